Background: an optimization exercise with open tools, aiming at small area. Do not read the settings as production practice. Where RTL was checked, it was by simulation tests only, not by an equivalence proof against the original. The runs stand in the order in which they began. Some may have run side by side, so a run need not build on the results above it, and the first need not be the original design. Some runs may be left out. An edit can pass the tests and still lose a function that they never use. Only the layout flow was run in runs 3, 5 and 6; the RTL was not checked for function there. In runs 4 to 11 the design's own scripts or RTL, not TritonCTS, make the clock network. No driver is modelled on the clock port, so clock power and skew are understated where the tree is cut down; a real chip needs a root buffer or a tree.

$ cat constraint.sdc
create_clock -name core_clock -period 20.0 [get_ports {clk}]
set_input_delay 4.0000 -clock core_clock [delete_from_list [all_inputs] [get_ports {clk}]]
set_output_delay 4.0000 -clock core_clock [all_outputs]
set_load 0.01 [all_outputs]
$ cat run.sh
#!/bin/bash
# synth_recipe.tcl (not shown) runs the flow's synth.tcl, then flattens the netlist and writes it again
# the make line also repeats each setting of config.mk as NAME=value (left out here)
make -C /OpenROAD-flow-scripts/flow DESIGN_CONFIG=/design/flow/config.mk WORK_HOME=/design/flow/orfs CLKGATE_MAP_FILE= SYNTH_SCRIPT=/design/flow/synth_recipe.tcl finish
$ cat config.mk
export PLATFORM = sky130hd
export DESIGN_NAME = top
export DESIGN_NICKNAME = top
export VERILOG_FILES = /design/flow/design.v
export SDC_FILE = /design/flow/constraint.sdc
export NUM_CORES = 4
export LEC_CHECK = 0
export CAP_MARGIN = 20
export CORE_MARGIN = 2
export CORE_UTILIZATION = 40
export SLEW_MARGIN = 20
$ cat design.v
`timescale 1ns / 1ps
module clock_divider #(parameter div_val = 24999)(  
input wire clk, 				 
input wire rst,				 
output reg divided_clk,		 
output wire rise			 
    );
integer counter_value;   
always@ (posedge clk)
begin
	if(rst)
		counter_value <= 0;
	else if(counter_value == div_val)
		counter_value <= 0;  
	else
		counter_value <= counter_value + 1;
end
always@ (posedge clk)
begin
	if(rst)
		divided_clk <= 1'b0;
	else if(counter_value == div_val)
		divided_clk <= ~divided_clk;	 
	else
		divided_clk <= divided_clk;	 
end
assign rise = (counter_value == div_val) && !divided_clk;
endmodule
`timescale 1ns / 1ps
module counter_14bit(
input wire clk,
input wire rst,					 
input wire counter_clk_signal,	 
input wire switch, 				 
output reg [13:0] counter 	 
    );
always@(posedge clk)
if (rst) begin
	counter <= 0;
end else if (counter_clk_signal) begin
	if (switch == 0) begin
		counter <= counter;
	end
	if (switch == 1) begin
		if (counter == 9999) begin
			counter <= 0;
		end else begin
			counter <= counter+1;
		end
	end
end
endmodule
`timescale 1ns / 1ps
module refreshcounter(
input clk,
input rst,					 
input refresh_clk,			 
output reg [1:0] refreshcounter
    );
always@ (posedge clk)
	if (rst) refreshcounter <= 0;
	else if (refresh_clk) refreshcounter <= refreshcounter+1;
endmodule
`timescale 1ns / 1ps
module bin_to_4dig_BCD(
input [13:0] bin,
output reg [15:0] bcd
    );
integer i;  
always @(bin) begin
    bcd=0;		 	
    for (i=0;i<14;i=i+1) begin					 
      if (bcd[3:0] >= 5) bcd[3:0] = bcd[3:0] + 3;		 
		if (bcd[7:4] >= 5) bcd[7:4] = bcd[7:4] + 3;
		if (bcd[11:8] >= 5) bcd[11:8] = bcd[11:8] + 3;
		if (bcd[15:12] >= 5) bcd[15:12] = bcd[15:12] + 3;
		bcd = {bcd[14:0],bin[13-i]};				 
    end
end
endmodule
`timescale 1ns / 1ps
module anode_control(
input [1:0] refreshcounter,
output reg [3:0] anode
    );
always@ (refreshcounter)
begin
	case (refreshcounter)
		2'b00:
			anode = 4'b1110;   
		2'b01:
			anode = 4'b1101;   
		2'b10:
			anode = 4'b1011;   
		2'b11:
			anode = 4'b0111;   
	endcase
end
endmodule
`timescale 1ns / 1ps
module BCD_control(
input [3:0] digit1,  
input [3:0] digit2,  
input [3:0] digit3,  
input [3:0] digit4,  
input [1:0] refreshcounter,
output reg [3:0] digit  
    );
always@ (*)  
begin
	case (refreshcounter)
		2'd0:
			digit = digit1;   
		2'd1:
			digit = digit2;   
		2'd2:
			digit = digit3;   
		2'd3:
			digit = digit4;   
	endcase
end
endmodule
`timescale 1ns / 1ps
module BCD_to_cathodes(
input [3:0] digit,
output reg [7:0] cathode
    );
always@ (digit)
begin
	case (digit)
		4'd0:
			cathode = 8'b00000011;  
		4'd1:
			cathode = 8'b10011111;  
		4'd2:
			cathode = 8'b00100101;  
		4'd3:
			cathode = 8'b00001101;  
		4'd4:
			cathode = 8'b10011001;  
		4'd5:
			cathode = 8'b01001001;  
		4'd6:
			cathode = 8'b01000001;  
		4'd7:
			cathode = 8'b00011111;  
		4'd8:
			cathode = 8'b00000001;  
		4'd9:
			cathode = 8'b00001001;  
		default:
			cathode = 8'b11111111;  
	endcase
end
endmodule
`timescale 1ns / 1ps
module top(
input wire clk,
input wire rst,		 
input switch,
output wire [3:0] anode,
output wire [7:0] cathode
    );
localparam REFRESH_DIV = 4;
localparam COUNT_DIV = 799;
wire refresh_clk_unused;
wire counter_clk_unused;
wire refresh_clk;			 
wire counter_clk_signal;
wire [1:0] refreshcounter;
wire [13:0] bin;
wire [15:0] bcd;
wire [3:0] digit;
clock_divider #(REFRESH_DIV) refreah_clk_generator(clk, rst, refresh_clk_unused, refresh_clk);  
clock_divider #(COUNT_DIV) counter_clk_generator(clk, rst, counter_clk_unused, counter_clk_signal);  
counter_14bit counter_14bit_uut (
.clk(clk),
.rst(rst),
.counter_clk_signal(counter_clk_signal),
.switch(switch),
.counter(bin)			
 );
bin_to_4dig_BCD bin_to_4dig_BCD_uut(
.bin(bin),
.bcd(bcd)
);
refreshcounter refreshcounter_uut (
.clk(clk),
.rst(rst),
.refresh_clk(refresh_clk),
.refreshcounter(refreshcounter)
);
anode_control anode_control_uut (
.refreshcounter(refreshcounter),
.anode(anode)
);
BCD_control BCD_control_uut (
.digit1(bcd[3:0]),
.digit2(bcd[7:4]),
.digit3(bcd[11:8]),
.digit4(bcd[15:12]),
.refreshcounter(refreshcounter),
.digit(digit)
);
BCD_to_cathodes BCD_to_cathode_uut (
.digit(digit),
.cathode(cathode)
);
endmodule
==> flow_summary_export.csv, run 1 <==
group,metric,value,unit
route,final_antenna_net_count,0,
final_layout,drive_gt1_share,7.81,%
place,port_buffers,13,
worst_setup_path,worstPathArrival,13660,ps
worst_setup_path,end_kind,"output pin",
floorplanning,initial_utilization,41.0,%
timing,maxSlewHeadroom,48.7,%
logic_synthesis,synth-edff-count,0,
floorplanning,core,19700,um^2
clock_tree,htree_levels,3,
final_layout,layout_commonest_cell,"nor2_1",
logic_synthesis,yosys.cell_types.count,109,
timing,slew_violations,0,
grt,antenna_found_initial,1,
logic_synthesis,ys_seq_elements,82,
grt,grt_pass1_vias,7024,
worst_setup_path,required,16000,ps
clock_tree,clk_pin_slew_worst_paths,60,ps
logic_synthesis,yosys_warnings,8,
final_layout,syn_to_final_growth,7.43,%
timing,setup_tns,0,ps
grt,grt-ovfl-total,0,
clock_tree,cts_tree,"yes",
floorplanning,rows,51,
clock_tree,post_cts_buffers,0,
route,first_pass_iters,4,
route,vias,7712,
clock_tree,numCtsBuffers,9,
clock_tree,cts.sinks,82,
logic_synthesis,async_flop_share,0,%
route,drc_errors,0,
logic_synthesis,synthCells,1084,
timing,fin_crit,17660,ps
min_path,hold_class,"flip-flop to flip-flop",
floorplanning,pin_count,15,
job,cap_violations,0,
place,place_area,8360,um^2
logic_synthesis,syn_avg_cell_area,7.44,um^2
timing,rsz0062_at_grt,"false",
final_layout,mostFrequentLayoutCells,"151 x nor2_1, 82 x dfxtp_1, 79 x nand2_1",
clock_tree,cts.repair.resized,0,
run_status,status,"timing/DRC/antenna clean",
timing,holdWs,460,ps
worst_setup_path,crit_buf_inv,8,
route,viasPerCell,5.75,
logic_synthesis,syn_area,8070,um^2
worst_setup_path,cpMaxStageDelayCell,"xnor2_1",
clock_tree,cts_buffer_depth,2,
timing,maxClockFrequency,56.6,MHz
worst_setup_path,critPathMaxFanout,11,
place,gp_routability_congestion,0.910,
clock_tree,clk_latency,340,ps
worst_setup_path,critPathMaxStageDelay,600,ps
worst_setup_path,r2r_slack,17120,ps
worst_setup_path,critPathKind,"flip-flop to output pin",
grt,grt_first_pass_wirelength,32.5,mm
timing,worstMarginPinSlew,769,ps
grt,grt_usage,17.3,%
clock_tree,ctsHoldBuffers,0,
grt,grt_max_degree,33,
place,place_hpwl,14.0,mm
logic_synthesis,yosys.area.top_type_share,20.4,%
floorplanning,die_h,146,um
final_layout,antenna_cells,0,
route,drt-initial-drc-count,450,
floorplanning,die_x,146,um
final_layout,finalNetCount,1114,
worst_setup_path,crit_top_cell,"ha_1",
worst_setup_path,crit_family,"compound AO/OA/AOI/OAI gates",
timing,finalHoldViolations,0,
clock_tree,root_buffer,"clkbuf_16",
route,routed_wl,18.6,mm
floorplanning,die_area,21300,um^2
logic_synthesis,synth_top_flop_cell,"dfxtp_1",
timing,min_period_over_period,88.3,%
final_layout,design_area,8660,um^2
logic_synthesis,synth_top_area_cell,"dfxtp_1",
worst_setup_path,cp-start-kind,"flip-flop",
timing,setup_violations,0,
route,routedWlPerCell,13.9,um
timing,skew,6.66,ps
logic_synthesis,synthesis.nets,1127,
logic_synthesis,ys_top_cells_by_area,"dfxtp_1 20%, nor2_1 7.0%, ha_1 6.2%",
logic_synthesis,seq_area_frac_synth,20.4,%
layout make-up:
type                    count  area (um^2)
clock buffers              11          243
flip-flops and latches     82         1640
repair buffers             14          138
well taps                 265          332
multi-input cells         898         6010
inverters                  66          250
fillers                  2034        11000
clock inverters             5         53.8
state kept, by name, summed over array words and instances, names as in the netlist:
name and count:
counter_clk_generator.counter_value 32, counter_14bit_uut.counter 14, counter_clk_generator.divided_clk 1, refreshcounter_uut.refreshcounter 2, refreah_clk_generator.counter_value 32, refreah_clk_generator.divided_clk 1
cells by family (layout without fill, tap and decap cells):
family / count (synthesis) / after routing / share of synthesized area (%)
AO/OA/AOI/OAI: 276 / 276 / 26.1
adder cells (fa/ha/maj): 40 / 40 / 6.21
multiplexers: 27 / 27 / 3.51
buffers and inverters: 104 / 96 / 5.23
flip-flops: 82 / 82 / 20.4
other: 1 / 1 / 0.0465
AND/OR/NAND/NOR: 471 / 471 / 29.2
XOR/XNOR: 83 / 83 / 9.39
cells in the mapped netlist, drive strengths merged, types with 5 or more instances:
| master | count |
|---|---|
| o21ai | 51 |
| or4 | 6 |
| xnor2 | 47 |
| buf | 10 |
| or3 | 20 |
| ha | 40 |
| mux2 | 7 |
| clkbuf | 28 |
| a22oi | 8 |
| and3 | 29 |
| a21oi | 49 |
| nand3 | 52 |
| nor4 | 23 |
| o31ai | 6 |
| o211ai | 13 |
| nor4b | 6 |
| and2 | 16 |
| mux2i | 20 |
| xor2 | 36 |
| nand2 | 80 |
| a211o | 7 |
| a32o | 5 |
| or2 | 6 |
| a32oi | 6 |
| a211oi | 14 |
| a31oi | 12 |
| nor2 | 152 |
| inv | 65 |
| o221ai | 8 |
| dfxtp | 82 |
| nand4 | 18 |
| nor3 | 37 |
| a221oi | 7 |
| a21o | 11 |
| a311oi | 6 |
| o21a | 10 |
| nand2b | 5 |
| o22ai | 11 |
per-layer routing:
metal | wire length (um) | global-route usage, %
met5 | 13 | 0
met4 | 261 | 4.71
met3 | 557 | 2.48
met2 | 8700 | 28.9
met1 | 9070 | 23.4
final timing paths:
path,endpoint,depth (start not counted),start
setup / recovery,cathode[6],56,counter_14bit_uut.counter[11]
hold / removal,counter_clk_generator.counter_value[0],1,counter_clk_generator.counter_value[0]
hold reg to reg,counter_clk_generator.counter_value[0],1,counter_clk_generator.counter_value[0]
setup reg to reg,counter_14bit_uut.counter[13],10,counter_clk_generator.counter_value[20]
stage by stage:
stage | worst slack [ps] | utilization (%) | instances
after floorplan | 4900 | - | 1084
after global placement | 3200 | 42.6 | 1325
after detailed placement | 2760 | 42.6 | 1325
after CTS | 2360 | 44.1 | 1341
after global routing | 975 | 44.1 | 1341
final | 2340 | 44.1 | 1341
Power of run 1 is not shown: the default activity estimate is doubtful for this run.
==> run 2: changes to the inputs <==
==> design.v (replaced) <==
module top(
input wire clk,
input wire rst,		 
input switch,
output wire [3:0] anode,
output wire [7:0] cathode
    );
reg [3:0] p;		 
reg [1:0] d;		 
reg [5:0] r;		 
reg [3:0] h, a, b, c;	 
reg cy;			 
wire pw    = p[3] & p[0];				 
wire first = r[5] & r[4];				 
wire rw    = r[5] & r[2] & r[1] & r[0];			 
wire ev    = p[2] & ~p[1] & ~p[0] & ~d[1] & ~d[0] & (r == 6'd19);	 
function [3:0] binc(input [3:0] x);
	binc = {(x[2] & x[1] & x[0]) | (x[3] & ~x[0]), x[2] ^ (x[1] & x[0]), (x[1] ^ x[0]) & ~x[3], ~x[0]};
endfunction
always @(posedge clk)
	if (rst) begin
		p <= 4'd5; d <= 2'd0; r <= 6'd63;
		h <= 4'd0;
	end else begin
		p <= pw ? 4'd0 : p + 4'd1;
		if (pw) d <= d + 2'd1;
		if (pw & d[1] & d[0]) r <= rw ? 6'd0 : r + 6'd1;
		if (pw) h <= first ? 4'd0 : cy ? binc(a) : a;
		else if (ev & switch) h <= binc(h);
	end
always @(posedge clk) begin
	if (pw) begin
		a <= b; b <= c; c <= h;
	end
	if (pw) cy <= cy & a[3] & a[0] & ~d[1];
	else if (ev) cy <= switch & h[3] & h[0];
end
assign anode = ~(4'b0001 << d);
wire w = h[3], x = h[2], y = h[1], z = h[0];
assign cathode[7] = (~w & ~x & ~y & z) | (x & ~y & ~z);		 
assign cathode[6] = x & (y ^ z);				 
assign cathode[5] = ~x & y & ~z;				 
assign cathode[4] = (~w & ~x & ~y & z) | (x & ~y & ~z) | (x & y & z);	 
assign cathode[3] = z | (x & ~y);				 
assign cathode[2] = (~x & y) | (y & z) | (~w & ~x & z);		 
assign cathode[1] = (~w & ~x & ~y) | (x & y & z);		 
assign cathode[0] = 1'b1;					 
endmodule
--- a/config.mk
+++ b/config.mk
@@ -7,2 +7,3 @@
 export LEC_CHECK = 0
+export ABC_AREA = 1
 export CAP_MARGIN = 20
==> run 2 against run 1 <==
  * Still clean
  * Global-route usage down 2.7 points
  * Area after synthesis down 82%
  * Clock skew is 2.5 ps higher
  * Design area fell by 81%
  * Cell count shrank 83%
  * Count of clock-buffer cells in the layout down 6
  * Register-to-register slack better by 1300 ps
  * First-iteration DRC count decreased by 92%
  * Sequential cell count is 53 lower
  * Utilization up 4.5 points
==> flow_summary_export.csv, run 2 <==
group,metric,value,unit
final_layout,fin_util,48.5,%
final_layout,drive_gt1_share,8.43,%
place,gp_routability_congestion,0.880,
timing,fin_crit,5800,ps
logic_synthesis,synth_mux_area_share,0,%
clock_tree,cts.sinks,29,
floorplanning,initial_utilization,42.0,%
worst_setup_path,cp-start-kind,"flip-flop",
timing,setup_tns,0,ps
clock_tree,cts_buffer_depth,2,
worst_setup_path,critPathMaxStageDelay,600,ps
grt,antenna_found_initial,0,
floorplanning,die_x,63.4,um
clock_tree,clk_latency,320,ps
timing,skew,9.20,ps
route,routed_wl,2.58,mm
logic_synthesis,ys_top_cells_by_area,"edfxtp_1 28%, dfxtp_1 23%, nand2_1 8.0%",
grt,use_met2,21.7,%
logic_synthesis,yosys.area.top_type_share,27.6,%
grt,busiest_layer,"met2",
timing,slew_violations,0,
worst_setup_path,crit_buf_inv,2,
worst_setup_path,worst_r2r_startpoint,"p[0]",
min_path,hold_start,"c[0]",
worst_setup_path,cpMaxStageDelayCell,"clkdlybuf4s50_1",
worst_setup_path,r2r_slack,18420,ps
place,port_buffers,13,
grt,grt_pass1_vias,996,
logic_synthesis,synth_top_flop_cell,"dfxtp_1",
logic_synthesis,synth_compound_area_share,8.59,%
logic_synthesis,ys_seq_elements,29,
timing,worst_slack,14200,ps
worst_setup_path,crit_path_cell_trace,"inv_1, o311ai_0, clkdlybuf4s50_1",
final_layout,syn_to_final_growth,15.6,%
min_path,hold_class,"flip-flop to flip-flop",
grt,grt_first_pass_wirelength,4.58,mm
route,viasPerCell,4.84,
floorplanning,core,3360,um^2
worst_setup_path,worstPathArrival,1800,ps
logic_synthesis,synth-simple-area-share,23.5,%
logic_synthesis,synthAdderAreaFrac,7.09,%
logic_synthesis,yosysMostFrequentCell,"nand2_1",
worst_setup_path,critPathMaxFanout,6,
floorplanning,die_area,4020,um^2
place,place_area,1580,um^2
logic_synthesis,syn_area,1410,um^2
worst_setup_path,crit_family,"buffers and inverters",
final_layout,mostFrequentLayoutCells,"30 x nand2_1, 20 x inv_1, 19 x nand3_1",
floorplanning,rows,21,
logic_synthesis,yosys.cell_types.count,26,
clock_tree,numCtsBuffers,5,
logic_synthesis,synth-edff-count,13,
final_layout,antenna_cells,0,
worst_setup_path,critPathKind,"flip-flop to output pin",
logic_synthesis,yosys_warnings,1,
floorplanning,die_h,63.4,um
grt,met3_usage,3.75,%
timing,setup_violations,0,
grt,grt_max_degree,20,
route,routedWlPerCell,11.5,um
grt,grt-ovfl-total,0,
logic_synthesis,synth_top_area_cell,"edfxtp_1",
worst_setup_path,end_kind,"output pin",
worst_setup_path,required,16000,ps
route,vias,1084,
route,drt-initial-drc-count,38,
route,final_antenna_net_count,0,
run_status,status,"timing/DRC/antenna clean",
final_layout,layout_commonest_cell,"nand2_1",
timing,finalHoldViolations,0,
clock_tree,ctsHoldBuffers,0,
job,cap_violations,0,
logic_synthesis,async_flop_share,0,%
grt,grt_use_met1,20.2,%
logic_synthesis,netlist_top_cells_count,"30 x nand2_1, 20 x inv_1, 19 x nand3_1, 16 x dfxtp_1, 14 x nor2_1",
clock_tree,root_buffer,"clkbuf_4",
timing,maxClockFrequency,172,MHz
grt,grt_usage,14.7,%
logic_synthesis,synthCells,160,
clock_tree,cts.repair.resized,0,
timing,rsz0062_at_grt,"false",
floorplanning,pin_count,15,
route,drc_errors,0,
timing,min_period_over_period,29.0,%
clock_tree,cts_tree,"yes",
final_layout,largest_register_ffs,6,
place,place_hpwl,1.86,mm
clock_tree,post_cts_buffers,0,
logic_synthesis,synth_top_family_by_area,"simple AND/OR/NAND/NOR gates",
final_layout,max_flop_register,"r",
final_layout,finalNetCount,188,
logic_synthesis,seq_area_frac_synth,50.3,%
place,dp_slack,14520,ps
clock_tree,htree_levels,2,
worst_setup_path,startpoint,"h[0]",
logic_synthesis,syn_avg_cell_area,8.83,um^2
route,first_pass_iters,4,
logic_synthesis,synthesis.nets,171,
logic_synthesis,synth_xor_area_share,3.10,%
clock_tree,clk_pin_slew_worst_paths,100,ps
final_layout,design_area,1630,um^2
run 2: changes by cell type in the layout (fill, tap and decap cells not counted), sizes merged, moves of 32 or more:
cell,delta
nor2,-136
a21oi,-43
xor2,-32
inv,-44
ha,-32
nand3,-33
xnor2,-46
nand2,-47
nor3,-35
o21ai,-44
dfxtp,-66
run 2: area by class of cell:
cell class / count / area, um^2
fill: 358 / 1730
sequential: 29 / 711
multi-input combinational: 106 / 601
timing repair buffer: 13 / 130
inverter: 22 / 83.8
tap: 46 / 57.6
clock buffer: 5 / 37.5
clock inverter: 3 / 12.5
run 2: cells by family after synthesis:
| family | after synthesis |
|---|---|
| flops | 29 |
| simple gates | 73 |
| buf+inv | 25 |
| fa+ha+maj | 8 |
| compound gates | 19 |
| other cells | 1 |
| xor+xnor | 5 |
run 2: metal layers:
metal	up-vias	part of all wire, %
met3	5	3.5
met1	488	52
met5	-	0
met2	22	43
li1	569	-
met4	0	1.7
run 2: path summary, 6_finish.rpt:
| kind | to | depth (start not counted) |
|---|---|---|
| worst max register to register | flip-flop | 8 |
| worst min-delay path | b[0] | 0 |
| worst max-delay path | cathode[2] | 3 |
| worst min register to register | b[0] | 0 |
run 2: through the flow:
stage / hold slack, ps / instances
after floorplan: 400 / 160
after global placement: 402 / 216
after detailed placement: 405 / 216
after CTS: 423 / 224
after global routing: 429 / 224
final: 415 / 224
run 2: worst reg2reg max path: stages, from the launching register on:
cell and delay [ps]:
dfxtp_1 360, nand2_2 270, clkinv_2 340, nand2_2 170
nor2_1 60, nand2_1 60, o21ai_0 70, nor2_1 100
nor2_1 50
Power of run 2 is not shown: the default activity estimate is doubtful for this run.
==> run 3: changes to the inputs <==
==> design.v (replaced) <==
module top(
input wire clk,
input wire rst,		 
input switch,
output wire [3:0] anode,
output wire [7:0] cathode
    );
reg [3:0] p;		 
reg [1:0] d;		 
reg [5:0] r;		 
reg [3:0] h, a, b, c;	 
wire pw    = p[3] & p[0];				 
wire rs    = p[2] & ~p[1] & ~p[0] & ~d[1] & ~d[0];	 
wire first = ~r[5] & ~r[3];				 
wire ev    = rs & (r == 6'd42);				 
wire d3    = d[1] & ~d[0];
wire cin   = pw ? (h[3] & h[1] & ~d3) : (ev & switch);
wire [3:0] x = pw ? a : h;
wire [3:0] xi = x + {3'd0, cin};
always @(posedge clk)
	if (rst) begin
		p <= 4'd5; d <= 2'd0; r <= 6'd23;
		h <= 4'd0;
	end else begin
		p <= pw ? 4'd0 : p + 4'd1;
		if (pw) d <= {d[0], ~d[1]};
		if (rs) r <= (&r) ? 6'd24 : r + 6'd1;
		h <= (pw & first) ? 4'd0 : xi;
	end
always @(posedge clk)
	if (pw) begin
		a <= b; b <= c; c <= {h[3] & ~h[1], h[2], h[1] & ~h[3], h[0]};
	end
assign anode = {~(d[1] & ~d[0]), ~(d[1] & d[0]), ~(~d[1] & d[0]), ~(~d[1] & ~d[0])};
wire w = h[3], xx = h[2], y = h[1], z = h[0];
assign cathode[7] = (~w & ~xx & ~y & z) | (xx & ~y & ~z);		 
assign cathode[6] = xx & (y ^ z);					 
assign cathode[5] = ~w & ~xx & y & ~z;					 
assign cathode[4] = (~w & ~xx & ~y & z) | (xx & ~y & ~z) | (xx & y & z);	 
assign cathode[3] = z | (xx & ~y);					 
assign cathode[2] = (~w & ~xx & (y | z)) | (y & z);			 
assign cathode[1] = (~w & ~xx & ~y) | (xx & y & z) | (w & y);		 
assign cathode[0] = 1'b1;						 
endmodule
==> flow/run.sh (new file) <==
#!/bin/bash
# Standard layout, with small port buffers and a clock tree of one cluster without dummy loads.
export BUFFER_PORTS_ARGS="-buffer_cell sky130_fd_sc_hd__buf_1"
export CTS_ARGS="-sink_clustering_enable -repair_clock_nets -dont_use_dummy_load -buf_list sky130_fd_sc_hd__clkbuf_8 -root_buf sky130_fd_sc_hd__clkbuf_8 -sink_clustering_size 40 -sink_clustering_max_diameter 200"
bash standard.sh > standard.log 2>&1
==> standard.sh (new file) <==
#!/bin/bash
# synth_recipe.tcl (not shown) runs the flow's synth.tcl, then flattens the netlist and writes it again
# the make line also repeats each setting of config.mk as NAME=value (left out here)
make -C /OpenROAD-flow-scripts/flow DESIGN_CONFIG=/design/flow/config.mk WORK_HOME=/design/flow/orfs CLKGATE_MAP_FILE= SYNTH_SCRIPT=/design/flow/synth_recipe.tcl "${@:-finish}"
removed: run.sh
==> run 3 against run 2 <==
  * Via count down 6.5%
  * Sequential share of layout area up 1.9 points
  * Maximum frequency up 5.5%
  * Die area down 2.3%
  * Count of clock-buffer cells in the layout down 2
  * Clock skew down 0.51 ps
  * Synthesized cell count down 5.6%
  * Utilization down 3.3 points
  * Sequential cell count down 1
  * Setup slack better by 300 ps
  * Critical path depth up 2
  * Still clean
  * Largest cell class unchanged
==> flow_summary_export.csv, run 3 <==
group,metric,value,unit
run_status,status,"timing/DRC/antenna clean",
grt,met3_usage,2.16,%
grt,grt_use_met1,17.1,%
final_layout,fillers,350,
final_layout,drive_gt1_share,13.4,%
logic_synthesis,synth-edff-count,12,
clock_tree,cts_tree,"yes",
worst_setup_path,end_kind,"output pin",
clock_tree,clk_pin_slew_worst_paths,90,ps
final_layout,largest_register_ffs,6,
worst_setup_path,worst_r2r_startpoint,"p[0]",
grt,antenna_found_initial,0,
place,place_hpwl,1.80,mm
clock_tree,cts_buffer_depth,2,
route,drc_errors,0,
worst_setup_path,critPathMaxFanout,7,
worst_setup_path,critPathKind,"flip-flop to output pin",
floorplanning,initial_utilization,41.6,%
logic_synthesis,synth_top_area_cell,"edfxtp_1",
logic_synthesis,syn_avg_cell_area,9.12,um^2
route,routed_wl,2.48,mm
logic_synthesis,syn_area,1380,um^2
timing,fin_crit,5500,ps
timing,maxClockFrequency,182,MHz
grt,use_met2,23.3,%
clock_tree,cts.repair.resized,0,
floorplanning,rows,21,
timing,slew_violations,0,
logic_synthesis,synthCells,151,
route,drt-initial-drc-count,32,
route,first_pass_iters,4,
timing,skew,8.69,ps
timing,min_period_over_period,27.5,%
final_layout,mostFrequentLayoutCells,"29 x nand2_1, 19 x inv_1, 16 x dfxtp_1",
min_path,min_to,"b[2]",
floorplanning,die_x,62.7,um
final_layout,layout_commonest_cell,"nand2_1",
worst_setup_path,required,16000,ps
min_path,whs_path_depth,0,
worst_setup_path,r2r_slack,17990,ps
worst_setup_path,r2r_cells,9,
route,final_antenna_net_count,0,
clock_tree,numCtsBuffers,3,
worst_setup_path,worstPathArrival,1500,ps
final_layout,finalNetCount,176,
grt,grt_usage,13.6,%
logic_synthesis,synthesis.nets,161,
timing,rsz0062_at_grt,"false",
clock_tree,root_buffer,"clkbuf_8",
route,vias,1014,
grt,grt_pass1_vias,994,
clock_tree,post_cts_buffers,0,
logic_synthesis,synth_top_flop_cell,"dfxtp_1",
logic_synthesis,yosysMostFrequentCell,"nand2_1",
route,routedWlPerCell,11.8,um
logic_synthesis,seq_area_frac_synth,49.4,%
clock_tree,cts.sinks,28,
floorplanning,die_h,62.7,um
logic_synthesis,ys_seq_elements,28,
grt,grt-ovfl-total,0,
clock_tree,ctsHoldBuffers,0,
min_path,hold_start,"c[2]",
clock_tree,clk_latency,270,ps
logic_synthesis,yosys.area.top_type_share,26.2,%
timing,setup_tns,0,ps
grt,busiest_layer,"met2",
route,viasPerCell,4.83,
worst_setup_path,rr_endpoint,"h[1]",
min_path,hold_class,"flip-flop to flip-flop",
logic_synthesis,yosys_warnings,1,
place,port_buffers,13,
floorplanning,die_area,3930,um^2
clock_tree,htree_levels,1,
final_layout,antenna_cells,0,
grt,grt_first_pass_wirelength,4.24,mm
grt,grt_max_degree,19,
timing,setup_violations,0,
place,gp_routability_congestion,0.846,
logic_synthesis,ys_top_cells_by_area,"edfxtp_1 26%, dfxtp_1 23%, nand2_1 7.9%",
timing,finalHoldViolations,0,
job,cap_violations,0,
floorplanning,core,3310,um^2
logic_synthesis,async_flop_share,0,%
floorplanning,pin_count,15,
worst_setup_path,cp-start-kind,"flip-flop",
final_layout,max_flop_register,"r",
final_layout,syn_to_final_growth,8.81,%
logic_synthesis,netlist_top_cells_count,"29 x nand2_1, 19 x inv_1, 16 x dfxtp_1, 12 x edfxtp_1, 11 x nor2_1",
logic_synthesis,yosys.cell_types.count,30,
run 3: worst max-delay path by stage:
stage	slack, ps	startpoint	end
2_1_floorplan	15020	switch	h[1]
3_3_place_gp	14840	h[1]	cathode[6]
3_5_place_dp	14790	h[1]	cathode[6]
4_1_cts	14490	h[1]	cathode[6]
5_1_grt	14380	h[1]	cathode[6]
6_report	14500	h[1]	cathode[6]
run 3: critical path: stages (launching register included):
cell	delay [ps]
dfxtp_1	490
inv_1	180
ha_1	320
nand2_1	50
inv_1	60
buf_1	140
run 3: layout make-up:
| type | count | area [um^2] | area share, % |
|---|---|---|---|
| tap | 46 | 57.6 | 3.84 |
| multi-input combinational | 98 | 586 | 39.1 |
| clock buffer | 3 | 41.3 | 2.75 |
| sequential | 28 | 681 | 45.4 |
| inverter | 22 | 85.1 | 5.68 |
| timing repair buffer | 13 | 48.8 | 3.26 |
run 3: routing by layer:
layer / vias to the layer above / wire length, um
met4: 0 / 33
met2: 14 / 1230
li1: 522 / -
met1: 474 / 1160
met3: 4 / 53
met5: - / 0
run 3: cells by family (layout without fill, tap and decap cells):
| logic type | Yosys count | count (layout) | synth area share (%) |
|---|---|---|---|
| AND/OR/NAND/NOR | 66 | 66 | 24.0 |
| flip-flops | 28 | 28 | 49.4 |
| buffers and inverters | 25 | 38 | 8.08 |
| AO/OA/AOI/OAI | 23 | 23 | 11.3 |
| adder cells (fa/ha/maj) | 7 | 7 | 6.36 |
| other | 1 | 1 | 0.272 |
| XOR/XNOR | 1 | 1 | 0.636 |
run 3: through the flow:
step	cell area, um^2	hold slack, ps	utilization [%]	setup WS, ps	cells
floorplan	1380	400	-	15020	151
global placement	1460	402	44.0	14840	207
detailed placement	1460	405	44.0	14790	207
CTS	1500	429	45.3	14490	210
global route	1500	436	45.3	14380	210
finish	1500	426	45.3	14500	210
Power of run 3 is not shown: the default activity estimate is doubtful for this run.
==> run 4: changes to the inputs <==
--- a/design.v
+++ b/design.v
@@ -9,8 +9,9 @@
 reg [1:0] d;		 
-reg [5:0] r;		 
+reg [2:0] q;		 
+reg [2:0] e;		 
 reg [3:0] h, a, b, c;	 
-wire pw    = p[3] & p[0];				 
-wire rs    = p[2] & ~p[1] & ~p[0] & ~d[1] & ~d[0];	 
-wire first = ~r[5] & ~r[3];				 
-wire ev    = rs & (r == 6'd42);				 
+wire pw    = ~p[0] & p[1] & p[2];			 
+wire rs    = ~p[0] & ~p[1] & ~p[2] & ~d[1] & ~d[0];	 
+wire first = q[2] & q[0];				 
+wire ev    = rs & ~q[1] & q[0] & (&e);		 
 wire d3    = d[1] & ~d[0];
@@ -21,8 +22,11 @@
 	if (rst) begin
-		p <= 4'd5; d <= 2'd0; r <= 6'd23;
+		p <= 4'b0001; d <= 2'd0; q <= 3'b111; e <= 3'b100;
 		h <= 4'd0;
 	end else begin
-		p <= pw ? 4'd0 : p + 4'd1;
+		p <= {p[2:0], (~p[3] & p[0]) | (p[3] & ~p[1] & ~p[0])};
 		if (pw) d <= {d[0], ~d[1]};
-		if (rs) r <= (&r) ? 6'd24 : r + 6'd1;
+		if (rs) begin
+			q <= {q[1:0], ~q[2] & ~q[1]};
+			e <= e + 3'd1;
+		end
 		h <= (pw & first) ? 4'd0 : xi;
==> flow/run.sh (replaced) <==
#!/bin/bash
# The standard layout (standard.sh), changed in four ways to save area:
#  - synthesis maps the logic with an area-oriented ABC script (flow/abc_amap.script);
#    everything else in synth_recipe.tcl is unchanged, so the registers are the same;
#  - the port buffers are buf_1;
#  - the clock tree is one clock buffer driving every flip-flop (flow/cts_one_buffer.tcl);
#  - repair_timing recovers power (downsizes cells) where there is slack.
set -euo pipefail
here=$(pwd)
{
  head -n 1 synth_recipe.tcl
  cat <<'TCL'
proc abc {args} {
  set i [lsearch -exact $args -script]
  if { $i >= 0 } {
    set args [lreplace $args [expr {$i + 1}] [expr {$i + 1}] $::env(FLOW_ABC_SCRIPT)]
  }
  yosys abc {*}$args
}
TCL
  tail -n +2 synth_recipe.tcl
} > flow_synth.tcl
sed "s|SYNTH_SCRIPT=[^ ]*|SYNTH_SCRIPT=$here/flow_synth.tcl|" standard.sh > flow_standard.sh
export FLOW_ABC_SCRIPT=$here/flow/abc_amap.script
export BUFFER_PORTS_ARGS="-buffer_cell sky130_fd_sc_hd__buf_1"
export PRE_CTS_TCL=$here/flow/cts_one_buffer.tcl
export FLOW_CLOCK_BUFFER=sky130_fd_sc_hd__clkbuf_16
export RECOVER_POWER=100
bash flow_standard.sh > flow_standard.log 2>&1
==> flow/abc_amap.script (new file) <==
strash
dch
amap
==> flow/cts_one_buffer.tcl (new file) <==
# Sourced by ORFS's cts.tcl before its clock_tree_synthesis call (PRE_CTS_TCL).
# The design has a few dozen flip-flops close together, so the clock tree is a
# single buffer: clk -> FLOW_CLOCK_BUFFER -> every clock sink. This replaces
# clock_tree_synthesis; the rest of cts.tcl (legalization, timing repair) runs as usual.
rename clock_tree_synthesis orfs_clock_tree_synthesis
proc clock_tree_synthesis { args } {
  set db [ord::get_db]
  set block [ord::get_db_block]
  set master [$db findMaster $::env(FLOW_CLOCK_BUFFER)]
  set clknet [$block findNet clk]
  set sinks {}
  set sx 0
  set sy 0
  foreach it [$clknet getITerms] {
    set inst [$it getInst]
    set loc [$inst getLocation]
    set sx [expr { $sx + [lindex $loc 0] }]
    set sy [expr { $sy + [lindex $loc 1] }]
    lappend sinks $it
  }
  set n [llength $sinks]
  puts "one-buffer clock tree: $n sinks"
  set buf [odb::dbInst_create $block $master clkbuf_0_clk]
  set net [odb::dbNet_create $block clknet_0_clk]
  foreach it $sinks {
    $it disconnect
    $it connect $net
  }
  [$buf findITerm A] connect $clknet
  [$buf findITerm X] connect $net
  $clknet setSigType CLOCK
  $net setSigType CLOCK
  $buf setLocation [expr { $sx / $n }] [expr { $sy / $n }]
  $buf setPlacementStatus PLACED
  global_connect
  set_propagated_clock [all_clocks]
}
--- a/config.mk
+++ b/config.mk
@@ -7,6 +7,5 @@
 export LEC_CHECK = 0
-export ABC_AREA = 1
 export CAP_MARGIN = 20
 export CORE_MARGIN = 2
-export CORE_UTILIZATION = 40
+export CORE_UTILIZATION = 25
 export SLEW_MARGIN = 20
==> run 4 against run 3 <==
  * Wire length down 18%
  * Register-to-register slack worse by 940 ps
  * Setup slack better by 76 ps
  * Die area up 28%
  * Utilization down 16 points
  * Sequential cell count unchanged
  * Critical path depth unchanged
  * Synthesized cell count down 29%
  * Cell count down 18%
==> flow_summary_export.csv, run 4 <==
group,metric,value,unit
route,final_antenna_net_count,0,
worst_setup_path,worstPathArrival,1420,ps
worst_setup_path,critPathMaxFanout,4,
route,first_pass_iters,4,
floorplanning,die_area,5030,um^2
timing,maxClockFrequency,184,MHz
logic_synthesis,synthCells,107,
route,drc_errors,0,
timing,rsz0062_at_grt,"false",
timing,worstMarginPinSlew,920,ps
logic_synthesis,syn_area,1120,um^2
floorplanning,rows,24,
final_layout,design_area,1250,um^2
route,drt-initial-drc-count,50,
floorplanning,die_x,70.9,um
final_layout,finalNetCount,132,
clock_tree,ctsHoldBuffers,0,
clock_tree,post_cts_buffers,0,
logic_synthesis,yosys.area.top_type_share,32.2,%
timing,slew_violations,0,
route,viasPerCell,4.72,
grt,grt_pass1_vias,778,
logic_synthesis,yosys.cell_types.count,24,
worst_setup_path,cpMaxStageDelayCell,"dfxtp_1",
timing,holdWs,430,ps
logic_synthesis,synth-edff-count,12,
timing,maxSlewHeadroom,38.7,%
place,gp_routability_congestion,0.863,
logic_synthesis,synth_top_flop_cell,"dfxtp_1",
route,vias,816,
floorplanning,initial_utilization,25.9,%
timing,setup_violations,0,
floorplanning,pin_count,15,
place,port_buffers,13,
grt,grt_max_degree,29,
logic_synthesis,ys_top_cells_by_area,"edfxtp_1 32%, dfxtp_1 29%, ha_1 6.7%",
logic_synthesis,syn_avg_cell_area,10.5,um^2
logic_synthesis,synthesis.nets,116,
logic_synthesis,seq_area_frac_synth,60.8,%
floorplanning,die_h,70.9,um
job,cap_violations,0,
place,place_area,1240,um^2
run_status,status,"timing/DRC/antenna clean",
worst_setup_path,required,16000,ps
worst_setup_path,critPathKind,"flip-flop to output pin",
route,routed_wl,2.04,mm
logic_synthesis,async_flop_share,0,%
grt,antenna_found_initial,0,
timing,finalHoldViolations,0,
worst_setup_path,end_kind,"output pin",
worst_setup_path,critPathMaxStageDelay,370,ps
clock_tree,clk_latency,160,ps
worst_setup_path,crit_path_cell_trace,"clkinv_1, o21ai_0, o21a_1, or2_0, buf_1",
place,place_hpwl,1.51,mm
logic_synthesis,synth_top_area_cell,"edfxtp_1",
route,routedWlPerCell,11.8,um
grt,grt_first_pass_wirelength,3.55,mm
worst_setup_path,cp-start-kind,"flip-flop",
clock_tree,clk_pin_slew_worst_paths,100,ps
timing,fin_crit,5420,ps
min_path,hold_class,"flip-flop to flip-flop",
logic_synthesis,netlist_top_cells_count,"16 x clkinv_1, 16 x dfxtp_1, 14 x nor2_1, 12 x edfxtp_1, 10 x nand2_1",
floorplanning,core,4320,um^2
timing,setup_tns,0,ps
final_layout,syn_to_final_growth,12.1,%
logic_synthesis,ys_seq_elements,28,
grt,grt-ovfl-total,0,
grt,grt_usage,8.30,%
timing,min_period_over_period,27.1,%
final_layout,antenna_cells,0,
logic_synthesis,yosys_warnings,1,
final_layout,drive_gt1_share,0.826,%
timing,skew,2.24,ps
final_layout,mostFrequentLayoutCells,"16 x clkinv_1, 16 x dfxtp_1, 14 x nor2_1",
clock_tree,cts.repair.resized,0,
run 4: cell count changes in the layout (fill, tap and decap cells not counted), moves of 4 or more:
| cell | before | now |
|---|---|---|
| clkinv_1 | 1 | 16 |
| o21ai_0 | 7 | 3 |
| nand2_1 | 29 | 10 |
| nand2_2 | 8 | 0 |
| inv_1 | 19 | 0 |
| o211ai_1 | 4 | 0 |
| nand3_1 | 7 | 0 |
| a21oi_1 | 7 | 3 |
| o22ai_1 | 0 | 4 |
run 4: cell families (layout without fill, tap and decap cells):
group           Yosys count  in the layout  share of synthesized area, %
compound gates           21             21                          13.0
fa+ha+maj                 6              6                          6.70
buf+inv                  17             31                          6.03
flops                    28             28                          60.8
other cells               1              1                         0.335
simple gates             34             34                          13.2
run 4: metal layers:
| layer | share of wire [%] | up-vias | global-route usage [%] |
|---|---|---|---|
| met5 | 0 | - | 0 |
| met4 | 0 | 0 | 0.210 |
| met3 | 2.9 | 0 | 0.570 |
| met2 | 52 | 12 | 16.4 |
| met1 | 45 | 403 | 10.4 |
| li1 | - | 401 | - |
run 4: stage by stage:
stage	std cells	utilization (%)	worst slack, ps
5_1_grt	173	29.0	14460
4_1_cts	173	29.2	14590
3_5_place_dp	172	28.6	14800
2_1_floorplan	107	-	14800
3_3_place_gp	172	28.6	14890
6_report	173	29.0	14580
run 4: layout make-up:
type                       instances  area (um^2)
inverter                          16         60.1
sequential                        28          681
multi-input combinational         62          372
buffer                             1         25.0
fill                             464         3070
timing repair buffer              14         52.6
tap                               52         65.1
run 4: path summary, 6_finish.rpt:
kind,from,endpoint,slack (ps),depth (start not counted)
setup / recovery,h[2],cathode[4],14580,5
hold / removal,c[3],b[3],430,0
setup reg to reg,p[1],h[1],17050,9
hold reg to reg,c[3],b[3],430,0
run 4: worst max-delay path, delay by kind of cell, from the launching register on:
kind,cells,cell delay [ps]
buffers and inverters,2,310
and+or+nand+nor,1,130
DFF,1,370
AOI/OAI and AO/OA,2,460
Power of run 4 is not shown: the default activity estimate is doubtful for this run.
==> run 5: changes to the inputs <==
==> design.v (replaced) <==
module top(
input wire clk,
input wire rst,		 
input switch,
output wire [3:0] anode,
output wire [7:0] cathode
    );
localparam [3:0] PM = 4'd1;
localparam [1:0] DM = 2'd0;
localparam [2:0] QM = 3'd2;
localparam [2:0] EM = 3'd0;
localparam [3:0] HM = 4'd5;
reg [3:0] ps;		 
reg [1:0] ds;		 
reg [2:0] qs;		 
reg [2:0] es;		 
reg [3:0] hs, as, bs, cs;	 
wire [3:0] p = ps ^ PM;
wire [1:0] d = ds ^ DM;
wire [2:0] q = qs ^ QM;
wire [2:0] e = es ^ EM;
wire [3:0] h = hs ^ HM;		 
wire [3:0] a = as ^ HM;
wire pw    = ~p[0] & p[1] & p[2];			 
wire rs    = ~p[0] & ~p[1] & ~p[2] & ~d[1] & ~d[0];	 
wire first = q[2] & q[0];				 
wire ev    = rs & ~q[1] & q[0] & (&e);		 
wire d3    = d[1] & ~d[0];
wire cin   = pw ? (h[3] & h[1] & ~d3) : (ev & switch);	 
wire [3:0] x = pw ? a : h;
wire [3:0] xi = x + {3'd0, cin};
always @(posedge clk)
	if (rst) begin
		ps <= 4'b0001 ^ PM; ds <= 2'd0 ^ DM; qs <= 3'b111 ^ QM; es <= 3'b100 ^ EM;
		hs <= 4'd0 ^ HM;
	end else begin
		ps <= {p[2:0], (~p[3] & p[0]) | (p[3] & ~p[1] & ~p[0])} ^ PM;
		if (pw) ds <= {d[0], ~d[1]} ^ DM;
		if (rs) begin
			qs <= {q[1:0], ~q[2] & ~q[1]} ^ QM;
			es <= (e + 3'd1) ^ EM;
		end
		hs <= ((pw & first) ? 4'd0 : xi) ^ HM;
	end
always @(posedge clk)
	if (pw) begin
		as <= bs; bs <= cs; cs <= {h[3] & ~h[1], h[2], h[1] & ~h[3], h[0]} ^ HM;
	end
assign anode = {~(d[1] & ~d[0]), ~(d[1] & d[0]), ~(~d[1] & d[0]), ~(~d[1] & ~d[0])};
wire w = h[3], xx = h[2], y = h[1], z = h[0];
assign cathode[7] = (~w & ~xx & ~y & z) | (xx & ~y & ~z);
assign cathode[6] = xx & (y ^ z);
assign cathode[5] = ~w & ~xx & y & ~z;
assign cathode[4] = (~w & ~xx & ~y & z) | (xx & ~y & ~z) | (xx & y & z);
assign cathode[3] = z | (xx & ~y);
assign cathode[2] = (~w & ~xx & (y | z)) | (y & z);
assign cathode[1] = (~w & ~xx & ~y) | (xx & y & z) | (w & y);
assign cathode[0] = 1'b1;
endmodule
==> run 5 against run 4 <==
  * Still clean on timing, DRC and antenna
  * Register-to-register slack improved by 540 ps
  * Clock skew decreased by 0.68 ps
  * Synthesized cell count decreased by 7.5%
  * Wire length decreased by 3.8%
  * Area after synthesis decreased by 1.7%
  * Sequential cell count unchanged
  * First-iteration DRC count decreased by 22%
  * Die area decreased by 1.6%
  * Largest cell class unchanged
==> flow_summary_export.csv, run 5 <==
group,metric,value,unit
timing,finalHoldViolations,0,
logic_synthesis,syn_area,1100,um^2
logic_synthesis,yosys.cell_types.count,28,
floorplanning,die_x,70.4,um
place,gp_routability_congestion,0.732,
logic_synthesis,synthCells,99,
logic_synthesis,yosys.area.top_type_share,32.7,%
worst_setup_path,critPathMaxFanout,6,
worst_setup_path,worst_r2r_startpoint,"ps[0]",
timing,rsz0062_at_grt,"false",
timing,worstMarginPinSlew,624,ps
timing,setup_violations,0,
run_status,status,"timing/DRC/antenna clean",
clock_tree,clk_latency,160,ps
worst_setup_path,critPathCapture,"cathode[6]",
timing,maxClockFrequency,185,MHz
timing,fin_crit,5390,ps
timing,setup_tns,0,ps
floorplanning,pin_count,15,
worst_setup_path,crit_path_cell_trace,"clkinv_1, ha_1, nor2b_1, buf_1",
final_layout,antenna_cells,0,
logic_synthesis,synth_top_flop_cell,"dfxtp_1",
logic_synthesis,yosysMostFrequentCell,"dfxtp_1",
floorplanning,core,4290,um^2
worst_setup_path,worstPathArrival,1390,ps
floorplanning,die_area,4950,um^2
grt,grt_usage,7.92,%
final_layout,drive_gt1_share,0.893,%
place,place_hpwl,1.50,mm
clock_tree,clk_pin_slew_worst_paths,100,ps
logic_synthesis,synth_top_area_cell,"edfxtp_1",
worst_setup_path,rr_endpoint,"hs[2]",
final_layout,mostFrequentLayoutCells,"16 x dfxtp_1, 13 x nor2_1, 12 x edfxtp_1, 12 x buf_1, 8 x clkinv_1",
worst_setup_path,cpMaxStageDelayCell,"dfxtp_1",
grt,grt_pass1_vias,716,
grt,grt-ovfl-total,0,
worst_setup_path,end_kind,"output pin",
logic_synthesis,syn_avg_cell_area,11.1,um^2
route,vias,760,
worst_setup_path,critPathMaxStageDelay,420,ps
logic_synthesis,netlist_top_cells_count,"16 x dfxtp_1, 13 x nor2_1, 12 x edfxtp_1, 8 x clkinv_1, 7 x nand2_1",
logic_synthesis,seq_area_frac_synth,61.8,%
grt,grt_first_pass_wirelength,3.37,mm
logic_synthesis,synthesis.nets,108,
clock_tree,post_cts_buffers,0,
floorplanning,die_h,70.4,um
clock_tree,ctsHoldBuffers,0,
logic_synthesis,yosys_warnings,1,
place,port_buffers,13,
timing,min_period_over_period,27.0,%
timing,skew,1.56,ps
route,drc_errors,0,
min_path,hold_class,"flip-flop to flip-flop",
route,drt-initial-drc-count,39,
route,first_pass_iters,4,
floorplanning,rows,24,
grt,grt_max_degree,29,
final_layout,finalNetCount,123,
worst_setup_path,r2r_cells,7,
clock_tree,cts.repair.resized,0,
worst_setup_path,cp-start-kind,"flip-flop",
logic_synthesis,ys_top_cells_by_area,"edfxtp_1 33%, dfxtp_1 29%, ha_1 6.8%",
job,cap_violations,0,
route,routedWlPerCell,11.9,um
route,routed_wl,1.96,mm
logic_synthesis,synth-edff-count,12,
logic_synthesis,async_flop_share,0,%
route,viasPerCell,4.63,
final_layout,layout_commonest_cell,"dfxtp_1",
timing,slew_violations,0,
worst_setup_path,required,16000,ps
grt,antenna_found_initial,0,
worst_setup_path,r2r_slack,17590,ps
route,final_antenna_net_count,0,
worst_setup_path,critPathKind,"flip-flop to output pin",
logic_synthesis,ys_seq_elements,28,
timing,maxSlewHeadroom,58.2,%
floorplanning,initial_utilization,25.6,%
worst_setup_path,startpoint,"hs[1]",
final_layout,syn_to_final_growth,11.9,%
==> run 5: cell count changes after synthesis, moves of 2 or more <==
cell | previous run | this run
clkinv_1 | 16 | 8
o221ai_1 | 3 | 0
nor3_1 | 4 | 2
nand3_1 | 0 | 4
o21ai_0 | 3 | 5
a21oi_1 | 3 | 1
nand2b_1 | 0 | 2
nand2_1 | 10 | 7
==> run 5: worst min-delay path by stage <==
stage,to,from,slack [ps],depth (start not counted)
2_1_floorplan,as[0],bs[0],400,0
3_3_place_gp,as[3],bs[3],410,0
3_5_place_dp,as[2],bs[2],410,0
4_1_cts,as[2],bs[2],430,0
5_1_grt,bs[1],cs[1],440,0
6_report,bs[1],cs[1],430,0
==> run 5: stage by stage <==
step           area [um^2]  setup WS [ps]  cells  util [%]  hold WS [ps]
2_1_floorplan         1100          14890     99         -           400
3_3_place_gp          1210          14820    163      28.1           406
3_5_place_dp          1210          14790    163      28.1           405
4_1_cts               1230          14610    164      28.7           430
5_1_grt               1230          14520    164      28.7           438
6_report              1230          14610    164      28.7           429
==> run 5: cell families (layout without fill, tap and decap cells) <==
logic type | Yosys count | in the layout | synth area share, %
buf+inv | 9 | 22 | 3.41
other cells | 1 | 1 | 0.341
flops | 28 | 28 | 61.8
fa+ha+maj | 6 | 6 | 6.82
simple gates | 34 | 34 | 14.1
compound gates | 20 | 20 | 12.7
xor+xnor | 1 | 1 | 0.796
==> run 5: final cells by class <==
class	count	area (um^2)
multi-input cells	62	383
repair buffers	13	48.8
fillers	450	3060
flip-flops and latches	28	681
well taps	52	65.1
inverters	8	30.0
plain buffers	1	25.0
==> run 5: layer usage <==
layer	up-vias	GRT usage [%]	share of wire (%)
li1	381	-	-
met1	367	11.5	49
met2	12	13.5	46
met3	0	0.722	4.6
met4	0	0.214	0
met5	-	0	0
==> run 5: critical path, delay by kind of cell (launching register included) <==
family	cells	cell delay, ps
buffers and inverters	2	360
adders and majority gates	1	320
DFF	1	420
and+or+nand+nor	1	120
Power of run 5 is not shown: the default activity estimate is doubtful for this run.
==> run 6: changes to the inputs <==
--- a/design.v
+++ b/design.v
@@ -11,3 +11,3 @@
 localparam [2:0] EM = 3'd0;
-localparam [3:0] HM = 4'd5;
+localparam [3:0] HM = 4'd15;
 reg [3:0] ps;		 
@@ -28,5 +28,8 @@
 wire d3    = d[1] & ~d[0];
-wire cin   = pw ? (h[3] & h[1] & ~d3) : (ev & switch);	 
+wire hz    = (~h[0] & h[2] & ~h[3]);	 
+wire cin   = pw ? (hz & ~d3) : (ev & switch);	 
 wire [3:0] x = pw ? a : h;
-wire [3:0] xi = x + {3'd0, cin};
+wire [3:0] xt = {	 
+	1'b1, (x[1]), (~x[1] & ~x[2]) | (~x[3]), (x[1]) | (x[0] & ~x[3])};
+wire [3:0] xi = x ^ ({4{cin}} & xt);
 always @(posedge clk)
@@ -46,13 +49,12 @@
 	if (pw) begin
-		as <= bs; bs <= cs; cs <= {h[3] & ~h[1], h[2], h[1] & ~h[3], h[0]} ^ HM;
+		as <= bs; bs <= cs; cs <= {h[3], h[2] & ~hz, h[1], h[0]} ^ HM;
 	end
 assign anode = {~(d[1] & ~d[0]), ~(d[1] & d[0]), ~(~d[1] & d[0]), ~(~d[1] & ~d[0])};
-wire w = h[3], xx = h[2], y = h[1], z = h[0];
-assign cathode[7] = (~w & ~xx & ~y & z) | (xx & ~y & ~z);
-assign cathode[6] = xx & (y ^ z);
-assign cathode[5] = ~w & ~xx & y & ~z;
-assign cathode[4] = (~w & ~xx & ~y & z) | (xx & ~y & ~z) | (xx & y & z);
-assign cathode[3] = z | (xx & ~y);
-assign cathode[2] = (~w & ~xx & (y | z)) | (y & z);
-assign cathode[1] = (~w & ~xx & ~y) | (xx & y & z) | (w & y);
+assign cathode[7] = (~h[0] & h[1] & ~h[2]);	 
+assign cathode[6] = (h[0] & ~h[1]);	 
+assign cathode[5] = (h[0] & h[1] & h[2]);	 
+assign cathode[4] = (~h[0] & h[1]);	 
+assign cathode[3] = (~h[0] & h[1]) | (h[3]);	 
+assign cathode[2] = (h[1] & h[2]) | (~h[2] & h[3]);	 
+assign cathode[1] = (h[1] & h[3]) | (~h[0] & ~h[1] & ~h[3]);	 
 assign cathode[0] = 1'b1;
==> run 6 against run 5 <==
  * Still clean
  * Via count is 2.1% lower
  * Sequential share of layout area grew 2.6 points
  * Synthesized cell count down 3.0%
  * Worst hold slack gained 1.2 ps
  * Die area fell by 4.6%
  * Critical path depth is 1 lower
  * Utilization up 0.49 points
  * Register-to-register slack gained 130 ps
  * Global-route usage fell by 0.36 points
  * Area after synthesis shrank 4.9%
  * Wire length shrank 7.0%
  * Critical path type unchanged
  * Highest routed layer is now met4
==> flow_summary_export.csv, run 6 <==
group,metric,value,unit
final_layout,design_area,1180,um^2
route,final_antenna_net_count,0,
route,first_pass_iters,4,
timing,setup_tns,0,ps
timing,maxClockFrequency,192,MHz
clock_tree,cts.repair.resized,0,
route,drc_errors,0,
timing,rsz0062_at_grt,"false",
final_layout,layout_commonest_cell,"dfxtp_1",
final_layout,antenna_cells,0,
final_layout,finalNetCount,116,
job,cap_violations,0,
logic_synthesis,yosys.area.top_type_share,34.4,%
worst_setup_path,cp-start-kind,"flip-flop",
logic_synthesis,synth-edff-count,12,
grt,grt-ovfl-total,0,
worst_setup_path,critPathMaxFanout,9,
floorplanning,rows,23,
final_layout,syn_to_final_growth,12.3,%
route,vias,744,
timing,slew_violations,0,
route,routed_wl,1.82,mm
logic_synthesis,ys_seq_elements,28,
timing,maxSlewHeadroom,60.5,%
logic_synthesis,syn_area,1050,um^2
timing,finalHoldViolations,0,
final_layout,drive_gt1_share,0.917,%
logic_synthesis,ys_top_cells_by_area,"edfxtp_1 34%, dfxtp_1 31%, clkinv_1 5.4%",
floorplanning,pin_count,15,
logic_synthesis,synth_top_flop_cell,"dfxtp_1",
final_layout,instances_no_fill,159,
logic_synthesis,synthesis.nets,101,
grt,grt_usage,7.57,%
floorplanning,initial_utilization,26.0,%
clock_tree,ctsHoldBuffers,0,
place,port_buffers,13,
logic_synthesis,netlist_top_cells_count,"16 x dfxtp_1, 15 x clkinv_1, 12 x edfxtp_1, 9 x nor2_1, 8 x nand2_1",
grt,grt_pass1_vias,649,
worst_setup_path,critPathKind,"flip-flop to output pin",
grt,grt_first_pass_wirelength,2.82,mm
worst_setup_path,required,16000,ps
logic_synthesis,yosys_warnings,1,
logic_synthesis,syn_avg_cell_area,10.9,um^2
timing,min_period_over_period,26.0,%
floorplanning,die_area,4720,um^2
logic_synthesis,async_flop_share,0,%
floorplanning,die_x,68.7,um
worst_setup_path,end_kind,"output pin",
timing,fin_crit,5210,ps
final_layout,mostFrequentLayoutCells,"16 x dfxtp_1, 15 x clkinv_1, 12 x edfxtp_1, 12 x buf_1, 9 x nor2_1",
route,routedWlPerCell,11.5,um
logic_synthesis,synth_top_area_cell,"edfxtp_1",
place,gp_routability_congestion,0.755,
floorplanning,die_h,68.7,um
route,drt-initial-drc-count,17,
timing,worstMarginPinSlew,588,ps
place,dpl.cell_count,158,
logic_synthesis,synthCells,96,
timing,skew,5.48,ps
grt,grt_max_degree,29,
run_status,status,"timing/DRC/antenna clean",
clock_tree,clk_latency,160,ps
floorplanning,core,4030,um^2
logic_synthesis,seq_area_frac_synth,65.0,%
logic_synthesis,yosys.cell_types.count,21,
timing,setup_violations,0,
route,viasPerCell,4.68,
clock_tree,clk_pin_slew_worst_paths,100,ps
place,place_hpwl,1.41,mm
worst_setup_path,worstPathArrival,1210,ps
min_path,hold_class,"flip-flop to flip-flop",
final_layout,fillers,426,
grt,antenna_found_initial,0,
place,place_area,1150,um^2
logic_synthesis,yosysMostFrequentCell,"dfxtp_1",
clock_tree,post_cts_buffers,0,
==> run 6: cell types whose count changed after synthesis, moves of 2 or more <==
cell | before | now
nor2b_1 | 3 | 1
o221ai_1 | 0 | 5
nand2b_1 | 2 | 0
o22ai_1 | 3 | 6
nand3_1 | 4 | 2
nor2_1 | 13 | 9
ha_1 | 6 | 2
a31oi_1 | 0 | 3
clkinv_1 | 8 | 15
==> run 6: worst max-delay path: stages, from the launching register on <==
cell,delay [ps]
dfxtp_1,510
clkinv_1,160
o22ai_1,200
buf_1,180
==> run 6: stage by stage <==
stage / utilization (%) / hold slack [ps] / setup slack, ps
after floorplan: - / 400 / 15190
after global placement: 28.6 / 405 / 15050
after detailed placement: 28.6 / 408 / 14970
after CTS: 29.2 / 434 / 14810
after global routing: 29.2 / 447 / 14740
final: 29.2 / 430 / 14790
==> run 6: layout make-up <==
type                       instances  area, um^2  share of cell area (%)
buffer                             1        25.0                    2.13
inverter                          15        56.3                    4.79
multi-input combinational         52         303                    25.7
sequential                        28         681                    57.9
tap                               50        62.6                    5.32
timing repair buffer              13        48.8                    4.15
==> run 6: cells by family (layout without fill, tap and decap cells) <==
group | Yosys count | after routing | share of synthesized area, %
flops | 28 | 28 | 65.0
compound gates | 26 | 26 | 17.0
simple gates | 23 | 23 | 9.20
buf+inv | 16 | 29 | 6.09
fa+ha+maj | 2 | 2 | 2.39
other cells | 1 | 1 | 0.358
==> run 6: routing by layer <==
| layer | vias to the layer above | routed length, um | track usage (%) |
|---|---|---|---|
| li1 | 376 | - | - |
| met1 | 349 | 795 | 10.3 |
| met2 | 15 | 934 | 13.5 |
| met3 | 4 | 61 | 0.325 |
| met4 | 0 | 29 | 1.47 |
| met5 | - | 0 | 0 |
==> run 6: path summary, 6_finish.rpt <==
check	from	endpoint	slack (ps)	cells after the start
worst max-delay path	hs[1]	cathode[1]	14790	3
worst min-delay path	bs[1]	as[1]	430	0
worst max register to register	ps[0]	hs[0]	17720	6
worst min register to register	bs[1]	as[1]	430	0
Power of run 6 is not shown: the default activity estimate is doubtful for this run.
==> run 7: changes to the inputs <==
--- a/design.v
+++ b/design.v
@@ -8,3 +8,3 @@
 localparam [3:0] PM = 4'd1;
-localparam [1:0] DM = 2'd0;
+localparam [1:0] DM = 2'd2;
 localparam [2:0] QM = 3'd2;
==> run 7 against run 6 <==
  * Still clean on timing, DRC and antenna
  * Utilization is the same
  * Register-to-register slack lost 20 ps
  * Cell count is the same
  * Die area is the same
  * Global-route usage grew 0.68 points
  * Critical path depth is the same
  * Wire length grew 3.1%
  * Setup slack gained 30 ps
  * Via count shrank 1.2%
  * Maximum frequency grew 0.59%
  * Synthesized cell count is the same
  * Largest cell class unchanged
==> flow_summary_export.csv, run 7 <==
group,metric,value,unit
run_status,status,"timing/DRC/antenna clean",
logic_synthesis,seq_area_frac_synth,65.0,%
logic_synthesis,yosys.area.top_type_share,34.4,%
final_layout,syn_to_final_growth,12.3,%
clock_tree,post_cts_buffers,0,
floorplanning,die_x,68.7,um
grt,grt_pass1_vias,702,
worst_setup_path,worst_r2r_startpoint,"ps[0]",
place,port_buffers,13,
grt,grt_max_degree,29,
route,drt-initial-drc-count,33,
worst_setup_path,critPathKind,"flip-flop to output pin",
floorplanning,initial_utilization,26.0,%
clock_tree,clk_latency,160,ps
final_layout,finalNetCount,116,
timing,maxClockFrequency,193,MHz
final_layout,mostFrequentLayoutCells,"16 x dfxtp_1, 15 x clkinv_1, 12 x edfxtp_1, 12 x buf_1, 9 x nor2_1",
logic_synthesis,ys_seq_elements,28,
logic_synthesis,yosysMostFrequentCell,"dfxtp_1",
route,routed_wl,1.88,mm
route,routedWlPerCell,11.8,um
timing,fin_crit,5180,ps
floorplanning,rows,23,
worst_setup_path,required,16000,ps
logic_synthesis,syn_area,1050,um^2
route,drc_errors,0,
route,first_pass_iters,4,
logic_synthesis,ys_top_cells_by_area,"edfxtp_1 34%, dfxtp_1 31%, clkinv_1 5.4%",
floorplanning,die_area,4720,um^2
worst_setup_path,rr_endpoint,"hs[0]",
worst_setup_path,critPathMaxFanout,9,
logic_synthesis,yosys.cell_types.count,21,
logic_synthesis,synth_top_flop_cell,"dfxtp_1",
worst_setup_path,r2r_slack,17700,ps
worst_setup_path,critPathCapture,"cathode[1]",
clock_tree,clk_pin_slew_worst_paths,100,ps
grt,grt-ovfl-total,0,
timing,slew_violations,0,
logic_synthesis,yosys_warnings,1,
final_layout,design_area,1180,um^2
job,cap_violations,0,
logic_synthesis,synth-edff-count,12,
min_path,hold_class,"flip-flop to flip-flop",
timing,setup_tns,0,ps
worst_setup_path,worstPathArrival,1180,ps
logic_synthesis,syn_avg_cell_area,10.9,um^2
min_path,hold_start,"bs[0]",
worst_setup_path,startpoint,"hs[1]",
timing,worstMarginPinSlew,612,ps
timing,setup_violations,0,
place,gp_routability_congestion,0.736,
floorplanning,pin_count,15,
place,dp_slack,14940,ps
logic_synthesis,synthesis.nets,101,
grt,grt_first_pass_wirelength,3.09,mm
min_path,whs_path_depth,0,
grt,grt_usage,8.25,%
logic_synthesis,synth_top_area_cell,"edfxtp_1",
worst_setup_path,r2r_cells,6,
final_layout,drive_gt1_share,0.917,%
timing,skew,5.02,ps
worst_setup_path,end_kind,"output pin",
worst_setup_path,cp-start-kind,"flip-flop",
logic_synthesis,async_flop_share,0,%
logic_synthesis,synthCells,96,
grt,antenna_found_initial,0,
final_layout,layout_commonest_cell,"dfxtp_1",
timing,worst_slack,14820,ps
place,place_area,1150,um^2
route,vias,735,
timing,min_period_over_period,25.9,%
logic_synthesis,netlist_top_cells_count,"16 x dfxtp_1, 15 x clkinv_1, 12 x edfxtp_1, 9 x nor2_1, 8 x nand2_1",
timing,finalHoldViolations,0,
timing,maxSlewHeadroom,59.0,%
route,viasPerCell,4.62,
clock_tree,ctsHoldBuffers,0,
floorplanning,die_h,68.7,um
floorplanning,core,4030,um^2
clock_tree,cts.repair.resized,0,
place,place_hpwl,1.47,mm
route,final_antenna_net_count,0,
timing,rsz0062_at_grt,"false",
final_layout,antenna_cells,0,
==> run 7: final cells by class <==
type                    count  area, um^2
repair buffers             13        48.8
plain buffers               1        25.0
fillers                   420        2850
flip-flops and latches     28         681
well taps                  50        62.6
multi-input cells          52         303
inverters                  15        56.3
==> run 7: worst max-delay path, stage by stage, from the launching register on <==
cell and delay, ps:
dfxtp_1 510, clkinv_1 150, o22ai_1 180, buf_1 190
==> run 7: cell families after synthesis <==
kind of cell	after synthesis	synth area share, %
fa+ha+maj	2	2.39
buf+inv	16	6.09
compound gates	26	17.0
other cells	1	0.358
simple gates	23	9.20
flops	28	65.0
==> run 7: how the worst min path moves through the flow <==
stage / end
after detailed placement: bs[2]
final: as[0]
after floorplan: as[0]
after global routing: bs[2]
after global placement: bs[2]
after CTS: as[0]
==> run 7: stage by stage <==
step	hold WS (ps)	instances	util (%)
3_5_place_dp	410	158	28.6
6_report	430	159	29.2
2_1_floorplan	400	96	-
5_1_grt	446	159	29.2
4_1_cts	432	159	29.2
3_3_place_gp	405	158	28.6
==> run 7: per-layer routing <==
layer	wire [um]	up-vias	global-route usage [%]
met3	31	0	0.487
met4	0	0	0.245
met1	788	354	10.5
met2	1060	6	16.1
li1	-	375	-
met5	0	-	0
Power of run 7 is not shown: the default activity estimate is doubtful for this run.
==> run 8: changes to the inputs <==
--- a/flow/run.sh
+++ b/flow/run.sh
@@ -26,3 +26,3 @@
 export PRE_CTS_TCL=$here/flow/cts_one_buffer.tcl
-export FLOW_CLOCK_BUFFER=sky130_fd_sc_hd__clkbuf_16
+export FLOW_CLOCK_BUFFER=sky130_fd_sc_hd__buf_12
 export RECOVER_POWER=100
==> run 8 against run 7 <==
  * Design area shrank 0.43%
  * Largest cell class unchanged
  * Sequential share of layout area grew 0.25 points
  * Via count grew 0.27%
  * Still clean on timing, DRC and antenna
  * Critical path type unchanged
  * Cell count is the same
  * Setup slack gained 20 ps
==> flow_summary_export.csv, run 8 <==
group,metric,value,unit
run_status,status,"timing/DRC/antenna clean",
floorplanning,rows,23,
worst_setup_path,critPathMaxFanout,9,
route,vias,737,
place,place_hpwl,1.47,mm
floorplanning,initial_utilization,26.0,%
timing,slew_violations,0,
clock_tree,cts.repair.resized,0,
floorplanning,die_x,68.7,um
final_layout,layout_commonest_cell,"dfxtp_1",
route,routedWlPerCell,11.8,um
final_layout,finalNetCount,116,
place,dp_slack,14940,ps
min_path,hold_start,"bs[0]",
floorplanning,core,4030,um^2
route,final_antenna_net_count,0,
place,gp_routability_congestion,0.736,
place,port_buffers,13,
timing,setup_violations,0,
floorplanning,die_h,68.7,um
timing,worst_slack,14840,ps
worst_setup_path,r2r_cells,6,
worst_setup_path,cpMaxStageDelayCell,"dfxtp_1",
final_layout,antenna_cells,0,
clock_tree,ctsHoldBuffers,0,
worst_setup_path,cp-start-kind,"flip-flop",
logic_synthesis,synth_top_flop_cell,"dfxtp_1",
worst_setup_path,worstPathArrival,1160,ps
timing,skew,1.46,ps
worst_setup_path,critPathMaxStageDelay,510,ps
logic_synthesis,synthCells,96,
final_layout,syn_to_final_growth,11.8,%
worst_setup_path,rr_endpoint,"hs[0]",
logic_synthesis,synth_top_area_cell,"edfxtp_1",
timing,rsz0062_at_grt,"false",
final_layout,fillers,420,
worst_setup_path,required,16000,ps
timing,fin_crit,5160,ps
floorplanning,die_area,4720,um^2
grt,grt-ovfl-total,0,
logic_synthesis,synth-edff-count,12,
grt,grt_max_degree,29,
min_path,whs_path_depth,0,
logic_synthesis,ys_top_cells_by_area,"edfxtp_1 34%, dfxtp_1 31%, clkinv_1 5.4%",
timing,maxClockFrequency,194,MHz
worst_setup_path,worst_r2r_startpoint,"ps[0]",
logic_synthesis,yosys.area.top_type_share,34.4,%
job,cap_violations,0,
logic_synthesis,yosys.cell_types.count,21,
timing,finalHoldViolations,0,
worst_setup_path,end_kind,"output pin",
grt,grt_pass1_vias,697,
grt,grt_first_pass_wirelength,3.10,mm
route,drt-initial-drc-count,31,
timing,setup_tns,0,ps
worst_setup_path,r2r_slack,17690,ps
min_path,hold_class,"flip-flop to flip-flop",
logic_synthesis,syn_area,1050,um^2
grt,grt_usage,8.22,%
min_path,min_to,"as[0]",
logic_synthesis,yosys_warnings,1,
grt,antenna_found_initial,0,
floorplanning,pin_count,15,
timing,min_period_over_period,25.8,%
final_layout,instances_no_fill,159,
route,viasPerCell,4.64,
worst_setup_path,critPathKind,"flip-flop to output pin",
timing,worstMarginPinSlew,617,ps
place,dpl.cell_count,158,
clock_tree,clk_latency,130,ps
worst_setup_path,crit_path_cell_trace,"clkinv_1, o22ai_1, buf_1",
timing,maxSlewHeadroom,58.6,%
logic_synthesis,seq_area_frac_synth,65.0,%
final_layout,mostFrequentLayoutCells,"16 x dfxtp_1, 15 x clkinv_1, 12 x edfxtp_1, 12 x buf_1, 9 x nor2_1",
route,first_pass_iters,4,
final_layout,drive_gt1_share,0.917,%
logic_synthesis,async_flop_share,0,%
route,drc_errors,0,
final_layout,seqCellArea,681,um^2
logic_synthesis,netlist_top_cells_count,"16 x dfxtp_1, 15 x clkinv_1, 12 x edfxtp_1, 9 x nor2_1, 8 x nand2_1",
final_layout,multi_input_area,303,um^2
logic_synthesis,synthesis.nets,101,
clock_tree,post_cts_buffers,0,
logic_synthesis,ys_seq_elements,28,
route,routed_wl,1.88,mm
logic_synthesis,syn_avg_cell_area,10.9,um^2
clock_tree,clk_pin_slew_worst_paths,100,ps
logic_synthesis,yosysMostFrequentCell,"dfxtp_1",
## run 8: final cells by class
type	count	area share, %
flip-flops and latches	28	58.1
multi-input cells	52	25.9
repair buffers	13	4.17
well taps	50	5.34
plain buffers	1	1.71
inverters	15	4.81
## run 8: logic make-up after synthesis
kind of cell | Yosys count | synth area share, %
AO/OA/AOI/OAI | 26 | 17.0
adder cells (fa/ha/maj) | 2 | 2.39
AND/OR/NAND/NOR | 23 | 9.20
flip-flops | 28 | 65.0
other | 1 | 0.358
buffers and inverters | 16 | 6.09
## run 8: how the worst max path moves through the flow
stage                            end  startpoint  slack (ps)
after floorplan                hs[0]      switch       15190
after global placement         hs[2]      switch       15050
after detailed placement       hs[2]      switch       14940
after CTS                 cathode[1]       hs[1]       14840
after global routing      cathode[1]       hs[1]       14720
final                     cathode[1]       hs[1]       14840
## run 8: critical path, delay by kind of cell (launching register included)
kind	cells	cell delay (ps)
compound gates	1	180
buf+inv	2	340
flops	1	510
## run 8: metal layers
metal / vias up / routed length (um) / track usage (%)
met5: - / 0 / 0
met4: 0 / 0 / 0.245
met3: 0 / 34 / 0.487
met2: 6 / 1050 / 16.2
met1: 357 / 797 / 10.3
li1: 374 / - / -
## run 8: stage by stage
| step | utilization (%) | area (um^2) | hold slack, ps |
|---|---|---|---|
| 2_1_floorplan | - | 1050 | 400 |
| 3_3_place_gp | 28.6 | 1150 | 405 |
| 3_5_place_dp | 28.6 | 1150 | 410 |
| 4_1_cts | 29.1 | 1170 | 433 |
| 5_1_grt | 29.1 | 1170 | 445 |
| 6_report | 29.1 | 1170 | 431 |
Power of run 8 is not shown: the default activity estimate is doubtful for this run.
==> run 9: changes to the inputs <==
--- a/design.v
+++ b/design.v
@@ -16,3 +16,4 @@
 reg [2:0] es;		 
-reg [3:0] hs, as, bs, cs;	 
+reg [3:0] hs;		 
+reg [3:0] r0s, r1s, r2s;	 
 wire [3:0] p = ps ^ PM;
@@ -22,3 +23,3 @@
 wire [3:0] h = hs ^ HM;		 
-wire [3:0] a = as ^ HM;
+wire [3:0] r2 = r2s ^ HM;	 
 wire pw    = ~p[0] & p[1] & p[2];			 
@@ -30,3 +31,3 @@
 wire cin   = pw ? (hz & ~d3) : (ev & switch);	 
-wire [3:0] x = pw ? a : h;
+wire [3:0] x = pw ? r2 : h;
 wire [3:0] xt = {	 
@@ -47,6 +48,7 @@
 	end
-always @(posedge clk)
-	if (pw) begin
-		as <= bs; bs <= cs; cs <= {h[3], h[2] & ~hz, h[1], h[0]} ^ HM;
-	end
+always @(posedge clk) begin
+	r1s <= r0s;
+	r2s <= r1s;
+	r0s <= pw ? {h[3], h[2] & ~hz, h[1], h[0]} ^ HM : r2s;
+end
 assign anode = {~(d[1] & ~d[0]), ~(d[1] & d[0]), ~(~d[1] & d[0]), ~(~d[1] & ~d[0])};
==> run 9 against run 8 <==
  * Critical path depth increased by 2
  * Via count increased by 3.4%
  * Worst hold slack got worse by 94 ps
  * Critical path type unchanged
  * Largest cell class unchanged
  * Still clean
==> flow_summary_export.csv, run 9 <==
group,metric,value,unit
run_status,status,"timing/DRC/antenna clean",
floorplanning,die_h,66.4,um
grt,grt_max_degree,29,
logic_synthesis,syn_area,973,um^2
route,drc_errors,0,
timing,skew,5.35,ps
timing,worstMarginPinSlew,556,ps
logic_synthesis,synth-edff-count,0,
place,port_buffers,13,
worst_setup_path,crit_path_cell_trace,"clkinv_1, nor2_1, nand2_1, o21ai_0, buf_1",
final_layout,seqCellArea,561,um^2
logic_synthesis,syn_avg_cell_area,9.10,um^2
floorplanning,pin_count,15,
min_path,min_to,"r2s[2]",
worst_setup_path,r2r_slack,17760,ps
worst_setup_path,crit_buf_inv,2,
logic_synthesis,synth_top_area_cell,"dfxtp_1",
timing,min_period_over_period,26.4,%
timing,fin_crit,5270,ps
clock_tree,clk_latency,140,ps
floorplanning,die_x,66.4,um
worst_setup_path,rr_endpoint,"hs[2]",
route,first_pass_iters,4,
clock_tree,cts.repair.resized,0,
worst_setup_path,worst_r2r_startpoint,"ps[2]",
worst_setup_path,crit_family,"flip-flops",
worst_setup_path,required,16000,ps
logic_synthesis,ys_top_cells_by_area,"dfxtp_1 58%, o21ai_0 6.2%, clkinv_1 5.4%",
worst_setup_path,critPathKind,"flip-flop to output pin",
clock_tree,ctsHoldBuffers,0,
grt,grt-ovfl-total,0,
place,place_hpwl,1.33,mm
timing,setup_violations,0,
final_layout,layout_commonest_cell,"dfxtp_1",
clock_tree,clk_pin_slew_worst_paths,110,ps
route,viasPerCell,4.54,
logic_synthesis,ys_seq_elements,28,
logic_synthesis,synth_top_flop_cell,"dfxtp_1",
timing,rsz0062_at_grt,"false",
worst_setup_path,cpMaxStageDelayCell,"dfxtp_1",
route,final_antenna_net_count,0,
timing,slew_violations,0,
logic_synthesis,netlist_top_cells_count,"28 x dfxtp_1, 14 x clkinv_1, 13 x nor2_1, 12 x o21ai_0, 10 x nand2_1",
final_layout,mostFrequentLayoutCells,"28 x dfxtp_1, 14 x clkinv_1, 13 x nor2_1",
worst_setup_path,critPathMaxStageDelay,400,ps
floorplanning,die_area,4410,um^2
floorplanning,rows,22,
grt,grt_first_pass_wirelength,3.17,mm
timing,finalHoldViolations,0,
grt,antenna_found_initial,0,
final_layout,antenna_cells,0,
worst_setup_path,critPathMaxFanout,5,
final_layout,finalNetCount,127,
min_path,hold_start,"r1s[2]",
timing,holdWs,337,ps
job,cap_violations,0,
worst_setup_path,cp-start-kind,"flip-flop",
final_layout,multi_input_area,353,um^2
place,gp_routability_congestion,0.666,
timing,maxSlewHeadroom,62.8,%
route,routedWlPerCell,10.5,um
logic_synthesis,yosys_warnings,1,
grt,grt_usage,8.52,%
floorplanning,core,3720,um^2
route,vias,762,
logic_synthesis,synthCells,107,
worst_setup_path,r2r_cells,7,
final_layout,syn_to_final_growth,12.5,%
worst_setup_path,end_kind,"output pin",
final_layout,fillers,419,
clock_tree,post_cts_buffers,0,
floorplanning,initial_utilization,26.2,%
logic_synthesis,seq_area_frac_synth,57.6,%
final_layout,drive_gt1_share,0.833,%
route,routed_wl,1.76,mm
route,drt-initial-drc-count,19,
logic_synthesis,yosys.area.top_type_share,57.6,%
logic_synthesis,yosysMostFrequentCell,"dfxtp_1",
worst_setup_path,worstPathArrival,1270,ps
min_path,hold_class,"flip-flop to flip-flop",
timing,maxClockFrequency,190,MHz
min_path,whs_path_depth,0,
timing,setup_tns,0,ps
logic_synthesis,async_flop_share,0,%
logic_synthesis,yosys.cell_types.count,22,
grt,grt_pass1_vias,723,
logic_synthesis,synthesis.nets,112,
-- run 9: changes by cell type after synthesis, moves of 2 or more --
| cell | delta |
|---|---|
| dfxtp_1 | +12 |
| edfxtp_1 | -12 |
| o21ai_0 | +7 |
| o221ai_1 | -5 |
| nor2_1 | +4 |
| a211o_1 | +2 |
| a31oi_1 | -2 |
| nand2_1 | +2 |
-- run 9: final cells by class --
cell class	count	area share [%]
Buffer	1	1.83
Inverter	14	4.80
Multi-Input combinational cell	64	32.2
Sequential cell	28	51.2
Tap cell	48	5.49
Timing Repair Buffer	13	4.46
-- run 9: kinds of logic after synthesis --
logic type      synth area share [%]
compound gates                  20.6
simple gates                    12.7
flops                           57.6
buf+inv                         6.17
fa+ha+maj                       2.57
other cells                    0.385
-- run 9: how the worst max path moves through the flow --
stage                start         end  slack (ps)  depth (start not counted)
floorplan           switch       hs[2]       14990                          6
global route         hs[0]  cathode[1]       14600                          5
CTS                  hs[0]  cathode[1]       14720                          5
finish               hs[0]  cathode[1]       14730                          5
global placement    switch       hs[2]       14820                          7
detailed placement  switch       hs[2]       14720                          7
-- run 9: through the flow --
stage,std cells,util (%),cell area [um^2],worst slack (ps)
after floorplan,107,-,973,14990
after global placement,167,28.9,1070,14820
after detailed placement,167,28.9,1070,14720
after CTS,168,29.5,1090,14720
after global routing,168,29.5,1090,14600
final,168,29.5,1090,14730
-- run 9: routing by layer --
| metal | vias to the layer above | global-route usage (%) | routed length [um] |
|---|---|---|---|
| li1 | 399 | - | - |
| met1 | 348 | 12.7 | 922 |
| met2 | 15 | 14.0 | 748 |
| met3 | 0 | 0.681 | 86 |
| met4 | 0 | 0.255 | 0 |
| met5 | - | 0 | 0 |
Power of run 9 is not shown: the default activity estimate is doubtful for this run.
==> run 10: changes to the inputs <==
--- a/design.v
+++ b/design.v
@@ -26,3 +26,3 @@
 wire rs    = ~p[0] & ~p[1] & ~p[2] & ~d[1] & ~d[0];	 
-wire first = q[2] & q[0];				 
+wire first = &q;					 
 wire ev    = rs & ~q[1] & q[0] & (&e);		 
@@ -37,3 +37,3 @@
 	if (rst) begin
-		ps <= 4'b0001 ^ PM; ds <= 2'd0 ^ DM; qs <= 3'b111 ^ QM; es <= 3'b100 ^ EM;
+		ps <= 4'b0001 ^ PM; ds <= 2'd0 ^ DM; qs <= 3'b111 ^ QM; es <= 3'b010 ^ EM;
 		hs <= 4'd0 ^ HM;
@@ -42,6 +42,4 @@
 		if (pw) ds <= {d[0], ~d[1]} ^ DM;
-		if (rs) begin
-			qs <= {q[1:0], ~q[2] & ~q[1]} ^ QM;
-			es <= (e + 3'd1) ^ EM;
-		end
+		qs <= {q[1:0], rs ? ~q[2] & ~q[1] : q[2]} ^ QM;
+		es <= {e[1:0], rs ? e[2] ^ (e[1] | ~e[0]) : e[2]} ^ EM;
 		hs <= ((pw & first) ? 4'd0 : xi) ^ HM;
==> run 10 against run 9 <==
  * Still clean on timing, DRC and antenna
  * Critical path depth stayed put
  * Synthesized cell count did not move
  * Wire length down 0.40%
  * Critical endpoint unchanged
  * Highest routed layer is now met4
==> flow_summary_export.csv, run 10 <==
group,metric,value,unit
final_layout,syn_to_final_growth,12.8,%
final_layout,antenna_cells,0,
worst_setup_path,r2r_slack,17880,ps
timing,worstMarginPinSlew,713,ps
logic_synthesis,syn_avg_cell_area,8.89,um^2
final_layout,layout_commonest_cell,"dfxtp_1",
timing,setup_tns,0,ps
grt,grt_max_degree,29,
logic_synthesis,synthCells,107,
timing,setup_violations,0,
floorplanning,die_h,65.7,um
timing,finalHoldViolations,0,
timing,fin_crit,5290,ps
route,first_pass_iters,4,
floorplanning,pin_count,15,
worst_setup_path,worstPathArrival,1290,ps
clock_tree,cts.repair.resized,0,
floorplanning,rows,22,
route,drc_errors,0,
floorplanning,core,3660,um^2
worst_setup_path,critPathMaxFanout,5,
timing,maxClockFrequency,189,MHz
job,cap_violations,0,
logic_synthesis,yosys.area.top_type_share,58.9,%
route,drt-initial-drc-count,22,
logic_synthesis,seq_area_frac_synth,58.9,%
min_path,hold_class,"flip-flop to flip-flop",
grt,grt_pass1_vias,719,
logic_synthesis,synthesis.nets,110,
place,gp_routability_congestion,0.779,
floorplanning,initial_utilization,26.0,%
route,met2_length,730,um
grt,grt_first_pass_wirelength,3.16,mm
route,routedWlPerCell,10.4,um
clock_tree,ctsHoldBuffers,0,
logic_synthesis,syn_area,951,um^2
min_path,min_to,"r2s[2]",
logic_synthesis,netlist_top_cells_count,"28 x dfxtp_1, 19 x clkinv_1, 13 x nor2_1, 11 x nand2_1, 8 x o21ai_0",
worst_setup_path,worst_r2r_startpoint,"ps[0]",
timing,worst_slack,14710,ps
timing,slew_violations,0,
final_layout,drive_gt1_share,0.833,%
logic_synthesis,synth_top_area_cell,"dfxtp_1",
clock_tree,clk_pin_slew_worst_paths,100,ps
logic_synthesis,yosysMostFrequentCell,"dfxtp_1",
worst_setup_path,cp-start-kind,"flip-flop",
final_layout,finalNetCount,125,
logic_synthesis,yosys_warnings,1,
min_path,whs_path_depth,0,
floorplanning,die_x,65.7,um
min_path,hold_start,"r1s[2]",
route,final_antenna_net_count,0,
worst_setup_path,critPathKind,"flip-flop to output pin",
timing,skew,2.30,ps
route,wl_met3,86,um
logic_synthesis,async_flop_share,0,%
grt,grt-ovfl-total,0,
logic_synthesis,synth-edff-count,0,
route,routed_wl,1.75,mm
place,dp_slack,14870,ps
worst_setup_path,rr_endpoint,"hs[2]",
worst_setup_path,required,16000,ps
route,viasPerCell,4.41,
grt,antenna_found_initial,0,
timing,maxSlewHeadroom,51.8,%
run_status,status,"timing/DRC/antenna clean",
clock_tree,post_cts_buffers,0,
worst_setup_path,end_kind,"output pin",
route,vias,741,
timing,min_period_over_period,26.4,%
final_layout,mostFrequentLayoutCells,"28 x dfxtp_1, 19 x clkinv_1, 13 x nor2_1",
grt,grt_usage,8.85,%
floorplanning,die_area,4310,um^2
worst_setup_path,r2r_cells,7,
place,port_buffers,13,
logic_synthesis,ys_seq_elements,28,
route,highest_layer,"met4",
place,place_hpwl,1.40,mm
logic_synthesis,yosys.cell_types.count,22,
route,met1_length,922,um
logic_synthesis,ys_top_cells_by_area,"dfxtp_1 59%, clkinv_1 7.5%, nor2_1 5.1%",
logic_synthesis,synth_top_flop_cell,"dfxtp_1",
timing,rsz0062_at_grt,"false",
clock_tree,clk_latency,130,ps
final_layout,fillers,398,
## run 10: cell count changes after synthesis, sizes merged, moves of 2 or more
| cell | previous run | this run |
|---|---|---|
| o21ai | 12 | 8 |
| clkinv | 14 | 19 |
| ha | 2 | 0 |
| nand3 | 3 | 1 |
## run 10: logic make-up (layout without fill, tap and decap cells)
kind of cell / Yosys count / in the layout / synth area share (%)
and+or+nand+nor: 32 / 32 / 14.2
DFF: 28 / 28 / 58.9
AOI/OAI and AO/OA: 26 / 26 / 18.2
buffers and inverters: 20 / 33 / 8.29
other: 1 / 1 / 0.394
## run 10: critical path: stages, from the launching register on
cell	delay (ps)
dfxtp_1	390
clkinv_1	150
nor2_1	180
clkinv_1	110
o22ai_1	160
buf_1	170
## run 10: per-stage QoR
step                cells  hold WS (ps)  utilization, %  instance area [um^2]
detailed placement    167           314            28.7                  1050
CTS                   168           340            29.3                  1070
global route          168           353            29.3                  1070
floorplan             107           310               -                   951
finish                168           336            29.3                  1070
global placement      167           313            28.7                  1050
## run 10: per-layer routing
layer	track usage [%]	vias to the layer above
met3	1.03	2
li1	-	390
met4	0.521	0
met5	0	-
met2	14.5	17
met1	13.0	332
## run 10: worst max-delay path by stage
stage / slack [ps] / startpoint / cells past startpoint / to
3_5_place_dp: 14870 / switch / 6 / hs[2]
2_1_floorplan: 15060 / hs[0] / 4 / cathode[1]
5_1_grt: 14550 / hs[0] / 5 / cathode[1]
6_report: 14710 / hs[0] / 5 / cathode[1]
3_3_place_gp: 14950 / switch / 6 / hs[2]
4_1_cts: 14700 / hs[0] / 5 / cathode[1]
## run 10: cell type report
class	instances	area, um^2	area share [%]
repair buffers	13	48.8	4.55
plain buffers	1	20.0	1.87
flip-flops and latches	28	561	52.3
multi-input cells	59	312	29.1
inverters	19	71.3	6.65
well taps	48	60.1	5.60
Power of run 10 is not shown: the default activity estimate is doubtful for this run.
==> run 11: changes to the inputs <==
--- a/design.v
+++ b/design.v
@@ -7,6 +7,6 @@
     );
-localparam [3:0] PM = 4'd1;
+localparam [3:0] PM = 4'd10;
 localparam [1:0] DM = 2'd2;
-localparam [2:0] QM = 3'd2;
-localparam [2:0] EM = 3'd0;
+localparam [2:0] QM = 3'd5;
+localparam [2:0] EM = 3'd2;
 localparam [3:0] HM = 4'd15;
==> run 11 against run 10 <==
  * Maximum frequency rose by 0.27%
  * Sequential share of layout area rose by 0.99 points
  * Cell count fell by 3.0%
  * Register-to-register slack improved by 150 ps
  * Worst hold slack got worse by 1.1 ps
  * Via count fell by 1.9%
  * Synthesized cell count down 4.7%
  * Area after synthesis fell by 2.1%
  * Die area fell by 2.0%
  * Design area is 1.9% lower
  * Sequential cell count is the same
  * Setup slack improved by 14 ps
  * Critical endpoint unchanged
  * Largest cell class unchanged
==> flow_summary_export.csv, run 11 <==
group,metric,value,unit
route,first_pass_iters,4,
place,place_hpwl,1.37,mm
logic_synthesis,async_flop_share,0,%
worst_setup_path,end_kind,"output pin",
final_layout,antenna_cells,0,
timing,rsz0062_at_grt,"false",
logic_synthesis,netlist_top_cells_count,"28 x dfxtp_1, 16 x clkinv_1, 12 x nand2_1, 10 x nor2_1, 7 x o22ai_1",
final_layout,finalNetCount,120,
worst_setup_path,cp-start-kind,"flip-flop",
route,vias,727,
final_layout,syn_to_final_growth,13.0,%
clock_tree,ctsHoldBuffers,0,
logic_synthesis,syn_area,931,um^2
final_layout,layout_commonest_cell,"dfxtp_1",
grt,grt_pass1_vias,655,
worst_setup_path,cpMaxStageDelayCell,"dfxtp_1",
floorplanning,die_x,65.0,um
logic_synthesis,seq_area_frac_synth,60.2,%
logic_synthesis,synth_top_flop_cell,"dfxtp_1",
timing,maxClockFrequency,190,MHz
final_layout,drive_gt1_share,0.870,%
floorplanning,core,3630,um^2
final_layout,multi_input_area,303,um^2
logic_synthesis,ys_seq_elements,28,
logic_synthesis,ys_top_cells_by_area,"dfxtp_1 60%, clkinv_1 6.5%, nand2_1 4.8%",
worst_setup_path,crit_buf_inv,3,
grt,grt_usage,8.07,%
worst_setup_path,critPathMaxStageDelay,390,ps
logic_synthesis,synth-edff-count,0,
grt,antenna_found_initial,0,
route,routed_wl,1.68,mm
clock_tree,post_cts_buffers,0,
grt,grt-ovfl-total,0,
route,drc_errors,0,
logic_synthesis,yosys.cell_types.count,18,
clock_tree,clk_latency,130,ps
final_layout,fillers,404,
grt,grt_first_pass_wirelength,2.88,mm
worst_setup_path,required,16000,ps
logic_synthesis,synthesis.nets,105,
worst_setup_path,crit_path_cell_trace,"clkinv_1, nor2_1, clkinv_1, o22ai_1, buf_1",
timing,finalHoldViolations,0,
worst_setup_path,startpoint,"hs[0]",
logic_synthesis,syn_avg_cell_area,9.13,um^2
final_layout,seqCellArea,561,um^2
job,cap_violations,0,
worst_setup_path,worst_r2r_startpoint,"ps[0]",
floorplanning,rows,22,
logic_synthesis,synth_top_area_cell,"dfxtp_1",
place,gp_routability_congestion,0.763,
worst_setup_path,crit_family,"buffers and inverters",
floorplanning,pin_count,15,
worst_setup_path,worstPathArrival,1280,ps
min_path,hold_start,"r1s[3]",
logic_synthesis,synthCells,102,
timing,slew_violations,0,
clock_tree,cts.repair.resized,0,
timing,min_period_over_period,26.4,%
run_status,status,"timing/DRC/antenna clean",
timing,setup_tns,0,ps
floorplanning,initial_utilization,25.6,%
logic_synthesis,yosysMostFrequentCell,"dfxtp_1",
grt,grt_max_degree,29,
route,routedWlPerCell,10.3,um
route,final_antenna_net_count,0,
route,viasPerCell,4.46,
route,drt-initial-drc-count,37,
clock_tree,clk_pin_slew_worst_paths,100,ps
floorplanning,die_h,65.0,um
worst_setup_path,critPathKind,"flip-flop to output pin",
min_path,hold_class,"flip-flop to flip-flop",
timing,fin_crit,5280,ps
logic_synthesis,yosys.area.top_type_share,60.2,%
timing,setup_violations,0,
worst_setup_path,crit_top_cell,"clkinv_1",
place,port_buffers,13,
timing,skew,2.63,ps
logic_synthesis,yosys_warnings,1,
final_layout,mostFrequentLayoutCells,"28 x dfxtp_1, 16 x clkinv_1, 12 x nand2_1, 12 x buf_1, 10 x nor2_1",
worst_setup_path,critPathMaxFanout,5,
floorplanning,die_area,4230,um^2
[run 11: cell types whose count changed after synthesis, moves of 2 or more]
cell | previous run | this run
o221ai_1 | 2 | 5
a21oi_1 | 1 | 4
nor2b_1 | 2 | 0
nor2_1 | 13 | 10
clkinv_1 | 19 | 16
o21ai_0 | 8 | 6
[run 11: layer usage]
layer	vias up	GRT usage (%)	wire length, um
met1	329	10.8	743
met2	20	15.2	832
met3	0	0.521	105
li1	378	-	-
met4	0	0	0
met5	-	0	0
[run 11: worst paths after layout]
kind	endpoint	slack, ps	cells past startpoint
hold reg to reg	r2s[3]	330	0
setup / recovery	cathode[1]	14720	5
setup reg to reg	hs[1]	18030	7
hold / removal	r2s[3]	330	0
[run 11: kinds of logic after synthesis]
kind of cell | synth area share [%]
buffers and inverters | 7.26
other | 0.403
DFF | 60.2
and+or+nand+nor | 13.0
AOI/OAI and AO/OA | 19.1
[run 11: final cells by class]
class	count	area share, %
repair buffers	13	4.64
well taps	48	5.71
flip-flops and latches	28	53.3
multi-input cells	57	28.8
inverters	16	5.71
plain buffers	1	1.90
[run 11: metrics by stage]
| stage | cell area (um^2) | instances | setup WS [ps] | utilization [%] | hold WS [ps] |
|---|---|---|---|---|---|
| 6_report | 1050 | 163 | 14720 | 29.0 | 335 |
| 5_1_grt | 1050 | 163 | 14560 | 29.0 | 344 |
| 4_1_cts | 1050 | 163 | 14710 | 29.0 | 337 |
| 3_5_place_dp | 1030 | 162 | 14880 | 28.4 | 313 |
| 3_3_place_gp | 1030 | 162 | 14950 | 28.4 | 313 |
| 2_1_floorplan | 931 | 102 | 15060 | - | 310 |
[run 11: worst reg2reg max path: cells and delay by family (launching register included)]
| kind | cells | cell delay (ps) |
|---|---|---|
| DFF | 1 | 370 |
| and+or+nand+nor | 2 | 370 |
| AOI/OAI and AO/OA | 3 | 580 |
| buffers and inverters | 2 | 520 |
Power of run 11 is not shown: the default activity estimate is doubtful for this run.

-- separate check: timing with driven ports --
The flow's constraints put no driver on any port. The routed layouts listed below were extracted and timed again, unchanged, in two steps. Step 1, drivers: a clkbuf_16 drives clk and a buf_2 each remaining input, both assumed. Step 2 moves the port delays by t, midway between the first and last clock arrival at a register: inputs arrive t later, outputs are due t later. That takes back most of the time a late clock gives input paths. Slacks: ideal / step 1 / step 2; pairs: ideal / step 1.
run	t, ns	setup WS [ns]	worst register clock-pin slew, ns
run 1	0.367	2.337 / 2.301 / 2.669	0.06 / 0.06
run 2	0.338	14.197 / 14.175 / 14.512	0.10 / 0.10
run 3	0.291	14.500 / 14.476 / 14.767	0.09 / 0.09
run 4	0.183	14.576 / 14.551 / 14.735	0.10 / 0.10
run 5	0.187	14.609 / 14.581 / 14.768	0.10 / 0.10
run 6	0.188	14.792 / 14.765 / 14.953	0.10 / 0.10
run 7	0.181	14.823 / 14.799 / 14.953	0.10 / 0.10
run 8	0.158	14.843 / 14.817 / 14.943	0.10 / 0.10
run 9	0.163	14.728 / 14.701 / 14.698	0.11 / 0.10
run 10	0.163	14.711 / 14.680 / 14.843	0.10 / 0.10
run 11	0.158	14.725 / 14.697 / 14.854	0.10 / 0.10
After both steps every run listed still meets setup and hold. The setup slack of run 9, which loses most, moves by -0.027 ns with the drivers and by -0.030 ns with both steps.
